This design comes from an exercise in tuning for a short achievable clock period and few clock cycles on the open sky130 flow, not from production work.
Function was checked by simulation only, so behaviour that the tests miss may differ from the original.
Runs are listed by start time; runs that overlapped did not see each other's results, and the first one shown may already differ from the original design.
Some runs may be left out. An edit can pass the tests and still lose a function that they never use.

==> flow/design.v <==
module OneBitAdder (
  input A,
  input B,
  input cin,
  output sum,
  output cout
);
  assign sum = (A ^ B) ^ cin;
  assign cout = ((A ^ B) & cin) | (A & B);
endmodule
module Adder_2_bits (
  input [1:0] bit_1, bit_2,
  input c_in,
  output [1:0] s,
  output c_out
);
  wire c0;  
  OneBitAdder birler (.A(bit_1[0]), .B(bit_2[0]), .cin(c_in), .sum(s[0]), .cout(c0));
  OneBitAdder onlar (.A(bit_1[1]), .B(bit_2[1]), .cin(c0), .sum(s[1]), .cout(c_out));
endmodule
module Adder_4_bits (
  input [3:0] bit_1, bit_2,
  input c_in,
  output [3:0] s,
  output c_out
);
  wire  c0;  
  Adder_2_bits a_2_0 (.bit_1(bit_1[1:0]), .bit_2(bit_2[1:0]), .c_in(c_in), .s(s[1:0]), .c_out(c0));
  Adder_2_bits a_2_1 (.bit_1(bit_1[3:2]), .bit_2(bit_2[3:2]), .c_in(c0), .s(s[3:2]), .c_out(c_out));
endmodule
module Adder_8_bits (
  input [7:0] bit_1, bit_2,
  input c_in,
  output [7:0] s,
  output c_out
);
  wire  c0;  
  Adder_4_bits a_4_0 (.bit_1(bit_1[3:0]), .bit_2(bit_2[3:0]), .c_in(c_in), .s(s[3:0]), .c_out(c0));
  Adder_4_bits a_4_1 (.bit_1(bit_1[7:4]), .bit_2(bit_2[7:4]), .c_in(c0), .s(s[7:4]), .c_out(c_out));
endmodule
  module Adder_10_bits(
  input [9:0] bit_1,bit_2, 
  input c_in,
  output [9:0] s,
  output c_out
);
 wire  c0;  
   Adder_8_bits a_8 (.bit_1(bit_1[7:0]), .bit_2(bit_2[7:0]), .c_in(c_in), .s(s[7:0]), .c_out(c0));
   Adder_2_bits a_2 (.bit_1(bit_1[9:8]), .bit_2(bit_2[9:8]), .c_in(c0), .s(s[9:8]), .c_out(c_out));
endmodule
module Adder_16_bits (
  input [15:0] bit_1, bit_2,
  input c_in,
  output [15:0] s,
  output c_out
);
  wire  c0;  
  Adder_8_bits a_8_0 (.bit_1(bit_1[7:0]), .bit_2(bit_2[7:0]), .c_in(c_in), .s(s[7:0]), .c_out(c0));
  Adder_8_bits a_8_1 (.bit_1(bit_1[15:8]), .bit_2(bit_2[15:8]), .c_in(c0), .s(s[15:8]), .c_out(c_out));
endmodule
module Adder_18_bits (
  input [17:0] bit_1, bit_2,
  input c_in,
  output [17:0] s,
  output c_out
);
  wire  c0;  
  Adder_16_bits a_16 (.bit_1(bit_1[15:0]), .bit_2(bit_2[15:0]), .c_in(c_in), .s(s[15:0]), .c_out(c0));
  Adder_2_bits a_2 (.bit_1(bit_1[17:16]), .bit_2(bit_2[17:16]), .c_in(c0), .s(s[17:16]), .c_out(c_out));
endmodule
module ExtendValue (
  input [0:5] inp,
  output reg [0:17] out
);
  always @* begin
    out[12:17] = inp[0:5];
    if (inp[0] == 1'b0)
      out[0:11] = 12'b0;
    else
      out[0:11] = 12'hfff;
  end
endmodule
module Mux_Alu (
  input  [1:0] whichalu,
  input  [17:0] input_0, input_1, input_2, input_3,
  output reg [17:0] out
);
    always @ (input_0 or input_1 or input_2 or input_3 or whichalu)
    begin
	out=input_0;
	if(whichalu== 2'b01)
	   out=input_1;
	if(whichalu== 2'b10)
	   out=input_2;
	if(whichalu== 2'b11)
	   out=input_3;
    end
endmodule
module Mux_18bit (
  input wire select,
  input wire [17:0] input_1,  
  input wire [17:0] input_2,  
  output reg [17:0] out  
);
    always @ (select or input_1 or input_2)
    begin
        if (select == 1'b0)
            out = input_1;
        else
            out = input_2;
    end
endmodule
module aluselect (
    input wire [17:0] R1,
    input wire [17:0] R2,
    input wire [1:0] alu_op_type,
    output wire [17:0] result,
    output wire cout
);
    wire [17:0] add_result, and_result, nand_result, nor_result;
    Adder_18_bits adder (.bit_1(R1), .bit_2(R2), .c_in(1'b0), .s(add_result), .c_out(cout));
    assign and_result = R1 & R2;
    assign nand_result = ~(R1 & R2);
    assign nor_result = ~(R1 | R2);
    Mux_Alu m1 (
        .whichalu(alu_op_type),
        .input_0(add_result),
        .input_1(and_result),
        .input_2(nand_result),
        .input_3(nor_result),
        .out(result)
    );
endmodule
module Regfile (
  input [0:4] select_register, reg_1, reg_2,
  input [0:17] data,
  input clck, reset_enable, write_enable, clear,
  output reg [0:17] read_reg_1_value,
  output reg [0:17] read_reg_2_value
);
  reg [0:17] registers [0:15];  
  integer i;
  always @(posedge clck or posedge reset_enable) begin
    if (reset_enable) begin
      for (i = 0; i < 16; i = i + 1) begin
        registers[i] <= 18'b0;
      end
    end
    else if (clear) begin
      for (i = 0; i < 16; i = i + 1) begin
        registers[i] <= 18'b0;
      end
    end
    else if (write_enable) begin
      registers[select_register[1:4]] <= data;
    end
  end
  always @(posedge clck) begin
    read_reg_1_value <= registers[reg_1[1:4]];
    read_reg_2_value <= registers[reg_2[1:4]];
  end
endmodule
module ProgramCounter (
  input wire clk,
  input wire rst,
  input wire is_jump,
  input wire pc_enable,
  input wire next,
  input wire [9:0] address_input,
  output reg [9:0] current_address
);
  always @(posedge clk or posedge rst) begin
    if (rst) begin
      current_address <= 10'b0;
    end else begin
      if (is_jump) begin
        current_address <= current_address+address_input;
      end else if (pc_enable && next) begin
        current_address <= current_address + 1;
      end
    end
  end
endmodule
module cpu18 (
  input  wire        clk,
  input  wire        rst,
  output wire [9:0]  imem_addr,
  input  wire [17:0] imem_rdata,
  output wire [9:0]  dmem_addr,
  output wire [17:0] dmem_wdata,
  output wire        dmem_we,
  input  wire [17:0] dmem_rdata,
  output wire        halt
);
  localparam S_FETCH  = 2'd0;
  localparam S_DECODE = 2'd1;
  localparam S_EXEC   = 2'd2;
  localparam S_HALT   = 2'd3;
  reg  [1:0]  state;
  reg  [17:0] ir;
  reg         zf, cf;
  wire [9:0]  pc;
  wire [3:0] opcode = ir[17:14];
  wire [3:0] f_dst  = ir[13:10];
  wire [3:0] f_src1 = ir[9:6];
  wire [3:0] f_src2 = ir[3:0];
  wire [5:0] f_imm  = ir[5:0];
  wire [9:0] f_addr = ir[9:0];
  wire is_alu = (opcode[3:2] == 2'b00);           
  wire is_imm = (opcode[3:1] == 3'b010);          
  wire is_ld  = (opcode == 4'b0110);
  wire is_st  = (opcode == 4'b0111);
  wire is_cmp = (opcode == 4'b1000);
  wire is_jmp = (opcode >= 4'b1001) && (opcode <= 4'b1110);
  wire is_rst = (opcode == 4'b1111);
  reg taken;
  always @* begin
    case (opcode)
      4'b1001: taken = 1'b1;           
      4'b1010: taken = zf;             
      4'b1011: taken = ~zf & ~cf;      
      4'b1100: taken = cf;             
      4'b1101: taken = ~cf;            
      4'b1110: taken = cf | zf;        
      default: taken = 1'b0;
    endcase
  end
  wire exec = (state == S_EXEC);
  wire [17:0] rv1, rv2, wb_data;
  wire [3:0]  rsel1 = is_st ? f_dst : f_src1;
  Regfile regs (
    .select_register({1'b0, f_dst}),
    .reg_1({1'b0, rsel1}),
    .reg_2({1'b0, f_src2}),
    .data(wb_data),
    .clck(clk),
    .reset_enable(rst),
    .write_enable(exec & (is_alu | is_imm | is_ld)),
    .clear(exec & is_rst),
    .read_reg_1_value(rv1),
    .read_reg_2_value(rv2)
  );
  wire [17:0] imm_ext, alu_b, alu_y;
  wire        alu_cout;
  ExtendValue ext (.inp(f_imm), .out(imm_ext));
  Mux_18bit   opb (.select(is_imm), .input_1(rv2), .input_2(imm_ext), .out(alu_b));
  aluselect   alu (.R1(rv1), .R2(alu_b), .alu_op_type(opcode[1:0]), .result(alu_y), .cout(alu_cout));
  Mux_18bit   wbm (.select(is_ld), .input_1(alu_y), .input_2(dmem_rdata), .out(wb_data));
  wire do_jump = exec & is_jmp & taken;
  ProgramCounter pcr (
    .clk(clk),
    .rst(rst),
    .is_jump(do_jump),
    .pc_enable(exec),
    .next(1'b1),
    .address_input(f_addr),
    .current_address(pc)
  );
  always @(posedge clk or posedge rst) begin
    if (rst) begin
      state <= S_FETCH;
      ir    <= 18'b0;
      zf    <= 1'b0;
      cf    <= 1'b0;
    end else begin
      case (state)
        S_FETCH: begin
          ir    <= imem_rdata;
          state <= S_DECODE;
        end
        S_DECODE: state <= S_EXEC;
        S_EXEC: begin
          if (is_cmp) begin
            zf <= (rv1 == rv2);
            cf <= (rv1 < rv2);
          end else if (is_rst) begin
            zf <= 1'b0;
            cf <= 1'b0;
          end
          if (do_jump && f_addr == 10'd0)
            state <= S_HALT;
          else
            state <= S_FETCH;
        end
        default: state <= S_HALT;
      endcase
    end
  end
  assign imem_addr  = pc;
  assign dmem_addr  = f_addr;
  assign dmem_wdata = rv1;
  assign dmem_we    = exec & is_st;
  assign halt       = (state == S_HALT);
endmodule
==> flow/run.sh <==
#!/bin/bash
# synth_recipe.tcl (not shown) runs the flow's synth.tcl, then flattens the netlist and writes it again
# the make line also repeats each setting of config.mk as NAME=value (left out here)
make -C /OpenROAD-flow-scripts/flow DESIGN_CONFIG=/design/flow/config.mk WORK_HOME=/design/flow/orfs CLKGATE_MAP_FILE= SYNTH_SCRIPT=/design/flow/synth_recipe.tcl finish
==> flow/config.mk <==
export PLATFORM = sky130hd
export DESIGN_NAME = cpu18
export DESIGN_NICKNAME = cpu18
export VERILOG_FILES = /design/flow/design.v
export SDC_FILE = /design/flow/constraint.sdc
export NUM_CORES = 4
export LEC_CHECK = 0
export CAP_MARGIN = 20
export CORE_MARGIN = 2
export CORE_UTILIZATION = 40
export SLEW_MARGIN = 20
==> flow/constraint.sdc <==
create_clock -name core_clock -period 9.0 [get_ports {clk}]
set_input_delay 1.8000 -clock core_clock [delete_from_list [all_inputs] [get_ports {clk}]]
set_output_delay 1.8000 -clock core_clock [all_outputs]
set_load 0.01 [all_outputs]
==> results.toml, run 1 <==
[sta]
worst-slew-pin-transition_ps = 1290
hold_slack_ps = 481
drv_slew = 0
max_freq_mhz = 117
rsz0062_at_grt = "false"
period_needed_ps = 8550
max_slew_margin_pct = 13.4
hold_viol_final = 0
fin_crit_sh_pct = 95.0
skew_ps = 31.7
setup_viol = 0

[detailed_routing]
detail_route.vias_per_cell = 6.61
routed_wl_um = 83300
drc = 0
vias = 17700
first_pass_iters = 6
first_iter_violations = 2676
ant_nets = 0
detail_route.wl_per_cell_um = 31.1

[yosys]
synth_xor_area_share_pct = 0.209
synth.ff_latch_count = 356
synth_commonest_cells = "mux2_2, dfrtp_1, a22oi_1"
synth.mux.area_fraction_pct = 20.1
synth-seq-area-share_pct = 41.6
synth_edf_count = 0
syn_inst = 1942
ys_types = 79
synth_top_family_by_area = "multiplexers"
synthTopCellsByArea = "dfrtp_1, mux2_2, a22oi_1"
synth_top_cell_area_share_pct = 38.2
syn_area_per_cell_um2 = 10.8
syn_nets = 2060
synthFlopType = "dfrtp_1"
yosysMostFrequentCell = "mux2_2"
synth_fa_ha_area_share_pct = 5.38
syn_area_um2 = 21000
synthSimpleGateAreaFrac_pct = 8.98
synth_warnings = 7
async_reset_ff_share_pct = 89.9
synth-compound-area-share_pct = 18.2
synth.largest_area_cell = "dfrtp_1"

[die]
die_area_um2 = 54300
pin_count = 78
initial_utilization_pct = 40.7
die_height_um = 233
dieWidth_um = 233
coreArea_um2 = 51600
row_count = 83

[final_layout]
syn_to_final_growth_pct = 13.7
n_fill_cell = 4754
drive_gt1_share_pct = 28.0
nets = 2085
layout.cells.non_filler = 2677

[worst_hold_path]
hp-start = "pcr.current_address[9]$_DFFE_PP0P_"
hold_class = "reg -> reg"

[clock_tree]
cts.sinks = 356
h-tree-depth = 2
cts-root-buf = "clkbuf_16"
cts_buffers = 39
clkLatencyLatePin_ps = 600
cts_setup_buffers = 0
path_clk_slew_ps = 60
clockBufferDepth = 3
cts_tree = "yes"

[global_route]
grt_usage_pct = 30.6
use_met2_pct = 45.8
grt_max_degree = 157
grt_use_met1_pct = 38.1
grt_pass1_wl_um = 120000
grt-busiest-layer = "met2"
antenna_found_initial = 2
met3_usage_pct = 9.97
grt-ovfl-total = 0
grt_pass1_vias = 17300

[run]
maxCapViolCount = 0

[placement]
place_inst = 2605
dp_hpwl_um = 53300
port-buffer-count = 77
place.gp.congestion = 0.977

[worst_setup_path]
cp.required_ps = 9530
cp.arrival_ps = 9090
path_class = "reg -> reg"
cp-start-kind = "register"
reg2reg_from = "ir[15]$_DFFE_PP0P_"
end_kind = "register"
worstSetupStartpoint = "ir[15]$_DFFE_PP0P_"
crit_fanout = 8

[status]
status = "no timing/DRC/antenna violations"
==> cell type report <==
type / count / area, um^2 / share of cell area [%]
Multi-Input combinational cell: 1345 / 11300 / 47.4
Clock inverter: 19 / 240 / 1.01
Clock buffer: 51 / 1100 / 4.62
Timing Repair Buffer: 151 / 1340 / 5.63
Inverter: 74 / 282 / 1.18
Antenna cell: 1 / 2.50 / 0.0105
Sequential cell: 356 / 8730 / 36.6
Tap cell: 680 / 851 / 3.57
==> flip-flops by register name, summed over array words and instances (netlist names) <==
signal                 count
cf                         1
regs.read_reg_2_value     18
regs.registers           288
state                      2
pcr.current_address       10
zf                         1
regs.read_reg_1_value     18
ir                        18
==> worst max-delay path: stages (launching register included) <==
cell and delay [ps]:
dfrtp_2 410, or3b_4 400, buf_4 150, nand2_1 60
o21ai_0 140, fa_2 400, fa_2 380, fa_2 390
fa_2 380, fa_2 370, fa_2 380, fa_2 380
fa_2 380, fa_2 370, fa_2 370, fa_2 380
fa_2 370, fa_2 390, fa_2 400, fa_1 440
inv_2 80, fa_1 380, nor2b_1 140, a211oi_1 200
a21oi_1 80, a211oi_2 350, buf_4 220, mux2_2 150
==> repair_timing <==
action / in CTS / in global routing
gates resized for setup: 1 / 12
endpoints found under the setup margin: 16 / 32
pin swaps: 0 / 4
gates cloned: 0 / 1
hold buffers: 0 / 0
==> stage by stage <==
stage | worst slack [ps] | util (%) | TNS [ps] | instance area, um^2
2_1_floorplan | 18.4 | - | 0 | 21000
3_3_place_gp | -205 | 43.4 | -3260 | 22400
3_5_place_dp | -265 | 43.5 | -4040 | 22400
4_1_cts | 39.4 | 46.1 | 0 | 23800
5_1_grt | 67.6 | 46.2 | 0 | 23900
6_report | 448 | 46.2 | 0 | 23900
==> cell usage in the layout, fill, tap and decap left out, drive strengths merged, types with 6 or more instances in the layout <==
master         count
nand3b             6
dfxtp             36
o32a              17
dfrtp            320
nor2b             22
and3               9
nor3              22
a22oi            115
o22a               8
o21a               7
nand2             95
ha                63
a221oi            28
buf               74
nand4             16
o22ai             19
nor3b             11
a21o              22
o31ai              7
and2              17
clkinv            12
clkbuf            51
a222oi            24
a31oi              9
fa                17
a32oi             13
nand3             40
mux2             336
o211ai            13
a22o              18
o2111ai            9
clkdlybuf4s50     77
a211oi            37
a21oi             70
nand2b            17
a32o               6
mux2i             43
inv               73
o21ai             53
nor2             104
==> worst paths after layout <==
path / to / depth (start not counted) / slack, ps
setup / recovery: regs.registers[0][1]$_DFFE_PP0P_ / 27 / 450
hold / removal: pcr.current_address[9]$_DFFE_PP0P_ / 1 / 480
setup reg to reg: regs.registers[0][1]$_DFFE_PP0P_ / 27 / 450
hold reg to reg: pcr.current_address[9]$_DFFE_PP0P_ / 1 / 480
max in group asynchronous: regs.registers[7][11]$_DFFE_PP0P_ / 4 / 5810
min in group asynchronous: regs.registers[10][14]$_DFFE_PP0P_ / 3 / 1820
==> cells by family after synthesis <==
| group | count (synthesis) |
|---|---|
| compound gates | 501 |
| flops | 356 |
| simple gates | 380 |
| mux | 379 |
| buf+inv | 241 |
| xor+xnor | 5 |
| fa+ha+maj | 80 |
==> metal layers <==
layer  up-vias  wire length (um)
li1       7296                 -
met1      8729             31200
met2      1283             35600
met3       389             10100
met4         2              6320
met5         -                10
Testbench counts, summed over its fixed seeds: cycles 198,764.
Power of run 1 is not shown: the default activity estimate is doubtful for this run.
==> run 2, diff against run 1 <==
==> flow/design.v (replaced) <==
module cpu18 (
  input  wire        clk,
  input  wire        rst,
  output wire [9:0]  imem_addr,
  input  wire [17:0] imem_rdata,
  output wire [9:0]  dmem_addr,
  output wire [17:0] dmem_wdata,
  output wire        dmem_we,
  input  wire [17:0] dmem_rdata,
  output wire        halt
);
  reg  [9:0]  pc;
  reg  [17:0] R [0:15];
  reg         zf, cf;
  reg         halted;
  reg  [15:0] e_wen;      
  reg         e_wr;       
  reg  [3:0]  e_dst;
  reg         e_ld, e_st, e_cmp, e_rst;
  reg  [1:0]  e_aluop;    
  reg  [17:0] opa, opb, sdata;
  reg  [9:0]  daddr;
  reg [17:0] alu;
  always @* begin
    case (e_aluop)
      2'd0: alu = opa + opb;
      2'd1: alu = opa & opb;
      2'd2: alu = ~(opa & opb);
      default: alu = ~(opa | opb);
    endcase
  end
  wire [17:0] result = e_ld ? dmem_rdata : alu;
  wire        c_eq   = (opa == opb);
  wire        c_lt   = (opa < opb);
  wire [17:0] ins  = imem_rdata;
  wire [3:0]  op   = ins[17:14];
  wire [3:0]  dst  = ins[13:10];
  wire [3:0]  src1 = ins[9:6];
  wire [3:0]  src2 = ins[3:0];
  wire [9:0]  off  = ins[9:0];
  wire f_alu = (op[3:2] == 2'b00);
  wire f_imm = (op[3:1] == 3'b010);
  wire f_ld  = (op == 4'b0110);
  wire f_st  = (op == 4'b0111);
  wire f_cmp = (op == 4'b1000);
  wire f_rst = (op == 4'b1111);
  wire zf_n = e_cmp ? c_eq : (e_rst ? 1'b0 : zf);
  wire cf_n = e_cmp ? c_lt : (e_rst ? 1'b0 : cf);
  reg taken;
  always @* begin
    case (op)
      4'b1001: taken = 1'b1;
      4'b1010: taken = zf_n;
      4'b1011: taken = ~zf_n & ~cf_n;
      4'b1100: taken = cf_n;
      4'b1101: taken = ~cf_n;
      4'b1110: taken = cf_n | zf_n;
      default: taken = 1'b0;
    endcase
  end
  function [17:0] rd;
    input [3:0] s;
    begin
      if (e_rst)
        rd = 18'd0;
      else if (e_wr && e_dst == s)
        rd = result;
      else
        rd = R[s];
    end
  endfunction
  wire [17:0] imm_ext = {{12{ins[5]}}, ins[5:0]};
  integer k;
  always @(posedge clk or posedge rst) begin
    if (rst) begin
      pc      <= 10'd0;
      halted  <= 1'b0;
      zf      <= 1'b0;
      cf      <= 1'b0;
      e_wen   <= 16'd0;
      e_wr    <= 1'b0;
      e_dst   <= 4'd0;
      e_ld    <= 1'b0;
      e_st    <= 1'b0;
      e_cmp   <= 1'b0;
      e_rst   <= 1'b0;
      e_aluop <= 2'd0;
      opa     <= 18'd0;
      opb     <= 18'd0;
      sdata   <= 18'd0;
      daddr   <= 10'd0;
      for (k = 0; k < 16; k = k + 1)
        R[k] <= 18'd0;
    end else begin
      for (k = 0; k < 16; k = k + 1)
        if (e_rst)
          R[k] <= 18'd0;
        else if (e_wen[k])
          R[k] <= result;
      zf <= zf_n;
      cf <= cf_n;
      pc      <= taken ? pc + off : pc + 10'd1;
      halted  <= halted | (taken && off == 10'd0);
      e_wr    <= f_alu | f_imm | f_ld;
      e_dst   <= dst;
      for (k = 0; k < 16; k = k + 1)
        e_wen[k] <= (f_alu | f_imm | f_ld) && dst == k;
      e_ld    <= f_ld;
      e_st    <= f_st;
      e_cmp   <= f_cmp;
      e_rst   <= f_rst;
      e_aluop <= op[1:0];
      opa     <= rd(src1);
      opb     <= f_imm ? imm_ext : rd(src2);
      sdata   <= rd(dst);
      daddr   <= off;
    end
  end
  assign imem_addr  = pc;
  assign dmem_addr  = daddr;
  assign dmem_wdata = sdata;
  assign dmem_we    = e_st;
  assign halt       = halted;
endmodule
==> results.toml, run 2 <==
[sta]
period_needed_ps = 5190
skew_ps = 30.7
rsz0062_at_grt = "false"
max_freq_mhz = 193
worst-slew-pin-transition_ps = 1150
fin_crit_sh_pct = 57.7
setup_viol = 0
max_slew_margin_pct = 23.1
fin_tns_setup_ps = 0
drv_slew = 0
hold_viol_final = 0

[final_layout]
largest_reg_flops = 288
syn_to_final_growth_pct = 13.0
final_common_cell = "dfrtp_1"
drive_gt1_share_pct = 10.7
nets = 2450
n_fill_cell = 5300
layout_common_cells = "dfrtp_1, nor2_1, a211oi_1"

[die]
die_height_um = 242
row_count = 87
coreArea_um2 = 56200
dieWidth_um = 242
die_area_um2 = 58600
pin_count = 78
initial_utilization_pct = 40.4

[clock_tree]
hold_buffers = 0
cts_resized = 0
cts_buffers = 43
clockBufferDepth = 3
cts_tree = "yes"
cts.sinks = 392
path_clk_slew_ps = 60
cts-root-buf = "clkbuf_16"
cts_setup_buffers = 0
clkLatencyLatePin_ps = 610
h-tree-depth = 2

[yosys]
synthFlopType = "dfrtp_1"
yosysMostFrequentCell = "dfrtp_1"
synth_commonest_cells = "dfrtp_1, nor2_1, a211oi_1"
async_reset_ff_share_pct = 100
syn_area_per_cell_um2 = 9.52
synthTopCellsByArea = "dfrtp_1, a211oi_1, a22oi_1"
synth_top_cell_area_share_pct = 43.3
synth.ff_latch_count = 392
synth-seq-area-share_pct = 43.3
ys_types = 76
synth.largest_area_cell = "dfrtp_1"
syn_area_um2 = 22700
synth_edf_count = 0
syn_nets = 2486
syn_inst = 2383
synth_warnings = 2

[worst_setup_path]
crit_fanout = 11
cp-start-kind = "register"
cp.required_ps = 9530
cp.arrival_ps = 5720
end_kind = "register"
path_class = "reg -> reg"

[placement]
place.gp.congestion = 0.970
dp_hpwl_um = 56700
port-buffer-count = 77

[run]
maxCapViolCount = 0

[global_route]
antenna_found_initial = 5
grt_pass1_wl_um = 148000
grt_max_degree = 182
grt_pass1_vias = 21300
grt-ovfl-total = 0
grt_usage_pct = 34.0

[detailed_routing]
first_iter_violations = 3524
detail_route.vias_per_cell = 7.06
first_pass_iters = 10
vias = 22200
drc = 0
ant_nets = 0
detail_route.wl_per_cell_um = 32.2
routed_wl_um = 101000

[worst_hold_path]
hold_class = "reg -> reg"

[status]
status = "no timing/DRC/antenna violations"
## run 2: cell count changes after synthesis, moves of 41 or more
cell / delta
dfrtp_1: +72
nand2_1: -56
clkbuf_1: +76
a211oi_1: +250
a22o_1: +44
nor2_1: +254
nand4_1: +41
mux2_2: -311
a22oi_1: +154
buf_4: -41
## run 2: layout make-up
type                    count  area, um^2  area share, %
inverters                  60         229          0.893
flip-flops and latches    392        9810           38.3
well taps                 756         946           3.69
multi-input cells        1702       11900           46.4
repair buffers            148        1330           5.18
clock inverters            21         206          0.805
clock buffers              57        1210           4.71
diodes                      2        5.00         0.0195
## run 2: worst paths after layout
path	startpoint	endpoint	slack (ps)	cells past startpoint
setup / recovery	opa[12]$_DFF_PP0_	pc[9]$_DFF_PP0_	3810	17
hold / removal	halted$_DFF_PP0_	halted$_DFF_PP0_	530	1
setup reg to reg	opa[12]$_DFF_PP0_	pc[9]$_DFF_PP0_	3810	17
hold reg to reg	halted$_DFF_PP0_	halted$_DFF_PP0_	530	1
max in group asynchronous	rst	R[4][6]$_DFFE_PP0P_	5470	4
min in group asynchronous	rst	R[14][16]$_DFFE_PP0P_	1590	2
## run 2: cells by family (layout without fill, tap and decap cells)
logic type	after synthesis	count (layout)	share of synthesized area (%)
AOI/OAI and AO/OA	901	901	30.2
and+or+nand+nor	645	645	13.5
DFF	392	392	43.3
buffers and inverters	289	286	5.45
adders and majority gates	65	65	3.65
muxes	58	58	2.73
xor gates and xnor gates	33	33	1.27
other	0	2	0
## run 2: metrics by stage
step / cells / util, % / cell area, um^2 / hold slack, ps / worst slack (ps)
6_report: 3138 / 45.6 / 25600 / 526 / 3810
5_1_grt: 3136 / 45.6 / 25600 / 543 / 3290
2_1_floorplan: 2383 / - / 22700 / 492 / 1930
4_1_cts: 3136 / 45.6 / 25600 / 537 / 3780
3_5_place_dp: 3058 / 43.1 / 24200 / 522 / 3310
3_3_place_gp: 3058 / 43.1 / 24200 / 498 / 3430
## run 2: per-layer routing
metal  wire length [um]  GRT usage (%)
met1              37200           42.5
met2              42300           49.3
met3              14300           14.6
met4               7220           18.6
met5                 35          0.163
## run 2: worst max-delay path, cell delays in order (launching register included)
cell	delay [ps]
dfrtp_1	370
inv_1	50
ha_1	430
nor4_1	530
nand3_1	260
o21ai_0	430
a221oi_1	140
a31oi_1	630
and2_1	260
ha_1	240
a21o_1	180
a21oi_1	220
o21bai_1	120
a2111oi_0	590
o31ai_1	140
a21oi_1	190
xnor2_1	160
xnor2_1	150
Testbench counts for the RTL of run 2, summed over its fixed seeds: cycles 66,468.
Power of run 2 is not shown: the default activity estimate is doubtful for this run.
==> run 3, diff against run 2 <==
--- a/flow/config.mk
+++ b/flow/config.mk
@@ -7,5 +7,7 @@
 export LEC_CHECK = 0
 export CAP_MARGIN = 20
 export CORE_MARGIN = 2
-export CORE_UTILIZATION = 40
+export CORE_UTILIZATION = 30
+export SETUP_SLACK_MARGIN = 5
 export SLEW_MARGIN = 20
+export TNS_END_PERCENT = 100
==> results.toml, run 3 <==
[global_route]
grt_pass1_wl_um = 156000
grt_usage_pct = 27.1
grt_pass1_vias = 22100
grt_max_degree = 171
grt-ovfl-total = 0
antenna_found_initial = 4

[final_layout]
nets = 2535
fin_area_um2 = 27200
layout.cells.non_filler = 3434
n_fill_cell = 7386
final_common_cell = "dfrtp_1"
syn_to_final_growth_pct = 19.9
drive_gt1_share_pct = 17.0
layout_common_cells = "dfrtp_1, nor2_1, a211oi_1"
largest_reg_flops = 288

[clock_tree]
cts.sinks = 392
clockBufferDepth = 3
hold_buffers = 0
cts_buffers = 43
cts-root-buf = "clkbuf_16"
clkLatencyLatePin_ps = 580
path_clk_slew_ps = 60
cts_tree = "yes"
h-tree-depth = 2

[sta]
fin_crit_sh_pct = 44.8
max_slew_margin_pct = 29.2
hold_viol_final = 0
period_needed_ps = 4030
setup_ws_ps = 4970
max_freq_mhz = 248
skew_ps = 16.2
setup_viol = 0
rsz0062_at_grt = "true"
worst-slew-pin-transition_ps = 1060
drv_slew = 0
fin_tns_setup_ps = 0

[placement]
dp_hpwl_um = 59700
dpl-instance-area_um2 = 24600
dp_slack_ps = 3480
place.gp.congestion = 0.960
place_inst = 3289
port-buffer-count = 77

[yosys]
synth_top_cell_area_share_pct = 43.3
synth_warnings = 2
syn_nets = 2486
synth-seq-area-share_pct = 43.3
synth_edf_count = 0
synth_commonest_cells = "dfrtp_1, nor2_1, a211oi_1"
syn_inst = 2383
synth.largest_area_cell = "dfrtp_1"
synthTopCellsByArea = "dfrtp_1, a211oi_1, a22oi_1"
yosysMostFrequentCell = "dfrtp_1"
syn_area_per_cell_um2 = 9.52
syn_area_um2 = 22700
async_reset_ff_share_pct = 100
ys_types = 76
synthFlopType = "dfrtp_1"
synth.ff_latch_count = 392

[detailed_routing]
routed_wl_um = 107000
drc = 0
vias = 22600
first_pass_iters = 11
detail_route.wl_per_cell_um = 31.1
detail_route.vias_per_cell = 6.58
ant_nets = 0
first_iter_violations = 3596

[worst_setup_path]
rr_endpoint = "pc[8]$_DFF_PP0_"
end_kind = "register"
reg2reg_depth = 20
reg2reg_from = "opb[14]$_DFF_PP0_"
reg2reg_slack_ps = 5060
crit_fanout = 14
path_class = "in -> reg"
cp-start-kind = "input pin"
cp.arrival_ps = 4510
cp.required_ps = 9470

[die]
coreArea_um2 = 74700
pin_count = 78
die_height_um = 279
initial_utilization_pct = 30.4
row_count = 100
die_area_um2 = 77800
dieWidth_um = 279

[worst_hold_path]
min_to = "halted$_DFF_PP0_"
hold_class = "reg -> reg"
whs_path_depth = 1
hp-start = "halted$_DFF_PP0_"

[run]
maxCapViolCount = 0

[status]
status = "no timing/DRC/antenna violations"
[run 3: layout make-up]
class	instances	area [um^2]	share of cell area [%]
Sequential cell	392	9820	36.1
Multi-Input combinational cell	1702	12400	45.6
Clock inverter	11	135	0.497
Timing Repair Buffer	233	2120	7.79
Tap cell	969	1210	4.46
Inverter	60	229	0.842
Antenna cell	5	12.5	0.0460
Clock buffer	62	1260	4.63
[run 3: layer usage]
metal | vias up | wire (um) | track usage (%) | share of wire (%)
met4 | 2 | 9110 | 16.5 | 8.5
met3 | 687 | 14400 | 11.4 | 14
met2 | 1809 | 44200 | 39.3 | 41
met5 | - | 66 | 0.125 | 0.062
met1 | 10900 | 38800 | 33.2 | 36
li1 | 9208 | - | - | -
[run 3: worst max-delay path by stage]
| stage | startpoint | end | slack (ps) | cells after the start |
|---|---|---|---|---|
| final | imem_rdata[3] | opb[3]$_DFF_PP0_ | 4970 | 11 |
| after global routing | opb[15]$_DFF_PP0_ | pc[9]$_DFF_PP0_ | 4880 | 19 |
| after CTS | imem_rdata[15] | pc[8]$_DFF_PP0_ | 5000 | 16 |
| after detailed placement | imem_rdata[14] | pc[8]$_DFF_PP0_ | 3480 | 16 |
| after global placement | imem_rdata[14] | pc[8]$_DFF_PP0_ | 3640 | 15 |
| after floorplan | rst | R[0][0]$_DFFE_PP0P_ | 1930 | 1 |
[run 3: repair_timing]
| item | 4_1_cts | 5_1_grt |
|---|---|---|
| setup buffers | 56 | 11 |
| pin swaps | 30 | 27 |
| endpoints found under the setup margin | 51 | 35 |
| gates resized for setup | 111 | 56 |
[run 3: critical path, cell delays in order]
cell             delay, ps
clkdlybuf4s50_1        470
buf_6                  220
nand2b_4               240
nor3_4                  90
buf_4                  300
a22o_1                 230
a221oi_1               260
nand4_1                380
o21ai_1                230
a21oi_1                 60
a21o_1                 190
[run 3: logic make-up (layout without fill, tap and decap cells)]
logic type | after synthesis | in the layout | share of synthesized area [%]
AO/OA/AOI/OAI | 901 | 901 | 30.2
XOR/XNOR | 33 | 33 | 1.27
adder cells (fa/ha/maj) | 65 | 65 | 3.65
buffers and inverters | 289 | 366 | 5.45
flip-flops | 392 | 392 | 43.3
multiplexers | 58 | 58 | 2.73
other | 0 | 5 | 0
AND/OR/NAND/NOR | 645 | 645 | 13.5
[run 3: per-stage QoR]
stage               hold WS [ps]  utilization, %
floorplan                    512               -
global placement             494            32.9
detailed placement           485            32.9
CTS                          501            36.1
global route                 512            36.4
finish                       508            36.4
Power of run 3 is not shown: the default activity estimate is doubtful for this run.
==> run 4, diff against run 3 <==
--- a/flow/design.v
+++ b/flow/design.v
@@ -44,20 +44,55 @@
   wire f_st  = (op == 4'b0111);
   wire f_cmp = (op == 4'b1000);
   wire f_rst = (op == 4'b1111);
-  wire zf_n = e_cmp ? c_eq : (e_rst ? 1'b0 : zf);
-  wire cf_n = e_cmp ? c_lt : (e_rst ? 1'b0 : cf);
-  reg taken;
-  always @* begin
-    case (op)
-      4'b1001: taken = 1'b1;
-      4'b1010: taken = zf_n;
-      4'b1011: taken = ~zf_n & ~cf_n;
-      4'b1100: taken = cf_n;
-      4'b1101: taken = ~cf_n;
-      4'b1110: taken = cf_n | zf_n;
-      default: taken = 1'b0;
-    endcase
-  end
+  wire zf_n = e_cmp ? c_eq : ~e_rst & zf;
+  wire cf_n = e_cmp ? c_lt : ~e_rst & cf;
+  function cond;
+    input [3:0] o;
+    input z, c;
+    begin
+      case (o)
+        4'b1001: cond = 1'b1;
+        4'b1010: cond = z;
+        4'b1011: cond = ~z & ~c;
+        4'b1100: cond = c;
+        4'b1101: cond = ~c;
+        4'b1110: cond = c | z;
+        default: cond = 1'b0;
+      endcase
+    end
+  endfunction
+  function [9:0] add10;
+    input [9:0] a, b;
+    reg [9:0] g, p, gg, pp, gn, pn;
+    integer i, d;
+    begin
+      g = a & b;
+      p = a ^ b;
+      gg = g;
+      pp = p;
+      for (d = 1; d < 10; d = d * 2) begin
+        gn = gg;
+        pn = pp;
+        for (i = d; i < 10; i = i + 1) begin
+          gn[i] = gg[i] | (pp[i] & gg[i-d]);
+          pn[i] = pp[i] & pp[i-d];
+        end
+        gg = gn;
+        pp = pn;
+      end
+      add10 = p ^ {gg[8:0], 1'b0};
+    end
+  endfunction
+  wire [9:0] pc1  = pc + 10'd1;
+  wire [9:0] tgt  = add10(pc, off);
+  wire       tk_n = cond(op, 1'b0, 1'b0);
+  wire       tk_z = cond(op, 1'b1, 1'b0);
+  wire       tk_c = cond(op, 1'b0, 1'b1);
+  wire [9:0] pc_n = tk_n ? tgt : pc1;
+  wire [9:0] pc_z = tk_z ? tgt : pc1;
+  wire [9:0] pc_c = tk_c ? tgt : pc1;
+  wire [9:0] pc_next = zf_n ? pc_z : cf_n ? pc_c : pc_n;
+  wire       taken   = zf_n ? tk_z : cf_n ? tk_c : tk_n;
   function [17:0] rd;
     input [3:0] s;
     begin
@@ -99,7 +134,7 @@
           R[k] <= result;
       zf <= zf_n;
       cf <= cf_n;
-      pc      <= taken ? pc + off : pc + 10'd1;
+      pc      <= pc_next;
       halted  <= halted | (taken && off == 10'd0);
       e_wr    <= f_alu | f_imm | f_ld;
       e_dst   <= dst;
==> flow/flow/run.sh (new file) <==
#!/bin/bash
# The standard layout, with timing repair aiming for a tighter target than
# the 9 ns clock (a larger setup slack margin); constraints are unchanged.
set -euo pipefail
bash standard.sh SETUP_SLACK_MARGIN=6 finish > make_finish.log 2>&1
==> flow/standard.sh (new file) <==
#!/bin/bash
# synth_recipe.tcl (not shown) runs the flow's synth.tcl, then flattens the netlist and writes it again
# the make line also repeats each setting of config.mk as NAME=value (left out here)
make -C /OpenROAD-flow-scripts/flow DESIGN_CONFIG=/design/flow/config.mk WORK_HOME=/design/flow/orfs CLKGATE_MAP_FILE= SYNTH_SCRIPT=/design/flow/synth_recipe.tcl "${@:-finish}"
==> flow/config.mk (replaced) <==
export PLATFORM = sky130hd
export DESIGN_NAME = cpu18
export DESIGN_NICKNAME = cpu18
export VERILOG_FILES = /design/flow/design.v
export SDC_FILE = /design/flow/constraint.sdc
export NUM_CORES = 4
export LEC_CHECK = 0
export CAP_MARGIN = 40
export CORE_MARGIN = 2
export CORE_UTILIZATION = 30
export SLEW_MARGIN = 40
export TNS_END_PERCENT = 100
removed: flow/run.sh
==> results.toml, run 4 <==
[die]
row_count = 101
pin_count = 78
die_area_um2 = 78600
coreArea_um2 = 75800
initial_utilization_pct = 30.2
die_height_um = 280
dieWidth_um = 280

[global_route]
grt_max_degree = 95
grt_usage_pct = 28.8
grt-ovfl-total = 0
grt_pass1_wl_um = 166000
grt_pass1_vias = 23600
antenna_found_initial = 2

[worst_setup_path]
reg2reg_from = "opa[1]$_DFF_PP0_"
rr_endpoint = "R[6][12]$_DFFE_PP0P_"
path_class = "in -> reg"
cp-start-kind = "input pin"
end_kind = "register"
cp.required_ps = 9450
cp.arrival_ps = 3640
crit_fanout = 7
reg2reg_slack_ps = 5860
reg2reg_depth = 12

[sta]
setup_viol = 0
skew_ps = 23.5
max_slew_margin_pct = 33.3
drv_slew = 0
max_freq_mhz = 314
period_needed_ps = 3190
hold_slack_ps = 492
fin_crit_sh_pct = 35.4
worst-slew-pin-transition_ps = 994
fin_tns_setup_ps = 0
rsz0062_at_grt = "true"
hold_viol_final = 0

[yosys]
synth_edf_count = 0
async_reset_ff_share_pct = 100
synth-compound-area-share_pct = 25.9
synthSimpleGateAreaFrac_pct = 14.4
synth_commonest_cells = "dfrtp_1, nor2_1, a22oi_1"
synth.largest_area_cell = "dfrtp_1"
synth-seq-area-share_pct = 42.8
synth_fa_ha_area_share_pct = 3.67
synthFlopType = "dfrtp_1"
synth_warnings = 2
yosysMostFrequentCell = "dfrtp_1"
synthTopCellsByArea = "dfrtp_1, a22oi_1, mux2i_1"
synth_top_family_by_area = "compound AO/OA/AOI/OAI gates"
synth_xor_area_share_pct = 1.30
syn_nets = 2570
synth.mux.area_fraction_pct = 7.15
syn_inst = 2466
syn_area_um2 = 22900
syn_area_per_cell_um2 = 9.29
synth_top_cell_area_share_pct = 42.8
ys_types = 68
synth.ff_latch_count = 392

[detailed_routing]
first_pass_iters = 7
vias = 24400
routed_wl_um = 117000
first_iter_violations = 4382
detail_route.vias_per_cell = 6.59
drc = 0
ant_nets = 0
detail_route.wl_per_cell_um = 31.7

[worst_hold_path]
min_to = "cf$_DFF_PP0_"
whs_path_depth = 2
hp-start = "cf$_DFF_PP0_"
hold_class = "reg -> reg"

[clock_tree]
cts.sinks = 392
cts_buffers = 45
path_clk_slew_ps = 60
cts-root-buf = "clkbuf_16"
hold_buffers = 0
clkLatencyLatePin_ps = 610
clockBufferDepth = 3
cts_tree = "yes"
h-tree-depth = 2

[final_layout]
nets = 2790
layout_common_cells = "dfrtp_1, nor2_1, a22oi_1"
largest_reg_flops = 288
fin_area_um2 = 31700
final_common_cell = "dfrtp_1"
drive_gt1_share_pct = 30.3
syn_to_final_growth_pct = 38.4

[placement]
port-buffer-count = 77
place.gp.congestion = 0.958
dpl-instance-area_um2 = 26000
dp_hpwl_um = 67100

[status]
status = "no timing/DRC/antenna violations"

[run]
maxCapViolCount = 0
-- run 4: final cells by class --
cell class,instances,area (um^2)
Antenna cell,2,5.00
Clock buffer,68,1350
Clock inverter,14,251
Fill cell,7073,44100
Inverter,64,263
Multi-Input combinational cell,1800,14400
Sequential cell,392,9880
Tap cell,978,1220
Timing Repair Buffer,382,4360
Timing Repair inverter,1,7.51
-- run 4: routing by layer --
layer	GRT usage [%]	routed length, um
met1	36.4	43700
met2	42.2	49100
met3	11.7	16200
met4	14.7	8450
met5	0.313	33
-- run 4: per-stage QoR --
step                util, %  worst slack, ps  cells
floorplan                 -             1930   2466
global placement       33.7             4170   3361
detailed placement     34.3             4250   3382
CTS                    40.0             5850   3638
global route           41.8             5800   3699
finish                 41.8             5810   3701
-- run 4: worst max-delay path by stage --
stage,from,to,slack (ps),depth (start not counted)
after floorplan,rst,R[0][0]$_DFFE_PP0P_,1930,1
after global placement,imem_rdata[1],opb[1]$_DFF_PP0_,4170,11
after detailed placement,imem_rdata[1],opb[1]$_DFF_PP0_,4250,11
after CTS,imem_rdata[1],pc[9]$_DFF_PP0_,5850,12
after global routing,opa[2]$_DFF_PP0_,R[14][16]$_DFFE_PP0P_,5800,13
final,imem_rdata[1],opb[7]$_DFF_PP0_,5810,13
-- run 4: worst max-delay path, cell delays in order --
cell and delay, ps:
buf_6 100, buf_12 130, buf_12 120, buf_12 120, nand2_8 80, nor2_4 70, buf_16 150, buf_12 130
a22o_1 200, a221oi_2 290, nand3_1 150, o221ai_2 160, o211ai_1 120
-- run 4: logic make-up after synthesis --
logic type | after synthesis
AOI/OAI and AO/OA | 809
xor gates and xnor gates | 34
adders and majority gates | 66
buffers and inverters | 277
DFF | 392
muxes | 163
and+or+nand+nor | 725
-- run 4: what timing repair did --
item / in CTS / in global routing
hold endpoints to repair: 0 / 0
setup buffers: 168 / 53
setup endpoints to repair: 512 / 431
gates resized for setup: 428 / 187
pin swaps: 106 / 121
cloned: 6 / 8
Testbench counts for the RTL of run 4, summed over its fixed seeds: cycles 66,468.
Power of run 4 is not shown: the default activity estimate is doubtful for this run.
==> run 5, diff against run 4 <==
--- a/flow/design.v
+++ b/flow/design.v
@@ -17,19 +17,25 @@
   reg         e_wr;       
   reg  [3:0]  e_dst;
   reg         e_ld, e_st, e_cmp, e_rst;
+  reg         e_sum;      
   reg  [1:0]  e_aluop;    
   reg  [17:0] opa, opb, sdata;
   reg  [9:0]  daddr;
-  reg [17:0] alu;
+  reg [17:0] lres;
   always @* begin
-    case (e_aluop)
-      2'd0: alu = opa + opb;
-      2'd1: alu = opa & opb;
-      2'd2: alu = ~(opa & opb);
-      default: alu = ~(opa | opb);
-    endcase
+    if (e_rst)
+      lres = 18'd0;
+    else if (e_ld)
+      lres = dmem_rdata;
+    else
+      case (e_aluop)
+        2'd1: lres = opa & opb;
+        2'd2: lres = ~(opa & opb);
+        default: lres = ~(opa | opb);
+      endcase
   end
-  wire [17:0] result = e_ld ? dmem_rdata : alu;
+  wire [17:0] sum    = opa + opb;
+  wire [17:0] result = e_sum ? sum : lres;
   wire        c_eq   = (opa == opb);
   wire        c_lt   = (opa < opb);
   wire [17:0] ins  = imem_rdata;
@@ -96,9 +102,7 @@
   function [17:0] rd;
     input [3:0] s;
     begin
-      if (e_rst)
-        rd = 18'd0;
-      else if (e_wr && e_dst == s)
+      if (e_rst || (e_wr && e_dst == s))
         rd = result;
       else
         rd = R[s];
@@ -114,42 +118,38 @@
       cf      <= 1'b0;
       e_wen   <= 16'd0;
       e_wr    <= 1'b0;
-      e_dst   <= 4'd0;
       e_ld    <= 1'b0;
       e_st    <= 1'b0;
       e_cmp   <= 1'b0;
       e_rst   <= 1'b0;
-      e_aluop <= 2'd0;
-      opa     <= 18'd0;
-      opb     <= 18'd0;
-      sdata   <= 18'd0;
-      daddr   <= 10'd0;
+      e_sum   <= 1'b0;
       for (k = 0; k < 16; k = k + 1)
         R[k] <= 18'd0;
     end else begin
       for (k = 0; k < 16; k = k + 1)
-        if (e_rst)
-          R[k] <= 18'd0;
-        else if (e_wen[k])
+        if (e_wen[k])
           R[k] <= result;
       zf <= zf_n;
       cf <= cf_n;
       pc      <= pc_next;
       halted  <= halted | (taken && off == 10'd0);
       e_wr    <= f_alu | f_imm | f_ld;
-      e_dst   <= dst;
       for (k = 0; k < 16; k = k + 1)
-        e_wen[k] <= (f_alu | f_imm | f_ld) && dst == k;
+        e_wen[k] <= f_rst || ((f_alu | f_imm | f_ld) && dst == k);
       e_ld    <= f_ld;
       e_st    <= f_st;
       e_cmp   <= f_cmp;
       e_rst   <= f_rst;
-      e_aluop <= op[1:0];
-      opa     <= rd(src1);
-      opb     <= f_imm ? imm_ext : rd(src2);
-      sdata   <= rd(dst);
-      daddr   <= off;
+      e_sum   <= (f_alu | f_imm) && op[1:0] == 2'd0;
     end
+  end
+  always @(posedge clk) begin
+    e_dst   <= dst;
+    e_aluop <= op[1:0];
+    opa     <= rd(src1);
+    opb     <= f_imm ? imm_ext : rd(src2);
+    sdata   <= rd(dst);
+    daddr   <= off;
   end
   assign imem_addr  = pc;
   assign dmem_addr  = daddr;
==> results.toml, run 5 <==
[die]
pin_count = 78
row_count = 101
initial_utilization_pct = 30.2
die_area_um2 = 78400
die_height_um = 280
dieWidth_um = 280
coreArea_um2 = 75700

[yosys]
syn_area_per_cell_um2 = 8.63
synthFlopType = "dfrtp_1"
synth_edf_count = 0
synth_warnings = 2
yosysMostFrequentCell = "nor2_1"
syn_nets = 2753
synth.ff_latch_count = 393
syn_area_um2 = 22900
synth_top_cell_area_share_pct = 35.4
async_reset_ff_share_pct = 82.2
synth-seq-area-share_pct = 41.5
syn_inst = 2647
synth.largest_area_cell = "dfrtp_1"
synthTopCellsByArea = "dfrtp_1, a21oi_1, nor2_1"
ys_types = 83
synth_commonest_cells = "nor2_1, a21oi_1, dfrtp_1"

[clock_tree]
clkLatencyLatePin_ps = 650
clockBufferDepth = 3
cts_tree = "yes"
path_clk_slew_ps = 70
cts.sinks = 393
cts_buffers = 45
hold_buffers = 0
h-tree-depth = 2
cts-root-buf = "clkbuf_16"

[detailed_routing]
drc = 0
first_pass_iters = 14
ant_nets = 0
detail_route.wl_per_cell_um = 34.1
routed_wl_um = 135000
vias = 26400
detail_route.vias_per_cell = 6.68
first_iter_violations = 4896

[sta]
rsz0062_at_grt = "true"
fin_tns_setup_ps = 0
fin_crit_sh_pct = 35.1
max_freq_mhz = 316
skew_ps = 36.2
drv_slew = 0
max_slew_margin_pct = 42.2
period_needed_ps = 3160
hold_viol_final = 0
setup_viol = 0
worst-slew-pin-transition_ps = 867
hold_slack_ps = 477

[final_layout]
nets = 3034
layout.cells.non_filler = 3956
fin_util_pct = 42.4
drive_gt1_share_pct = 28.8
layout_common_cells = "a21oi_1, nor2_1, dfrtp_1"
n_fill_cell = 7192
largest_reg_flops = 288
syn_to_final_growth_pct = 40.5
final_common_cell = "a21oi_1"

[worst_setup_path]
cp.required_ps = 9520
end_kind = "register"
path_class = "in -> reg"
cp.arrival_ps = 3680
cp_common_cell = "a21oi_2"
slowest_delay_ps = 340
crit_buf_inv = 2
cp_slowest_cell = "mux2i_1"
worstSetupStartpoint = "imem_rdata[1]"
critical_path.top_delay_family = "compound AO/OA/AOI/OAI gates"
crit_chain = "buf_16 -> ha_4 -> a21o_1 -> a21oi_2 -> o21ai_2 -> o41ai_4 -> mux2i_1 -> buf_4 -> a21oi_2 -> o2bb2ai_1 -> o211ai_1"
crit_fanout = 8
reg2reg_from = "opa[6]$_DFF_P_"
cp-start-kind = "input pin"

[global_route]
grt_max_degree = 153
grt_usage_pct = 33.3
antenna_found_initial = 11
grt-ovfl-total = 0
grt_pass1_vias = 24000
grt_pass1_wl_um = 185000

[placement]
place_inst = 3562
dp_hpwl_um = 78100
place.gp.congestion = 1.05
port-buffer-count = 77

[run]
maxCapViolCount = 0

[status]
status = "no timing/DRC/antenna violations"

[worst_hold_path]
hp-start = "e_wen[4]$_DFF_PP0_"
hold_class = "reg -> reg"
-- run 5: changes by cell type after synthesis, moves of 28 or more --
| cell | change |
|---|---|
| a21oi_1 | +305 |
| a22oi_1 | -113 |
| a211oi_1 | -106 |
| mux2i_1 | -85 |
| nand2_1 | +78 |
| o21ai_0 | +77 |
| dfxtp_1 | +70 |
| dfrtp_1 | -69 |
| o22ai_1 | -69 |
| nand2b_1 | -47 |
| nor2_1 | +39 |
| nand4_1 | -29 |
| nand3_1 | -28 |
-- run 5: cell families (layout without fill, tap and decap cells) --
family                   after synthesis  count (layout)  share of synthesized area, %
multiplexers                         113             113                          5.74
AO/OA/AOI/OAI                        979             979                          28.0
AND/OR/NAND/NOR                      765             766                          14.6
flip-flops                           393             393                          41.5
buffers and inverters                292             608                          4.93
XOR/XNOR                              37              37                          1.42
adder cells (fa/ha/maj)               68              68                          3.79
other                                  0              14                             0
-- run 5: final cells by class --
cell class	instances	area (um^2)	share of cell area [%]
timing repair inverter	1	7.51	0.0234
tap	978	1220	3.81
sequential	393	9570	29.8
timing repair buffer	455	5360	16.7
antenna	14	35.0	0.109
clock buffer	63	1260	3.94
clock inverter	20	230	0.717
multi-input combinational	1963	14100	43.9
inverter	69	314	0.978
-- run 5: per-layer routing --
metal,track usage (%),vias to the layer above,part of all wire (%)
met5,0.0625,-,0.030
met2,45.3,2583,39
met1,40.1,12500,36
met3,17.3,963,16
met4,23.4,2,9.8
li1,-,10400,-
-- run 5: worst paths after layout --
kind	endpoint	slack (ps)	depth (start not counted)
worst max-delay path	pc[9]$_DFF_PP0_	5840	11
worst min-delay path	R[4][6]$_DFFE_PP0P_	480	1
worst max register to register	pc[1]$_DFF_PP0_	6000	9
worst min register to register	R[4][6]$_DFFE_PP0P_	480	1
max in group asynchronous	R[0][14]$_DFFE_PP0P_	6180	4
min in group asynchronous	R[2][6]$_DFFE_PP0P_	1550	2
-- run 5: metrics by stage --
stage          worst slack (ps)  cell area (um^2)
6_report                   5840             32100
5_1_grt                    5790             32100
3_3_place_gp               3830             25300
4_1_cts                    5940             30300
3_5_place_dp               4100             25500
2_1_floorplan              2890             24500
-- run 5: repair_timing --
item / 4_1_cts / 5_1_grt
buffers inserted: 164 / 103
gates resized for setup: 369 / 216
gates cloned: 22 / 5
pin swaps: 54 / 84
setup endpoints to repair: 300 / 272
Testbench counts for the RTL of run 5, summed over its fixed seeds: cycles 66,468.
Power of run 5 is not shown: the default activity estimate is doubtful for this run.
==> run 6, diff against run 5 <==
==> flow/design.v (replaced) <==
module cpu18 (
  input  wire        clk,
  input  wire        rst,
  output wire [9:0]  imem_addr,
  input  wire [17:0] imem_rdata,
  output wire [9:0]  dmem_addr,
  output wire [17:0] dmem_wdata,
  output wire        dmem_we,
  input  wire [17:0] dmem_rdata,
  output wire        halt
);
  function is_wr;  input [3:0] op; is_wr  = (op[3:2] == 2'b00) || (op[3:1] == 3'b010) || (op == 4'b0110); endfunction
  function is_imm; input [3:0] op; is_imm = (op[3:1] == 3'b010); endfunction
  function is_mem; input [3:0] op; is_mem = (op[3:1] == 3'b011); endfunction
  function is_jmp; input [3:0] op; is_jmp = (op >= 4'b1001) && (op <= 4'b1110); endfunction
  function is_sum; input [3:0] op; is_sum = (op == 4'b0000) || (op == 4'b0100); endfunction
  function cond;
    input [3:0] op;
    input z, c;
    begin
      case (op)
        4'b1001: cond = 1'b1;
        4'b1010: cond = z;
        4'b1011: cond = ~z & ~c;
        4'b1100: cond = c;
        4'b1101: cond = ~c;
        4'b1110: cond = c | z;
        default: cond = 1'b0;
      endcase
    end
  endfunction
  function [15:0] rmask;
    input [17:0] w;
    begin
      rmask = 16'd0;
      case (w[17:14])
        4'b0000, 4'b0001, 4'b0010, 4'b0011, 4'b1000: begin
          rmask[w[9:6]] = 1'b1;
          rmask[w[3:0]] = 1'b1;
        end
        4'b0100, 4'b0101: rmask[w[9:6]] = 1'b1;
        4'b0111:          rmask[w[13:10]] = 1'b1;
        default: ;
      endcase
    end
  endfunction
  function [15:0] wmask;
    input [17:0] w;
    begin
      wmask = 16'd0;
      if (is_wr(w[17:14]))
        wmask[w[13:10]] = 1'b1;
    end
  endfunction
  function compat;
    input [17:0] a, b;
    reg [15:0] rb;
    begin
      rb = rmask(b);
      compat = a[17:14] != 4'b1111 && b[17:14] != 4'b1111 &&
               !(is_mem(a[17:14]) && is_mem(b[17:14])) &&
               !(is_wr(a[17:14]) && rb[a[13:10]]) &&
               !(a[17:14] == 4'b1000 && is_jmp(b[17:14]) && b[17:14] != 4'b1001) &&
               !(is_jmp(b[17:14]) && b[9:0] == 10'd0);
    end
  endfunction
  function [9:0] add10;
    input [9:0] a, b;
    reg [9:0] g, p, gg, pp, gn, pn;
    integer i, d;
    begin
      g = a & b;
      p = a ^ b;
      gg = g;
      pp = p;
      for (d = 1; d < 10; d = d * 2) begin
        gn = gg;
        pn = pp;
        for (i = d; i < 10; i = i + 1) begin
          gn[i] = gg[i] | (pp[i] & gg[i-d]);
          pn[i] = pp[i] & pp[i-d];
        end
        gg = gn;
        pp = pn;
      end
      add10 = p ^ {gg[8:0], 1'b0};
    end
  endfunction
  reg  [9:0]  pc;
  reg  [9:0]  pc1, pc2;   
  reg  [17:0] R [0:15];
  reg         zf, cf;
  reg         halted;
  localparam CW = 10 + 1 + 18;
  reg  [15:0]   c_val;
  reg  [5:0]    c_tag [0:15];
  reg  [CW-1:0] c_dat [0:15];
  reg  [7:0]    j_val;
  reg  [6:0]    j_tag [0:7];
  reg  [CW-1:0] j_dat [0:7];
  reg           j1_v, j2_v, j3_v;
  reg  [9:0]    j1_a, j2_a, j3_a;
  reg           pw_v, pw2_v, fv;
  reg  [17:0]   pw, pw2;
  reg  [9:0]    fk;    
  reg  [9:0]    ft;    
  reg           s1_v;
  reg  [CW-1:0] s1;
  wire [17:0] ins1 = s1[17:0];
  wire        ps1  = s1[18];
  wire [9:0]  tgt1 = s1[28:19];
  wire [3:0]  op1  = ins1[17:14];
  reg  [15:0] e0_wen;           
  reg  [15:0] e1_wm;            
  reg         e1_v;             
  reg         e0_ld, e1_ld, e0_cmp, e1_cmp, e0_sum, e1_sum;
  reg         e_rst, e_st;
  reg  [1:0]  e0_aluop, e1_aluop;  
  reg  [17:0] opa0, opb0, opa1, opb1, sdata;
  reg  [9:0]  daddr;
  function [17:0] logic_op;
    input [1:0]  f;
    input [17:0] a, b;
    begin
      case (f)
        2'd1: logic_op = a & b;
        2'd2: logic_op = ~(a & b);
        default: logic_op = ~(a | b);
      endcase
    end
  endfunction
  wire [17:0] lres0 = e_rst ? 18'd0 : e0_ld ? dmem_rdata : logic_op(e0_aluop, opa0, opb0);
  wire [17:0] lres1 = e1_ld ? dmem_rdata : logic_op(e1_aluop, opa1, opb1);
  wire [17:0] sum0  = opa0 + opb0;
  wire [17:0] sum1  = opa1 + opb1;
  wire [17:0] result0 = e0_sum ? sum0 : lres0;
  wire [17:0] result1 = e1_sum ? sum1 : lres1;
  wire [15:0] e1_wen  = e1_v ? e1_wm : 16'd0;
  wire zf_n = e1_cmp ? (opa1 == opb1) : e0_cmp ? (opa0 == opb0) : ~e_rst & zf;
  wire cf_n = e1_cmp ? (opa1 <  opb1) : e0_cmp ? (opa0 <  opb0) : ~e_rst & cf;
  wire [17:0] ins0 = imem_rdata;
  wire [3:0]  op0  = ins0[17:14];
  wire [3:0]  d0   = ins0[13:10];
  wire        halt0 = ins0[9:0] == 10'd0;
  wire [9:0] tgt0  = add10(pc,  ins0[9:0]);
  wire [9:0] tgt0a = add10(pc1, ins0[9:0]);   
  wire [9:0] tgt0b = add10(pc2, ins0[9:0]);   
  wire [9:0] pc3   = pc2 + 10'd1;
  wire [9:0] pc4   = pc2 + 10'd2;
  wire [9:0] tgt1a = tgt1 + 10'd1;
  wire [9:0] tgt1b = tgt1 + 10'd2;
  function [CW:0] lookup;
    input [9:0] a;
    begin
      lookup = {c_val[a[3:0]] && c_tag[a[3:0]] == a[9:4], c_dat[a[3:0]]};
    end
  endfunction
  wire [CW:0] l_pc1  = lookup(pc1);
  wire [CW:0] l_pc2  = lookup(pc2);
  wire [CW:0] l_tgt1 = lookup(tgt1);
  wire [CW:0] l_jmp  = {j_val[pc[2:0]] && j_tag[pc[2:0]] == pc[9:3], j_dat[pc[2:0]]};
  wire pairable = s1_v & ps1;
  wire tk0_n = cond(op0, 1'b0, 1'b0), tk1_n = cond(op1, 1'b0, 1'b0);
  wire tk0_z = cond(op0, 1'b1, 1'b0), tk1_z = cond(op1, 1'b1, 1'b0);
  wire tk0_c = cond(op0, 1'b0, 1'b1), tk1_c = cond(op1, 1'b0, 1'b1);
  wire pr_n = pairable & ~tk0_n;
  wire pr_z = pairable & ~tk0_z;
  wire pr_c = pairable & ~tk0_c;
  wire [9:0] pc_n = pr_n ? (tk1_n ? tgt1 : pc2) : (tk0_n ? tgt0 : pc1);
  wire [9:0] pc_z = pr_z ? (tk1_z ? tgt1 : pc2) : (tk0_z ? tgt0 : pc1);
  wire [9:0] pc_c = pr_c ? (tk1_c ? tgt1 : pc2) : (tk0_c ? tgt0 : pc1);
  wire [9:0] pa_n = pr_n ? (tk1_n ? tgt1a : pc3) : (tk0_n ? tgt0a : pc2);
  wire [9:0] pa_z = pr_z ? (tk1_z ? tgt1a : pc3) : (tk0_z ? tgt0a : pc2);
  wire [9:0] pa_c = pr_c ? (tk1_c ? tgt1a : pc3) : (tk0_c ? tgt0a : pc2);
  wire [9:0] pb_n = pr_n ? (tk1_n ? tgt1b : pc4) : (tk0_n ? tgt0b : pc3);
  wire [9:0] pb_z = pr_z ? (tk1_z ? tgt1b : pc4) : (tk0_z ? tgt0b : pc3);
  wire [9:0] pb_c = pr_c ? (tk1_c ? tgt1b : pc4) : (tk0_c ? tgt0b : pc3);
  wire [CW:0] s1_n = pr_n ? (tk1_n ? l_tgt1 : l_pc2) : (tk0_n ? l_jmp : l_pc1);
  wire [CW:0] s1_z = pr_z ? (tk1_z ? l_tgt1 : l_pc2) : (tk0_z ? l_jmp : l_pc1);
  wire [CW:0] s1_c = pr_c ? (tk1_c ? l_tgt1 : l_pc2) : (tk0_c ? l_jmp : l_pc1);
  wire        pair     = zf_n ? pr_z : cf_n ? pr_c : pr_n;
  wire        tk0      = zf_n ? tk0_z : cf_n ? tk0_c : tk0_n;
  wire [9:0]  pc_next  = zf_n ? pc_z : cf_n ? pc_c : pc_n;
  wire [9:0]  pc1_next = zf_n ? pa_z : cf_n ? pa_c : pa_n;
  wire [9:0]  pc2_next = zf_n ? pb_z : cf_n ? pb_c : pb_n;
  wire [CW:0] s1_next  = zf_n ? s1_z : cf_n ? s1_c : s1_n;
  function [17:0] rd;
    input [3:0] s;
    begin
      if (e1_wen[s])
        rd = result1;
      else if (e0_wen[s])
        rd = result0;
      else
        rd = R[s];
    end
  endfunction
  wire [9:0] pcm1 = pc - 10'd1;
  integer k;
  always @(posedge clk or posedge rst) begin
    if (rst) begin
      pc       <= 10'd0;
      pc1      <= 10'd1;
      pc2      <= 10'd2;
      halted   <= 1'b0;
      zf       <= 1'b0;
      cf       <= 1'b0;
      c_val    <= 16'd0;
      pw_v     <= 1'b0;
      pw2_v    <= 1'b0;
      fv       <= 1'b0;
      j_val    <= 8'd0;
      j1_v     <= 1'b0;
      j2_v     <= 1'b0;
      j3_v     <= 1'b0;
      s1_v     <= 1'b0;
      e0_wen   <= 16'd0;
      e1_v     <= 1'b0;
      e0_ld    <= 1'b0;
      e1_ld    <= 1'b0;
      e0_cmp   <= 1'b0;
      e1_cmp   <= 1'b0;
      e0_sum   <= 1'b0;
      e1_sum   <= 1'b0;
      e_rst    <= 1'b0;
      e_st     <= 1'b0;
      for (k = 0; k < 16; k = k + 1)
        R[k] <= 18'd0;
    end else begin
      for (k = 0; k < 16; k = k + 1)
        if (e1_wen[k])
          R[k] <= result1;
        else if (e0_wen[k])
          R[k] <= result0;
      zf <= zf_n;
      cf <= cf_n;
      if (fv)
        c_val[fk[3:0]] <= 1'b1;
      fv       <= 1'b1;
      if (j3_v)
        j_val[j3_a[2:0]] <= 1'b1;
      j1_v     <= tk0 & ~halt0;
      j2_v     <= j1_v & ~pair & ~tk0;
      j3_v     <= j2_v;
      pw_v     <= ~pair & ~tk0;
      pw2_v    <= pw_v;
      pc       <= pc_next;
      pc1      <= pc1_next;
      pc2      <= pc2_next;
      s1_v     <= s1_next[CW];
      halted   <= halted | (tk0 && halt0);
      e0_wen   <= op0 == 4'b1111 ? 16'hffff : wmask(ins0);
      e0_ld    <= op0 == 4'b0110;
      e0_cmp   <= op0 == 4'b1000;
      e0_sum   <= is_sum(op0);
      e_rst    <= op0 == 4'b1111;
      e1_v     <= pair;
      e1_ld    <= op1 == 4'b0110;
      e1_cmp   <= pair && op1 == 4'b1000;
      e1_sum   <= is_sum(op1);
      e_st     <= op0 == 4'b0111 || (pair && op1 == 4'b0111);
    end
  end
  always @(posedge clk) begin
    e0_aluop <= op0[1:0];
    opa0     <= rd(ins0[9:6]);
    opb0     <= is_imm(op0) ? {{12{ins0[5]}}, ins0[5:0]} : rd(ins0[3:0]);
    e1_wm    <= wmask(ins1);
    e1_aluop <= op1[1:0];
    opa1     <= rd(ins1[9:6]);
    opb1     <= is_imm(op1) ? {{12{ins1[5]}}, ins1[5:0]} : rd(ins1[3:0]);
    daddr    <= is_mem(op0) ? ins0[9:0] : ins1[9:0];
    sdata    <= is_mem(op0) ? rd(d0) : rd(ins1[13:10]);
    pw       <= ins0;
    pw2      <= pw;
    fk       <= pcm1;
    ft       <= tgt0;
    s1       <= s1_next[CW-1:0];
    j1_a     <= pc;
    j2_a     <= j1_a;
    j3_a     <= j2_a;
    if (j3_v) begin
      j_tag[j3_a[2:0]] <= j3_a[9:3];
      j_dat[j3_a[2:0]] <= {ft, pw2_v && compat(pw2, pw), pw};
    end
    c_tag[fk[3:0]] <= fk[9:4];
    c_dat[fk[3:0]] <= {ft, pw2_v && compat(pw2, pw), pw};
  end
  assign imem_addr  = pc;
  assign dmem_addr  = daddr;
  assign dmem_wdata = sdata;
  assign dmem_we    = e_st;
  assign halt       = halted;
endmodule
==> results.toml, run 6 <==
[status]
status = "no timing/DRC/antenna violations"

[global_route]
grt-ovfl-total = 0
grt_max_degree = 98
grt_usage_pct = 30.9
grt_pass1_wl_um = 641000
antenna_found_initial = 40
grt_pass1_vias = 77800

[worst_setup_path]
slowest_delay_ps = 550
end_kind = "register"
cp.arrival_ps = 4340
crit_buf_inv = 4
cp_slowest_cell = "or4_4"
crit_fanout = 7
path_class = "reg -> reg"
crit_chain = "inv_4 -> ha_4 -> or4_4 -> nor4b_4 -> o41a_4 -> o221ai_4 -> buf_12 -> or3_4 -> buf_8 -> clkbuf_16 -> a21oi_2 -> nor3_1 -> a22oi_1"
critical_path.top_delay_family = "simple AND/OR/NAND/NOR gates"
cp-start-kind = "register"
cp.required_ps = 9810

[yosys]
syn_nets = 7787
syn_area_um2 = 87500
synth.largest_area_cell = "edfxtp_1"
synth_warnings = 2
synth.ff_latch_count = 1448
syn_inst = 7567
synth-seq-area-share_pct = 45.0
yosysMostFrequentCell = "edfxtp_1"
syn_area_per_cell_um2 = 11.6
synth_edf_count = 848
synthFlopType = "edfxtp_1"
async_reset_ff_share_pct = 26.0
ys_types = 95
synth_commonest_cells = "edfxtp_1, mux4_2, nand2_1"
synth_top_cell_area_share_pct = 29.1
synthTopCellsByArea = "edfxtp_1, mux4_2, dfrtp_1"

[detailed_routing]
detail_route.wl_per_cell_um = 40.3
vias = 82200
ant_nets = 0
first_iter_violations = 15300
first_pass_iters = 28
routed_wl_um = 479000
detail_route.vias_per_cell = 6.91
drc = 0

[final_layout]
layout.cells.non_filler = 11900
syn_to_final_growth_pct = 25.8
final_common_cell = "edfxtp_1"
layout_common_cells = "edfxtp_1, mux4_2, nand2_1"
largest_reg_flops = 464
nets = 8059
drive_gt1_share_pct = 31.7

[clock_tree]
path_clk_slew_ps = 60
clockBufferDepth = 4
cts-root-buf = "clkbuf_16"
h-tree-depth = 4
cts_buffers = 170
cts.sinks = 1448
cts_tree = "yes"
clkLatencyLatePin_ps = 930

[die]
pin_count = 78
coreArea_um2 = 291000
row_count = 198
initial_utilization_pct = 30.1
dieWidth_um = 544
die_height_um = 544
die_area_um2 = 296000

[sta]
worst-slew-pin-transition_ps = 1030
period_needed_ps = 3530
setup_ws_ps = 5470
drv_slew = 0
rsz0062_at_grt = "true"
fin_tns_setup_ps = 0
setup_viol = 0
skew_ps = 116
fin_crit_sh_pct = 39.2
hold_viol_final = 0
max_freq_mhz = 284
max_slew_margin_pct = 31.4

[placement]
port-buffer-count = 77
dp_slack_ps = 3620
place.gp.congestion = 1.02
dp_hpwl_um = 256000
place_inst = 11100

[run]
maxCapViolCount = 0

[worst_hold_path]
hold_class = "reg -> reg"
[run 6: cell count changes after synthesis, moves of 97 or more]
cell,change
nand2_1,+460
ha_1,+111
nand3_1,+97
mux2i_1,+126
edfxtp_1,+848
clkbuf_1,+380
o211ai_1,+240
o21ai_0,+358
mux4_2,+634
a22oi_1,+440
dfxtp_1,+153
[run 6: kinds of logic after synthesis]
| family | after synthesis | synth area share, % |
|---|---|---|
| other | 1 | 0.00429 |
| muxes | 919 | 19.9 |
| xor gates and xnor gates | 128 | 1.28 |
| buffers and inverters | 886 | 4.00 |
| DFF | 1448 | 45.0 |
| and+or+nand+nor | 1594 | 8.40 |
| adders and majority gates | 182 | 2.65 |
| AOI/OAI and AO/OA | 2409 | 18.8 |
[run 6: cell type report]
type	count	area, um^2
antenna	23	57.6
clock buffer	225	4800
clock inverter	80	881
fill	27300	181000
inverter	167	712
multi-input combinational	5242	48700
sequential	1448	39700
tap	3900	4880
timing repair buffer	806	10300
timing repair inverter	4	36.3
[run 6: routing by layer]
| layer | part of all wire, % | wire, um | GRT usage [%] |
|---|---|---|---|
| met1 | 34 | 163000 | 36.5 |
| met3 | 15 | 71200 | 13.5 |
| met5 | 0.17 | 806 | 1.54 |
| met2 | 41 | 195000 | 43.6 |
| met4 | 10 | 49800 | 23.8 |
[run 6: per-stage QoR]
stage	instance area [um^2]	utilization, %	hold slack, ps
finish	110000	37.9	325
global route	110000	37.8	330
CTS	106000	36.6	325
detailed placement	94100	32.4	312
global placement	93500	32.2	310
floorplan	88700	-	310
[run 6: timing repair]
item,CTS,global route
resized for setup,956,425
endpoints found under the setup margin,654,483
hold endpoints to repair,0,0
buffers inserted,252,125
hold buffers,0,0
pin swaps,135,186
cloned,51,29
[run 6: worst paths after layout]
path | startpoint | endpoint | slack (ps) | cells past startpoint
max in group asynchronous | rst | R[13][10]$_DFFE_PP0P_ | 6320 | 4
worst min register to register | j1_a[3]$_DFF_P_ | j2_a[3]$_DFF_P_ | 330 | 0
worst min-delay path | j1_a[3]$_DFF_P_ | j2_a[3]$_DFF_P_ | 330 | 0
min in group asynchronous | rst | e1_v$_DFF_PP0_ | 1470 | 2
worst max register to register | opa0[17]$_DFF_P_ | s1[17]$_DFF_P_ | 5470 | 13
worst max-delay path | opa0[17]$_DFF_P_ | s1[17]$_DFF_P_ | 5470 | 13
Testbench counts for the RTL of run 6, summed over its fixed seeds: cycles 55,825.
Power of run 6 is not shown: the default activity estimate is doubtful for this run.
==> run 7, diff against run 6 <==
--- a/flow/config.mk
+++ b/flow/config.mk
@@ -8,5 +8,6 @@
 export CAP_MARGIN = 40
 export CORE_MARGIN = 2
 export CORE_UTILIZATION = 30
+export PLACE_DENSITY = 0.42
 export SLEW_MARGIN = 40
 export TNS_END_PERCENT = 100
==> results.toml, run 7 <==
[final_layout]
layout_common_cells = "edfxtp_1, mux4_2, a22oi_1"
largest_reg_flops = 464
syn_to_final_growth_pct = 32.1
final_common_cell = "edfxtp_1"
drive_gt1_share_pct = 36.3
fin_area_um2 = 116000
nets = 8289

[clock_tree]
clockBufferDepth = 4
cts-root-buf = "clkbuf_16"
clkLatencyLatePin_ps = 920
cts.sinks = 1448
h-tree-depth = 4
cts_tree = "yes"
cts_buffers = 184
path_clk_slew_ps = 70

[placement]
dp_hpwl_um = 281000
dpl-instance-area_um2 = 94600
place.gp.congestion = 0.981
dp_slack_ps = 3720
port-buffer-count = 77

[detailed_routing]
first_pass_iters = 11
ant_nets = 0
first_iter_violations = 13900
drc = 0
detail_route.vias_per_cell = 6.87
vias = 83500
routed_wl_um = 534000
detail_route.wl_per_cell_um = 43.9

[worst_setup_path]
worstSetupStartpoint = "imem_rdata[1]"
cp.arrival_ps = 4310
reg2reg_from = "opa0[16]$_DFF_P_"
path_class = "in -> reg"
end_kind = "register"
cp.required_ps = 9700
cp-start-kind = "input pin"
crit_fanout = 18

[worst_hold_path]
hp-start = "j1_a[6]$_DFF_P_"
hold_class = "reg -> reg"

[sta]
setup_viol = 0
worst-slew-pin-transition_ps = 1010
hold_slack_ps = 320
period_needed_ps = 3620
rsz0062_at_grt = "true"
setup_ws_ps = 5380
max_freq_mhz = 277
max_slew_margin_pct = 32.5
skew_ps = 103
hold_viol_final = 0
fin_crit_sh_pct = 40.2
fin_tns_setup_ps = 0
drv_slew = 0

[yosys]
syn_inst = 7567
async_reset_ff_share_pct = 26.0
synth_edf_count = 848
synthFlopType = "edfxtp_1"
synth.largest_area_cell = "edfxtp_1"
synth_commonest_cells = "edfxtp_1, mux4_2, nand2_1"
synth-seq-area-share_pct = 45.0
ys_types = 95
syn_nets = 7787
syn_area_per_cell_um2 = 11.6
synth_warnings = 2
yosysMostFrequentCell = "edfxtp_1"
syn_area_um2 = 87500
synth_top_cell_area_share_pct = 29.1
synth.ff_latch_count = 1448
synthTopCellsByArea = "edfxtp_1, mux4_2, dfrtp_1"

[global_route]
grt_usage_pct = 34.9
grt_max_degree = 107
grt_pass1_wl_um = 707000
grt_pass1_vias = 78900
antenna_found_initial = 56
grt-ovfl-total = 0

[die]
row_count = 198
pin_count = 78
die_area_um2 = 296000
initial_utilization_pct = 30.1
die_height_um = 544
dieWidth_um = 544
coreArea_um2 = 291000

[run]
maxCapViolCount = 0

[status]
status = "no timing/DRC/antenna violations"
==> run 7: stage by stage <==
| step | util [%] | cells |
|---|---|---|
| 2_1_floorplan | - | 7567 |
| 3_3_place_gp | 32.3 | 11100 |
| 3_5_place_dp | 32.6 | 11100 |
| 4_1_cts | 38.4 | 11900 |
| 5_1_grt | 39.7 | 12100 |
| 6_report | 39.8 | 12100 |
==> run 7: final cells by class <==
| cell class | instances | area [um^2] |
|---|---|---|
| timing repair buffer | 1014 | 13500 |
| timing repair inverter | 3 | 26.3 |
| antenna | 30 | 75.1 |
| clock inverter | 88 | 1270 |
| multi-input combinational | 5251 | 50300 |
| inverter | 167 | 718 |
| clock buffer | 248 | 5120 |
| fill | 27200 | 175000 |
| tap | 3900 | 4880 |
| sequential | 1448 | 39700 |
==> run 7: final timing paths <==
kind / slack [ps] / cells past startpoint / endpoint
setup / recovery: 5380 / 10 / opb0[12]$_DFF_P_
min in group asynchronous: 1480 / 3 / pc2[6]$_DFF_PP0_
setup reg to reg: 5510 / 14 / s1[9]$_DFF_P_
max in group asynchronous: 6150 / 4 / R[0][12]$_DFFE_PP0P_
hold / removal: 320 / 0 / j2_a[6]$_DFF_P_
hold reg to reg: 320 / 0 / j2_a[6]$_DFF_P_
==> run 7: routing by layer <==
layer	GRT usage, %	vias to the layer above	wire length, um
met1	43.1	42600	199000
met2	48.9	7201	216000
met3	14.1	2312	69800
met5	0.698	-	504
met4	24.7	46	48500
li1	-	31400	-
==> run 7: worst max-delay path, cell delays in order <==
cell and delay (ps):
buf_8 90, bufbuf_16 240, nand2b_4 160, nor3_2 50, buf_6 240, a22oi_1 220, nand4_1 700, o221ai_2 420
o211a_1 280, o31ai_1 90
==> run 7: cell families (layout without fill, tap and decap cells) <==
logic type | Yosys count | after routing | synth area share [%]
other | 1 | 31 | 0.00429
buffers and inverters | 886 | 1520 | 4.00
muxes | 919 | 924 | 19.9
DFF | 1448 | 1448 | 45.0
adders and majority gates | 182 | 182 | 2.65
and+or+nand+nor | 1594 | 1606 | 8.40
xor gates and xnor gates | 128 | 128 | 1.28
AOI/OAI and AO/OA | 2409 | 2410 | 18.8
==> run 7: timing repair <==
item | CTS | global route
endpoints found under the hold margin | 0 | 0
buffers inserted | 397 | 154
setup endpoints to repair | 517 | 393
pin swaps | 220 | 280
resized for setup | 1366 | 499
hold buffers | 0 | 0
gates cloned | 93 | 15
Power of run 7 is not shown: the default activity estimate is doubtful for this run.

[afterwards: timing with drivers on the ports]
How much do the figures lean on ideal ports? The routed layouts below were timed once more, with nothing changed but the port constraints.
Step 1 assumes that a clkbuf_16 drives the clock port and a buf_2 every other input.
Step 2 moves the port delays by t, midway between the first and last clock arrival at a register: inputs arrive t later, outputs are due t later. That takes back most of the time a late clock gives input paths.
a / b / c = ideal / step 1 / step 2; a / b = the first two.
run | shift t [ns] | setup WS [ns] | hold WS [ns] | clock arrival spread, ns | worst data-port slew with drivers (ns)
run 1 | 0.647 | 0.448 / 0.448 / 0.448 | 0.481 / 0.481 / 0.481 | 0.032 / 0.031 | 0.06
run 2 | 0.653 | 3.811 / 3.811 / 3.271 | 0.526 / 0.526 / 0.526 | 0.031 / 0.032 | 0.06
run 3 | 0.645 | 4.967 / 4.998 / 4.354 | 0.508 / 0.508 / 0.508 | 0.020 / 0.021 | 0.08
run 4 | 0.657 | 5.812 / 5.845 / 5.188 | 0.492 / 0.492 / 0.492 | 0.024 / 0.024 | 0.08
run 5 | 0.705 | 5.837 / 5.679 / 4.974 | 0.477 / 0.477 / 0.477 | 0.037 / 0.037 | 0.28
run 6 | 0.961 | 5.473 / 5.473 / 4.645 | 0.325 / 0.325 / 0.325 | 0.116 / 0.116 | 0.34
run 7 | 0.970 | 5.385 / 5.355 / 4.396 | 0.320 / 0.320 / 0.320 | 0.109 / 0.108 | 0.46
After both steps every run listed still meets setup and hold. For run 7, which loses most, drivers alone change the setup slack by -0.030 ns; drivers and shift together by -0.989 ns.
